This is an optimization exercise on Yosys and OpenROAD, whose aim is a short achievable clock period and few clock cycles, not a production implementation. Only simulation tests tie the RTL to the original design; equivalence was not proved. Runs are listed by start time; runs that overlapped did not see each other's results, and the first one shown may already differ from the original design. Some runs may be left out. An edit can pass the tests and still lose a function that they never use. Power figures rest on the tool's default switching activity, not on a simulated workload.

==> design/flow/design.v <==
module hart #(
    parameter RESET_ADDR = 32'h00000000
) (
    input  wire        i_clk,
    input  wire        i_rst,
    output wire [31:0] o_imem_raddr,
    input  wire [31:0] i_imem_rdata,
    output wire [31:0] o_dmem_addr,
    output wire        o_dmem_ren,
    output wire        o_dmem_wen,
    output wire [31:0] o_dmem_wdata,
    output wire [ 3:0] o_dmem_mask,
    input  wire [31:0] i_dmem_rdata,
    output wire        o_retire_valid,
    output wire [31:0] o_retire_inst,
    output wire        o_retire_halt,
    output wire [ 4:0] o_retire_rs1_raddr,
    output wire [ 4:0] o_retire_rs2_raddr,
    output wire [31:0] o_retire_rs1_rdata,
    output wire [31:0] o_retire_rs2_rdata,
    output wire [ 4:0] o_retire_rd_waddr,
    output wire [31:0] o_retire_rd_wdata,
    output wire [31:0] o_retire_dmem_addr,
    output wire [ 3:0] o_retire_dmem_mask,
    output wire        o_retire_dmem_ren,
    output wire        o_retire_dmem_wen,
    output wire [31:0] o_retire_dmem_rdata,
    output wire [31:0] o_retire_dmem_wdata,
    output wire [31:0] o_retire_pc
);
    reg  [31:2] pc_f;        
    reg  [31:2] i_pc;        
    reg         i_v;
    reg  [31:2] exp_pc;      
    reg  [31:2] i_succ;      
    reg         i_bp;        
    localparam NBTB = 4;
    reg         btb_v   [0:NBTB-1];
    reg  [31:2] btb_tag [0:NBTB-1];
    reg  [31:2] btb_tgt [0:NBTB-1];
    reg  [1:0]  btb_ptr;
    reg         d_v;
    reg  [31:2] d_pc;
    reg  [31:0] d_ir;
    reg         d_bp;
    reg         halted;      
    reg         rst_q;
    always @(posedge i_clk) rst_q <= i_rst;
    reg         e_v;
    reg  [31:2] e_pc;
    reg  [31:0] e_ir;
    reg  [ 4:0] e_rs1a, e_rs2a, e_rd;
    reg  [31:0] e_rs1v, e_rs2v;
    reg  [31:0] e_imm;
    reg  [31:0] e_pre;       
    reg  [31:2] e_tgt;       
    reg  [31:2] e_pc4;
    reg         e_f1m, e_f1w, e_f1r, e_f2m, e_f2w, e_f2r;    
    reg         e_useimm, e_sub, e_pre_sel;
    reg         e_op_add, e_op_sll, e_op_slt, e_op_sltu, e_op_xor, e_op_srl, e_op_or, e_op_and;
    reg         e_sra;
    reg         e_br, e_jalr, e_ld, e_st, e_sys, e_pcop, e_jmp, e_rs1use, e_rs2use;
    reg         e_pred;      
    reg  [ 2:0] e_f3;
    reg         m_v;
    reg  [31:2] m_pc;
    reg  [31:0] m_ir;
    reg  [ 4:0] m_rs1a, m_rs2a, m_rd;
    reg  [31:0] m_rs1v, m_rs2v;
    reg  [31:0] m_res;
    reg         m_ld, m_st, m_sys;
    reg  [ 2:0] m_f3;
    reg  [ 1:0] m_alo;
    reg  [31:2] dm_addr;
    reg         dm_ren, dm_wen;
    reg  [ 3:0] dm_mask;
    reg  [31:0] dm_wdata;
    reg         w_v;
    reg  [31:2] w_pc;
    reg  [31:0] w_ir;
    reg  [ 4:0] w_rs1a, w_rs2a, w_rd;
    reg  [31:0] w_rs1v, w_rs2v;
    reg  [31:0] w_res;
    reg         w_ld, w_st, w_sys;
    reg  [ 2:0] w_f3;
    reg  [ 1:0] w_alo;
    reg  [31:2] w_daddr;
    reg  [ 3:0] w_dmask;
    reg  [31:0] w_dwdata;
    reg         r_v;
    reg  [31:2] r_pc;
    reg  [31:0] r_ir;
    reg  [ 4:0] r_rs1a, r_rs2a, r_rd;
    reg  [31:0] r_rs1v, r_rs2v;
    reg  [31:0] r_res;
    reg         r_ld, r_st, r_sys;
    reg  [31:2] r_daddr;
    reg  [ 3:0] r_dmask;
    reg  [31:0] r_dwdata;
    reg  [31:0] r_drdata;
    reg  [31:0] rf [1:31];
    wire [4:0] d_opc = d_ir[6:2];
    wire d_is_lui   = d_opc == 5'b01101;
    wire d_is_auipc = d_opc == 5'b00101;
    wire d_is_jal   = d_opc == 5'b11011;
    wire d_is_jalr  = d_opc == 5'b11001;
    wire d_is_br    = d_opc == 5'b11000;
    wire d_is_ld    = d_opc == 5'b00000;
    wire d_is_st    = d_opc == 5'b01000;
    wire d_is_opi   = d_opc == 5'b00100;
    wire d_is_op    = d_opc == 5'b01100;
    wire d_is_sys   = d_opc == 5'b11100;
    wire [2:0] d_f3 = d_ir[14:12];
    wire d_rs1use = !(d_is_lui | d_is_auipc | d_is_jal | d_is_sys);
    wire d_rs2use = d_is_op | d_is_st | d_is_br;
    wire d_rdwr   = d_is_op | d_is_opi | d_is_lui | d_is_auipc | d_is_ld | d_is_jal | d_is_jalr;
    wire [4:0] d_rs1a = d_rs1use ? d_ir[19:15] : 5'd0;
    wire [4:0] d_rs2a = d_rs2use ? d_ir[24:20] : 5'd0;
    wire [4:0] d_rd   = d_rdwr   ? d_ir[11:7]  : 5'd0;
    wire [31:0] imm_i = {{21{d_ir[31]}}, d_ir[30:20]};
    wire [31:0] imm_s = {{21{d_ir[31]}}, d_ir[30:25], d_ir[11:7]};
    wire [31:0] imm_b = {{20{d_ir[31]}}, d_ir[7], d_ir[30:25], d_ir[11:8], 1'b0};
    wire [31:0] imm_u = {d_ir[31:12], 12'd0};
    wire [31:0] imm_j = {{12{d_ir[31]}}, d_ir[19:12], d_ir[20], d_ir[30:21], 1'b0};
    wire [31:0] d_imm = d_is_st ? imm_s :
                        d_is_br ? imm_b :
                        (d_is_lui | d_is_auipc) ? imm_u :
                        d_is_jal ? imm_j : imm_i;
    wire [31:0] d_pcx   = {d_pc, 2'b00};
    wire [31:0] d_pcimm = d_pcx + (d_is_br ? imm_b : d_is_jal ? imm_j : imm_u);
    wire [31:2] d_pc4   = d_pc + 30'd1;
    wire [31:0] d_pre   = d_is_lui ? imm_u : d_is_auipc ? d_pcimm : {d_pc4, 2'b00};
    wire [31:0] rf1 = (d_ir[19:15] == 5'd0) ? 32'd0 : rf[d_ir[19:15]];
    wire [31:0] rf2 = (d_ir[24:20] == 5'd0) ? 32'd0 : rf[d_ir[24:20]];
    wire r_wr = r_v & (r_rd != 5'd0);
    wire [31:0] d_rs1v = !d_rs1use ? 32'd0 : (r_wr & (r_rd == d_ir[19:15])) ? r_res : rf1;
    wire [31:0] d_rs2v = !d_rs2use ? 32'd0 : (r_wr & (r_rd == d_ir[24:20])) ? r_res : rf2;
    wire e_wr = e_v & (e_rd != 5'd0);
    wire m_wr = m_v & (m_rd != 5'd0);
    wire w_wr = w_v & (w_rd != 5'd0);
    wire h1e = e_wr & (e_rd == d_rs1a);
    wire h1m = m_wr & (m_rd == d_rs1a);
    wire h1w = w_wr & (w_rd == d_rs1a);
    wire h2e = e_wr & (e_rd == d_rs2a);
    wire h2m = m_wr & (m_rd == d_rs2a);
    wire h2w = w_wr & (w_rd == d_rs2a);
    wire stall = d_v & (((h1e | h2e) & e_ld) | ((h1m & !h1e | h2m & !h2e) & m_ld));
    wire [31:0] mw_res = w_res;
    wire [31:0] ea = e_f1m ? m_res : e_f1w ? w_res : e_f1r ? r_res : e_rs1v;
    wire [31:0] eb = e_f2m ? m_res : e_f2w ? w_res : e_f2r ? r_res : e_rs2v;
    wire [31:0] op2 = e_useimm ? e_imm : eb;
    wire [31:0] sum = e_sub ? ea - op2 : ea + op2;
    wire        lt_s = $signed(ea) < $signed(op2);
    wire        lt_u = ea < op2;
    wire        blt_s = $signed(ea) < $signed(eb);
    wire        blt_u = ea < eb;
    wire        eq   = ea == eb;
    wire [31:0] sll  = ea << op2[4:0];
    wire [31:0] srx  = $signed({e_sra & ea[31], ea}) >>> op2[4:0];
    wire [31:0] e_alu = e_pre_sel ? e_pre :
                        ({32{e_op_add}}  & sum) |
                        ({32{e_op_sll}}  & sll) |
                        ({32{e_op_slt}}  & {31'd0, lt_s}) |
                        ({32{e_op_sltu}} & {31'd0, lt_u}) |
                        ({32{e_op_xor}}  & (ea ^ op2)) |
                        ({32{e_op_srl}}  & srx) |
                        ({32{e_op_or}}   & (ea | op2)) |
                        ({32{e_op_and}}  & (ea & op2));
    wire br_taken = (e_f3[2:1] == 2'b00) ? (eq ^ e_f3[0]) :
                    (e_f3[2:1] == 2'b10) ? (blt_s ^ e_f3[0]) :
                                           (blt_u ^ e_f3[0]);
    wire red_e  = e_v & ((e_br & (br_taken ^ e_pred)) | e_jalr);
    wire [31:2] tgt_e = e_jalr ? sum[31:2] : (br_taken ? e_tgt : e_pc4);
    wire [1:0] alo = sum[1:0];
    wire [3:0] st_mask = (e_f3[1:0] == 2'b00) ? (4'b0001 << alo) :
                         (e_f3[1:0] == 2'b01) ? (alo[1] ? 4'b1100 : 4'b0011) : 4'b1111;
    wire [31:0] st_data = (e_f3[1:0] == 2'b00) ? {4{eb[7:0]}} :
                          (e_f3[1:0] == 2'b01) ? {2{eb[15:0]}} : eb;
    wire d_move = d_v & !stall;
    wire d_free = !d_v | !stall;
    wire red_d  = d_move & !d_bp & (d_is_jal | (d_is_br & d_ir[31]));
    wire accept_d = d_free & i_v & (i_pc == exp_pc) & !red_d;
    wire accept   = accept_d & !red_e;
    wire [31:2] pcf_p4 = pc_f + 30'd1;
    reg         btb_hit;
    reg  [31:2] btb_t;
    integer j;
    always @(*) begin
        btb_hit = 1'b0;
        btb_t   = pcf_p4;
        for (j = 0; j < NBTB; j = j + 1)
            if (btb_v[j] && btb_tag[j] == pc_f) begin
                btb_hit = 1'b1;
                btb_t   = btb_tgt[j];
            end
    end
    wire [31:2] succ_f = btb_t;
    wire pcf_eq_exp   = pc_f == exp_pc;
    wire pcf_eq_isucc = pc_f == i_succ;
    wire pcf_eq_tgtd  = pc_f == d_pcimm[31:2];
    reg [31:2] pc_f_n, exp_n;
    always @(*) begin
        if (red_e) begin
            exp_n  = tgt_e;
            pc_f_n = tgt_e;
        end else if (red_d) begin
            exp_n  = d_pcimm[31:2];
            pc_f_n = pcf_eq_tgtd ? succ_f : d_pcimm[31:2];
        end else if (accept) begin
            exp_n  = i_succ;
            pc_f_n = pcf_eq_isucc ? succ_f : i_succ;
        end else begin
            exp_n  = exp_pc;
            pc_f_n = pcf_eq_exp ? succ_f : exp_pc;
        end
    end
    wire [31:0] ldw = i_dmem_rdata;
    wire [7:0]  ldb = (w_alo == 2'd0) ? ldw[7:0] : (w_alo == 2'd1) ? ldw[15:8] :
                      (w_alo == 2'd2) ? ldw[23:16] : ldw[31:24];
    wire [15:0] ldh = w_alo[1] ? ldw[31:16] : ldw[15:0];
    wire [31:0] ldv = (w_f3[1:0] == 2'b00) ? {{24{ldb[7] & !w_f3[2]}}, ldb} :
                      (w_f3[1:0] == 2'b01) ? {{16{ldh[15] & !w_f3[2]}}, ldh} : ldw;
    wire [31:0] w_final = w_ld ? ldv : w_res;
    integer k;
    always @(posedge i_clk) begin
        if (i_rst) begin
            pc_f   <= RESET_ADDR[31:2];
            i_v    <= 1'b0;
        end else begin
            i_v    <= 1'b1;
            pc_f   <= pc_f_n;
        end
        i_pc   <= pc_f;
        i_succ <= succ_f;
        i_bp   <= btb_hit;
        if (rst_q) begin
            exp_pc <= RESET_ADDR[31:2];
            d_v    <= 1'b0;
            halted <= 1'b0;
            e_v    <= 1'b0;
            m_v    <= 1'b0;
            dm_ren <= 1'b0;
            dm_wen <= 1'b0;
            w_v    <= 1'b0;
            r_v    <= 1'b0;
        end else begin
            exp_pc <= exp_n;
            if (accept_d) begin
                d_pc <= i_pc;
                d_ir <= i_imem_rdata;
                d_bp <= i_bp;
            end
            if (accept)
                d_v  <= 1'b1;
            else if (d_move | red_e)
                d_v  <= 1'b0;
            if (d_move & !red_e & !halted) begin
                e_v      <= 1'b1;
                halted   <= d_is_sys;
            end else begin
                e_v      <= 1'b0;
            end
            begin
                e_pc     <= d_pc;
                e_ir     <= d_ir;
                e_rs1a   <= d_rs1a;
                e_rs2a   <= d_rs2a;
                e_rd     <= d_rd;
                e_rs1v   <= d_rs1v;
                e_rs2v   <= d_rs2v;
                e_imm    <= d_imm;
                e_pre    <= d_pre;
                e_tgt    <= d_pcimm[31:2];
                e_pc4    <= d_pc4;
                e_f1m    <= h1e;
                e_f1w    <= !h1e & h1m;
                e_f1r    <= !h1e & !h1m & h1w;
                e_f2m    <= h2e;
                e_f2w    <= !h2e & h2m;
                e_f2r    <= !h2e & !h2m & h2w;
                e_useimm <= !(d_is_op | d_is_br);
                e_sub    <= d_is_op & d_ir[30] & (d_f3 == 3'b000);
                e_sra    <= d_ir[30];
                e_pre_sel <= d_is_lui | d_is_auipc | d_is_jal | d_is_jalr;
                e_op_add <= ((d_is_op | d_is_opi) & (d_f3 == 3'b000)) | d_is_ld | d_is_st;
                e_op_sll <= (d_is_op | d_is_opi) & (d_f3 == 3'b001);
                e_op_slt <= (d_is_op | d_is_opi) & (d_f3 == 3'b010);
                e_op_sltu <= (d_is_op | d_is_opi) & (d_f3 == 3'b011);
                e_op_xor <= (d_is_op | d_is_opi) & (d_f3 == 3'b100);
                e_op_srl <= (d_is_op | d_is_opi) & (d_f3 == 3'b101);
                e_op_or  <= (d_is_op | d_is_opi) & (d_f3 == 3'b110);
                e_op_and <= (d_is_op | d_is_opi) & (d_f3 == 3'b111);
                e_br     <= d_is_br;
                e_jalr   <= d_is_jalr;
                e_ld     <= d_is_ld;
                e_st     <= d_is_st;
                e_sys    <= d_is_sys;
                e_pcop   <= d_is_auipc | d_is_jal | d_is_jalr;
                e_jmp    <= d_is_jal | d_is_jalr;
                e_rs1use <= d_rs1use;
                e_rs2use <= d_rs2use;
                e_pred   <= d_bp | (d_is_br & d_ir[31]);
                e_f3     <= d_f3;
            end
            m_v    <= e_v;
            m_pc   <= e_pc;
            m_ir   <= e_ir;
            m_rs1a <= e_rs1a;
            m_rs2a <= e_rs2a;
            m_rd   <= e_rd;
            m_rs1v <= e_pcop ? {e_pc, 2'b00} : ea;
            m_rs2v <= e_jmp ? 32'd4 : eb;
            m_res  <= e_alu;
            m_ld   <= e_ld;
            m_st   <= e_st;
            m_sys  <= e_sys;
            m_f3   <= e_f3;
            m_alo  <= alo;
            dm_addr  <= sum[31:2];
            dm_ren   <= e_v & e_ld;
            dm_wen   <= e_v & e_st;
            dm_mask  <= e_ld ? ((e_f3[1:0] == 2'b00) ? (4'b0001 << alo) :
                                (e_f3[1:0] == 2'b01) ? (alo[1] ? 4'b1100 : 4'b0011) : 4'b1111)
                             : st_mask;
            dm_wdata <= st_data;
            w_v    <= m_v;
            w_pc   <= m_pc;
            w_ir   <= m_ir;
            w_rs1a <= m_rs1a;
            w_rs2a <= m_rs2a;
            w_rd   <= m_rd;
            w_rs1v <= m_rs1v;
            w_rs2v <= m_rs2v;
            w_res  <= m_res;
            w_ld   <= m_ld;
            w_st   <= m_st;
            w_sys  <= m_sys;
            w_f3   <= m_f3;
            w_alo  <= m_alo;
            w_daddr  <= dm_addr;
            w_dmask  <= dm_mask;
            w_dwdata <= dm_wdata;
            r_v    <= w_v;
            r_pc   <= w_pc;
            r_ir   <= w_ir;
            r_rs1a <= w_rs1a;
            r_rs2a <= w_rs2a;
            r_rd   <= w_rd;
            r_rs1v <= w_rs1v;
            r_rs2v <= w_rs2v;
            r_res  <= w_final;
            r_ld   <= w_ld;
            r_st   <= w_st;
            r_sys  <= w_sys;
            r_daddr  <= w_daddr;
            r_dmask  <= w_dmask;
            r_dwdata <= w_dwdata;
            r_drdata <= i_dmem_rdata;
        end
    end
    always @(posedge i_clk) begin
        if (rst_q) begin
            for (k = 0; k < NBTB; k = k + 1)
                btb_v[k] <= 1'b0;
            btb_ptr <= 2'd0;
        end else if (red_d & d_is_br) begin
            btb_v[btb_ptr]   <= 1'b1;
            btb_tag[btb_ptr] <= d_pc;
            btb_tgt[btb_ptr] <= d_pcimm[31:2];
            btb_ptr          <= btb_ptr + 2'd1;
        end
    end
    always @(posedge i_clk) begin
        for (k = 1; k < 32; k = k + 1) begin
            if (rst_q)
                rf[k] <= 32'd0;
            else if (r_wr && r_rd == k)
                rf[k] <= r_res;
        end
    end
    assign o_imem_raddr = {pc_f, 2'b00};
    assign o_dmem_addr  = {dm_addr, 2'b00};
    assign o_dmem_ren   = dm_ren;
    assign o_dmem_wen   = dm_wen;
    assign o_dmem_mask  = dm_mask;
    assign o_dmem_wdata = dm_wdata;
    assign o_retire_valid      = r_v;
    assign o_retire_inst       = r_ir;
    assign o_retire_halt       = r_sys;
    assign o_retire_rs1_raddr  = r_rs1a;
    assign o_retire_rs2_raddr  = r_rs2a;
    assign o_retire_rs1_rdata  = r_rs1v;
    assign o_retire_rs2_rdata  = r_rs2v;
    assign o_retire_rd_waddr   = r_rd;
    assign o_retire_rd_wdata   = r_res;
    assign o_retire_dmem_addr  = {r_daddr, 2'b00};
    assign o_retire_dmem_mask  = r_dmask;
    assign o_retire_dmem_ren   = r_ld;
    assign o_retire_dmem_wen   = r_st;
    assign o_retire_dmem_rdata = r_drdata;
    assign o_retire_dmem_wdata = r_dwdata;
    assign o_retire_pc         = {r_pc, 2'b00};
endmodule
==> design/flow/flow/run.sh <==
#!/bin/bash
set -euo pipefail
REPAIR_MARGIN=$(cat flow/margin.txt)
bash standard.sh SETUP_SLACK_MARGIN=$REPAIR_MARGIN finish > standard.log 2>&1
==> design/flow/flow/margin.txt <==
9.5
==> design/flow/standard.sh <==
#!/bin/bash
# synth_recipe.tcl (not shown) runs the flow's synth.tcl, then flattens the netlist and writes it again
# the make line also repeats each setting of config.mk as NAME=value (left out here)
make -C /OpenROAD-flow-scripts/flow DESIGN_CONFIG=/design/flow/config.mk WORK_HOME=/design/flow/orfs CLKGATE_MAP_FILE= SYNTH_SCRIPT=/design/flow/synth_recipe.tcl "${@:-finish}"
==> design/flow/config.mk <==
export PLATFORM = sky130hd
export DESIGN_NAME = hart
export DESIGN_NICKNAME = hart
export VERILOG_FILES = /design/flow/design.v
export SDC_FILE = /design/flow/constraint.sdc
export NUM_CORES = 4
export LEC_CHECK = 0
export ABC_CLOCK_PERIOD_IN_PS = 3000
export CAP_MARGIN = 20
export CORE_MARGIN = 2
export CORE_UTILIZATION = 30
export GPL_ROUTABILITY_DRIVEN = 1
export GPL_TIMING_DRIVEN = 1
export SLEW_MARGIN = 20
==> design/flow/constraint.sdc <==
create_clock -name core_clock -period 14.0 [get_ports {i_clk}]
set_input_delay 2.8000 -clock core_clock [delete_from_list [all_inputs] [get_ports {i_clk}]]
set_output_delay 2.8000 -clock core_clock [all_outputs]
set_load 0.01 [all_outputs]
==> out/results.ini, run 1 <==
[detailed_routing]
vias=115000
via_per_inst=6.28
totalWireLength_um=666000
first_iter_violations=24700
ant_nets=0
drcViolationCount=0
dr.pass1.iters=13
wire_per_inst_um=36.4

[worst_setup_path]
r2r-end=pc_f[6]$_SDFF_PP0_
worstSetupPathType=reg -> reg
cp-end-kind=flip-flop
critPathLaunchType=flip-flop
r2r.worst_path.cells=20
crit_end=pc_f[6]$_SDFF_PP0_
crit_fanout=12
critPathRequiredTime_ns=14.79
crit_start=d_ir[4]$_DFFE_PP_
r2r_slack_ns=8.68
reg2reg_from=d_ir[4]$_DFFE_PP_
cp.arrival_ns=6.11

[pwr]
power.share.combinational_pct=28.9
power.density_nw_per_um2=151
vdd_drop_max_mv=0.120
clkPwrFrac_pct=33.0
p_seq_share_pct=38.1
cellLeakagePower_nw=53.1
internal_power_w=0.0149
sw_frac_of_total_pct=34.4
switching_power_w=0.00781

[final_layout]
largest_reg_flops=992
nets=13000
instances_no_fill=18300
regMostFlops=rf
syn2layout_area_growth_pct=28.7
drive_gt1_share_pct=19.3
final_area_um2=150000
utilization_pct=38.7
top_regs=rf (992), btb_tag (120), btb_tgt (120)

[grt]
grt_remaining_overflow=0
antenna_found_initial=91
grt_max_degree=208
grt_use_total_pct=32.0
grt_pass1_vias=102000
grt_pass1_wl_um=882000

[yosys]
synthAdderAreaFrac_pct=2.01
postSynthCellCount=11900
synthXorXnorAreaFrac_pct=2.92
yosysTopAreaCell=edfxtp_1
ys_ff_latch=2482
synth_compound_area_share_pct=19.1
synthArstFlopShare_pct=0
synth_edf_count=1357
syn_avg_cell_area_um2=9.79
synthTopCellsByArea=edfxtp_1, dfxtp_1, nand2_1, a21oi_1, a221oi_1
synth-simple-area-share_pct=14.5
synthMuxAreaShare_pct=3.17
synthFlopType=edfxtp_1
ys_types=133
synth-seq-area-share_pct=54.1
synth_warnings=34
syn-cell-area_um2=117000
synth_top_family_by_area=compound AO/OA/AOI/OAI gates
synth_top_area_share_pct=34.9

[timing]
fmax_mhz=188
slew_headroom_pct=12.7
clock_skew_ns=0.168
maxSlewViolCount=0
rsz0062_at_grt=yes
min_period_over_period_pct=38.0
tightest_slew_ns=1.31
finalHoldViolCount=0
final.min_clock_period_ns=5.32
finalSetupViolations=0

[placed_design]
routabilityCongestion=1.01
place_area_um2=128000
port_buffers=438
placed_cells=17000
dp_hpwl_um=389000

[clock_network]
clkSlewWorstSetupHoldPaths_ns=0.06
cts.path.max_buffers=4
clockRootBuffer=clkbuf_16
clk_latency_ns=1.06
htree_num_levels=5
cts-buffers-inserted=277
cts_tree=yes
clock_sinks=2482

[run_status]
status=timing/DRC/antenna clean

[die]
fp-row-count=229
die_w_um=628
ios=447
die_h_um=628
die_area_um2=395000
core-area_um2=389000
initial_core_util_pct=30.1

[job]
drv_cap=0

[worst_hold_path]
hold_class=reg -> reg

[metal layers]
metal  up-vias  global-route usage [%]  part of all wire [%]
li1      45300                       -                     -
met1     54800                    39.3                    36
met2     11100                    42.8                    38
met3      3346                    14.5                    16
met4        44                    25.1                    10
met5         -                    1.21                 0.080
[synth_stat cells, drive strengths merged (43+ instances only)]
cell type     n
inv         262
nand3       109
clkbuf      859
a21oi      1383
o21ai       314
o211ai      114
nand4       212
nor2        485
dfxtp      1125
a21o         43
buf         122
edfxtp     1357
nor2b        53
a31oi        57
a211oi       63
nand2      2745
o221ai       81
xor2        138
mux2         92
nor4         60
nand2b       63
o21a         44
nor3         73
xnor2       241
a22o        389
a222oi       68
mux2i       251
ha          183
a221oi      473
[cell families (layout without fill, tap and decap cells)]
family	Yosys count	in the layout
simple gates	3992	4007
buf+inv	1245	2292
fa+ha+maj	186	186
flops	2482	2482
mux	350	350
other cells	1	63
compound gates	3302	3302
xor+xnor	382	382
[final cells by class]
type,instances,area [µm²]
timing repair buffer,1525,16100
fill,38000,238000
antenna,54,135
inverter,264,1110
tap,5197,6500
sequential,2482,63300
clock buffer,379,7740
multi-input combinational,8236,54200
clock inverter,124,1290
[worst min path at each step]
stage | start | to | slack, ns | cells past startpoint
final | w_ir[15]$_DFFE_PN_ | r_ir[15]$_DFFE_PN_ | 0.39 | 0
after global routing | w_ir[15]$_DFFE_PN_ | r_ir[15]$_DFFE_PN_ | 0.40 | 0
after CTS | w_ir[15]$_DFFE_PN_ | r_ir[15]$_DFFE_PN_ | 0.39 | 0
after detailed placement | i_bp$_SDFF_PP1_ | d_bp$_DFFE_PP_ | 0.39 | 0
after global placement | i_bp$_SDFF_PP1_ | d_bp$_DFFE_PP_ | 0.39 | 0
after floorplan | i_bp$_SDFF_PP1_ | d_bp$_DFFE_PP_ | 0.39 | 0
[power by group through the flow]
stage / clock network [W] / logic [W] / registers (W)
2_1_floorplan: 0 / 0.00245 / 0.00870
3_3_place_gp: 0 / 0.00469 / 0.00875
3_5_place_dp: 0 / 0.00465 / 0.00876
4_1_cts: 0.00747 / 0.00589 / 0.00862
5_1_grt: 0.00776 / 0.00663 / 0.00866
6_report: 0.00748 / 0.00656 / 0.00864
[worst max-delay path: stages, from the launching register on]
cell	delay, ns
edfxtp_1	0.48
or4_4	0.66
inv_8	0.12
nor2_2	0.05
buf_6	0.15
nor2b_1	0.13
ha_1	0.32
a21oi_1	0.18
nor2_1	0.13
or2_2	0.33
o21ai_1	0.30
nor3_1	0.15
a211oi_2	0.35
nand4_1	0.17
or4_4	0.46
or4b_4	0.60
buf_12	0.18
buf_12	0.13
nor3_1	0.18
o21ai_2	0.07
o311ai_1	0.07
[placed cells by master, fill, tap and decap left out, types with 226 or more instances in the layout]
cell type / Yosys / layout
dfxtp_1: 1125 / 1113
clkbuf_16: 0 / 286
a22o_1: 389 / 389
a221oi_1: 473 / 456
nand2_1: 2745 / 2697
edfxtp_1: 1357 / 1357
buf_4: 15 / 760
o21ai_0: 302 / 233
xnor2_1: 239 / 226
nor2_1: 485 / 371
dlygate4sd2_1: 0 / 281
a21oi_1: 1380 / 1305
[timing repair]
action,CTS,global route
cloned,78,3
pin swaps,237,202
setup endpoints to repair,1076,537
resized for setup,1709,262
hold buffers,0,0
buffers inserted,486,144
[per-stage QoR]
stage	power (W)	hold slack, ns	TNS, ns	worst slack, ns
after floorplan	0.0111	0.386	-3496.82	-2.80
after global placement	0.0134	0.393	0	6.76
after detailed placement	0.0134	0.390	0	6.75
after CTS	0.0220	0.393	0	8.69
after global routing	0.0231	0.402	0	8.52
final	0.0227	0.395	0	8.68
Testbench counts, summed over its fixed seeds: cycles 42,841.
==> run 2: changes to the inputs <==
==> design/flow/design.v (replaced) <==
module hart #(
    parameter RESET_ADDR = 32'h00000000
) (
    input  wire        i_clk,
    input  wire        i_rst,
    output wire [31:0] o_imem_raddr,
    input  wire [31:0] i_imem_rdata,
    output wire [31:0] o_dmem_addr,
    output wire        o_dmem_ren,
    output wire        o_dmem_wen,
    output wire [31:0] o_dmem_wdata,
    output wire [ 3:0] o_dmem_mask,
    input  wire [31:0] i_dmem_rdata,
    output wire        o_retire_valid,
    output wire [31:0] o_retire_inst,
    output wire        o_retire_halt,
    output wire [ 4:0] o_retire_rs1_raddr,
    output wire [ 4:0] o_retire_rs2_raddr,
    output wire [31:0] o_retire_rs1_rdata,
    output wire [31:0] o_retire_rs2_rdata,
    output wire [ 4:0] o_retire_rd_waddr,
    output wire [31:0] o_retire_rd_wdata,
    output wire [31:0] o_retire_dmem_addr,
    output wire [ 3:0] o_retire_dmem_mask,
    output wire        o_retire_dmem_ren,
    output wire        o_retire_dmem_wen,
    output wire [31:0] o_retire_dmem_rdata,
    output wire [31:0] o_retire_dmem_wdata,
    output wire [31:0] o_retire_pc
);
    reg         rst_q;
    always @(posedge i_clk) rst_q <= i_rst;
    reg  [31:2] pc_f;        
    reg  [31:2] i_pc;        
    reg         i_v;
    reg  [31:2] i_succ;      
    reg         i_bp;        
    reg  [31:2] exp_mv;      
    reg  [31:2] exp_st;      
    reg         stalled;     
    wire [31:2] exp_pc = stalled ? exp_st : exp_mv;    
    reg         halted;      
    localparam NBTB = 4;
    reg         btb_v   [0:NBTB-1];
    reg  [31:2] btb_tag [0:NBTB-1];
    reg  [31:2] btb_tgt [0:NBTB-1];
    reg  [1:0]  btb_ptr;
    reg         btb_wr;      
    reg  [31:2] btb_wpc, btb_wtgt;
    reg         e_v;
    reg  [31:2] e_pc;
    reg  [31:0] e_ir;
    reg  [ 4:0] e_rs1a, e_rs2a, e_rd;
    reg  [31:0] e_pa, e_pb;     
    reg  [31:0] e_po2;          
    reg  [31:0] e_timm;         
    reg  [31:2] e_pc4;
    reg         e_f1m, e_f2m, e_fo2;    
    reg         e_sub, e_sra, e_link, e_lui, e_rs1use, e_rs2use;
    reg         e_op_add, e_op_sll, e_op_slt, e_op_sltu, e_op_xor, e_op_srl, e_op_or, e_op_and;
    reg         e_br, e_jal, e_jalr, e_ld, e_st, e_sys, e_pcop;
    reg         e_pred;      
    reg         e_t4;        
    reg         e_t8;        
    reg  [ 2:0] e_f3;
    reg         m_v;
    reg  [31:2] m_pc;
    reg  [31:0] m_ir;
    reg  [ 4:0] m_rs1a, m_rs2a, m_rd;
    reg  [31:0] m_rs1v, m_rs2v;
    reg  [31:0] m_res;
    reg         m_ld, m_st, m_sys;
    reg  [ 2:0] m_f3;
    reg  [ 1:0] m_alo;
    reg  [31:2] dm_addr;
    reg         dm_ren, dm_wen;
    reg  [ 3:0] dm_mask;
    reg  [31:0] dm_wdata;
    reg         w_v;
    reg  [31:2] w_pc;
    reg  [31:0] w_ir;
    reg  [ 4:0] w_rs1a, w_rs2a, w_rd;
    reg  [31:0] w_rs1v, w_rs2v;
    reg  [31:0] w_res;
    reg         w_ld, w_st, w_sys;
    reg  [ 2:0] w_f3;
    reg  [ 1:0] w_alo;
    reg  [31:2] w_daddr;
    reg  [ 3:0] w_dmask;
    reg  [31:0] w_dwdata;
    reg         r_v;
    reg  [31:2] r_pc;
    reg  [31:0] r_ir;
    reg  [ 4:0] r_rs1a, r_rs2a, r_rd;
    reg  [31:0] r_rs1v, r_rs2v;
    reg  [31:0] r_res;
    reg         r_ld, r_st, r_sys;
    reg  [31:2] r_daddr;
    reg  [ 3:0] r_dmask;
    reg  [31:0] r_dwdata;
    reg  [31:0] r_drdata;
    reg  [31:0] rf [1:31];
    wire [31:0] rfa [0:31];      
    genvar g;
    assign rfa[0] = 32'd0;
    generate
        for (g = 1; g < 32; g = g + 1) begin : g_rfa
            assign rfa[g] = rf[g];
        end
    endgenerate
    wire [31:0] d_ir = i_imem_rdata;
    wire [31:2] d_pc = exp_pc;
    wire        d_v  = i_v & (i_pc == exp_pc);
    wire [4:0] d_opc = d_ir[6:2];
    wire d_is_lui   = d_opc == 5'b01101;
    wire d_is_auipc = d_opc == 5'b00101;
    wire d_is_jal   = d_opc == 5'b11011;
    wire d_is_jalr  = d_opc == 5'b11001;
    wire d_is_br    = d_opc == 5'b11000;
    wire d_is_ld    = d_opc == 5'b00000;
    wire d_is_st    = d_opc == 5'b01000;
    wire d_is_opi   = d_opc == 5'b00100;
    wire d_is_op    = d_opc == 5'b01100;
    wire d_is_sys   = d_opc == 5'b11100;
    wire [2:0] d_f3 = d_ir[14:12];
    wire d_rs1use = !(d_is_lui | d_is_auipc | d_is_jal | d_is_sys);
    wire d_rs2use = d_is_op | d_is_st | d_is_br;
    wire d_rdwr   = d_is_op | d_is_opi | d_is_lui | d_is_auipc | d_is_ld | d_is_jal | d_is_jalr;
    wire [4:0] d_rs1a = d_rs1use ? d_ir[19:15] : 5'd0;
    wire [4:0] d_rs2a = d_rs2use ? d_ir[24:20] : 5'd0;
    wire [4:0] d_rd   = d_rdwr   ? d_ir[11:7]  : 5'd0;
    wire [31:0] imm_i = {{21{d_ir[31]}}, d_ir[30:20]};
    wire [31:0] imm_s = {{21{d_ir[31]}}, d_ir[30:25], d_ir[11:7]};
    wire [31:0] imm_b = {{20{d_ir[31]}}, d_ir[7], d_ir[30:25], d_ir[11:8], 1'b0};
    wire [31:0] imm_u = {d_ir[31:12], 12'd0};
    wire [31:0] imm_j = {{12{d_ir[31]}}, d_ir[19:12], d_ir[20], d_ir[30:21], 1'b0};
    wire [31:0] d_imm = d_is_st ? imm_s : (d_is_lui | d_is_auipc) ? imm_u : imm_i;
    wire        d_sub = d_is_op & d_ir[30] & (d_f3 == 3'b000);
    wire [31:0] rf1 = rfa[d_ir[19:15]];
    wire [31:0] rf2 = rfa[d_ir[24:20]];
    wire e_wr = e_v & (e_rd != 5'd0);
    wire m_wr = m_v & (m_rd != 5'd0);
    wire w_wr = w_v & (w_rd != 5'd0);
    wire h1e = e_wr & (e_rd == d_rs1a);
    wire h1m = m_wr & (m_rd == d_rs1a);
    wire h1w = w_wr & (w_rd == d_rs1a);
    wire h2e = e_wr & (e_rd == d_rs2a);
    wire h2m = m_wr & (m_rd == d_rs2a);
    wire h2w = w_wr & (w_rd == d_rs2a);
    wire stall = ((h1e | h2e) & e_ld) | ((h1m & !h1e | h2m & !h2e) & m_ld);
    wire [31:0] ldw = i_dmem_rdata;
    wire [7:0]  ldb = (w_alo == 2'd0) ? ldw[7:0] : (w_alo == 2'd1) ? ldw[15:8] :
                      (w_alo == 2'd2) ? ldw[23:16] : ldw[31:24];
    wire [15:0] ldh = w_alo[1] ? ldw[31:16] : ldw[15:0];
    wire [31:0] ldv = (w_f3[1:0] == 2'b00) ? {{24{ldb[7] & !w_f3[2]}}, ldb} :
                      (w_f3[1:0] == 2'b01) ? {{16{ldh[15] & !w_f3[2]}}, ldh} : ldw;
    wire [31:0] w_final = w_ld ? ldv : w_res;
    wire        x1m = m_wr & (m_rd == d_ir[19:15]);
    wire        x1w = w_wr & (w_rd == d_ir[19:15]);
    wire        x2m = m_wr & (m_rd == d_ir[24:20]);
    wire        x2w = w_wr & (w_rd == d_ir[24:20]);
    wire        d_pcsel = d_is_auipc | d_is_jal;
    wire        d_f1    = d_pcsel | x1m | x1w;
    wire [31:0] d_f1v   = d_pcsel ? {d_pc, 2'b00} : x1m ? m_res : w_final;
    wire [31:0] d_pa    = d_f1 ? d_f1v : rf1;
    wire        d_f2    = x2m | x2w;
    wire [31:0] d_f2v   = x2m ? m_res : w_final;
    wire [31:0] d_pb    = d_f2 ? d_f2v : rf2;
    wire        d_rsel  = d_is_op | d_is_br;
    wire        d_po2rf = d_rsel & !d_f2;
    wire [31:0] d_po2o  = d_rsel ? (d_f2v ^ {32{d_sub}}) : d_imm;
    wire [31:0] d_po2   = d_po2rf ? (rf2 ^ {32{d_sub}}) : d_po2o;
    wire [31:0] ea  = e_f1m ? m_res : e_pa;
    wire [31:0] eb  = e_f2m ? m_res : e_pb;
    wire [31:0] op2 = e_fo2 ? (m_res ^ {32{e_sub}}) : e_po2;
    wire [32:0] sum33 = {ea, 1'b1} + {op2, e_sub};
    wire [31:0] sum = sum33[32:1];
    wire        lt_s = $signed(ea) < $signed(op2);
    wire        lt_u = ea < op2;
    wire        blt_s = $signed(ea) < $signed(eb);
    wire        blt_u = ea < eb;
    wire        eq   = ea == eb;
    wire [31:0] sll  = ea << op2[4:0];
    wire [31:0] srx  = $signed({e_sra & ea[31], ea}) >>> op2[4:0];
    wire [31:0] e_alu = ({32{e_link}}    & {e_pc4, 2'b00}) |
                        ({32{e_lui}}     & e_po2) |
                        ({32{e_op_add}}  & sum) |
                        ({32{e_op_sll}}  & sll) |
                        ({32{e_op_slt}}  & {31'd0, lt_s}) |
                        ({32{e_op_sltu}} & {31'd0, lt_u}) |
                        ({32{e_op_xor}}  & (ea ^ op2)) |
                        ({32{e_op_srl}}  & srx) |
                        ({32{e_op_or}}   & (ea | op2)) |
                        ({32{e_op_and}}  & (ea & op2));
    wire [31:0] e_tgtx = {e_pc, 2'b00} + e_timm;
    wire [31:2] e_tgt  = e_tgtx[31:2];
    wire br_taken = (e_f3[2:1] == 2'b00) ? (eq ^ e_f3[0]) :
                    (e_f3[2:1] == 2'b10) ? (blt_s ^ e_f3[0]) :
                                           (blt_u ^ e_f3[0]);
    wire e_brv   = e_v & e_br;
    wire e_jalrv = e_v & e_jalr;
    wire e_jalv  = e_v & e_jal & !e_pred & !e_t4;
    wire e_bjump = e_brv & !e_pred & !e_t4;    
    wire red_e   = e_jalrv | e_jalv | (e_bjump & br_taken) | (e_brv & e_pred & !br_taken);
    wire [31:2] e_pc8 = e_pc4 + 30'd1;
    wire        e_tf  = e_t8 & (pc_f == e_pc8);
    wire [1:0] alo = sum[1:0];
    wire [3:0] st_mask = (e_f3[1:0] == 2'b00) ? (4'b0001 << alo) :
                         (e_f3[1:0] == 2'b01) ? (alo[1] ? 4'b1100 : 4'b0011) : 4'b1111;
    wire [31:0] st_data = (e_f3[1:0] == 2'b00) ? {4{eb[7:0]}} :
                          (e_f3[1:0] == 2'b01) ? {2{eb[15:0]}} : eb;
    wire d_move = d_v & !stall;
    wire [31:2] pcf_p4 = pc_f + 30'd1;
    reg         btb_hit;
    reg  [31:2] btb_t;
    integer j;
    always @(*) begin
        btb_hit = 1'b0;
        btb_t   = pcf_p4;
        for (j = 0; j < NBTB; j = j + 1)
            if (btb_v[j] && btb_tag[j] == pc_f) begin
                btb_hit = 1'b1;
                btb_t   = btb_tgt[j];
            end
    end
    wire [31:2] succ_f = btb_t;
    wire pcf_eq_exp   = pc_f == exp_pc;
    wire pcf_eq_isucc = pc_f == i_succ;
    wire [31:2] exp_ne = d_v ? i_succ : exp_pc;
    wire [31:2] pcf_ne = d_v ? (pcf_eq_isucc ? succ_f : i_succ)
                             : (pcf_eq_exp ? succ_f : exp_pc);
    wire [31:2] tgt_f = e_tf ? succ_f : e_tgt;   
    wire [31:2] pcf_t = e_bjump ? tgt_f : pcf_ne;
    wire [31:2] pcf_n = (e_brv &  e_pred) ? e_pc4 : pcf_ne;
    wire [31:2] exp_t = e_bjump ? e_tgt : exp_ne;
    wire [31:2] exp_nt = (e_brv &  e_pred) ? e_pc4 : exp_ne;
    wire [31:2] pc_f_n = e_jalrv ? sum[31:2] : e_jalv ? tgt_f : br_taken ? pcf_t : pcf_n;
    wire [31:2] exp_n  = e_jalrv ? sum[31:2] : e_jalv ? e_tgt : br_taken ? exp_t : exp_nt;
    integer k;
    always @(posedge i_clk) begin
        if (i_rst) begin
            pc_f   <= RESET_ADDR[31:2];
            i_v    <= 1'b0;
        end else begin
            i_v    <= 1'b1;
            pc_f   <= pc_f_n;
        end
        i_pc   <= pc_f;
        i_succ <= succ_f;
        i_bp   <= btb_hit;
        if (rst_q) begin
            exp_mv  <= RESET_ADDR[31:2];
            exp_st  <= RESET_ADDR[31:2];
            stalled <= 1'b0;
            halted <= 1'b0;
            e_v    <= 1'b0;
            m_v    <= 1'b0;
            dm_ren <= 1'b0;
            dm_wen <= 1'b0;
            w_v    <= 1'b0;
            r_v    <= 1'b0;
        end else begin
            exp_mv  <= exp_n;
            exp_st  <= exp_pc;
            stalled <= d_v & stall & !red_e;
            if (d_move & !red_e & !halted) begin
                e_v    <= 1'b1;
                halted <= d_is_sys;
            end else begin
                e_v    <= 1'b0;
            end
            m_v    <= e_v;
            dm_ren <= e_v & e_ld;
            dm_wen <= e_v & e_st;
            w_v    <= m_v;
            r_v    <= w_v;
        end
    end
    always @(posedge i_clk) begin
        e_pc      <= d_pc;
        e_ir      <= d_ir;
        e_rs1a    <= d_rs1a;
        e_rs2a    <= d_rs2a;
        e_rd      <= d_rd;
        e_pa      <= d_pa;
        e_pb      <= d_pb;
        e_po2     <= d_po2;
        e_timm    <= d_is_br ? imm_b : imm_j;
        e_pc4     <= d_pc + 30'd1;
        e_f1m     <= h1e & !(d_is_auipc | d_is_jal);
        e_f2m     <= h2e;
        e_fo2     <= h2e & (d_is_op | d_is_br);
        e_sub     <= d_sub;
        e_sra     <= d_ir[30];
        e_link    <= d_is_jal | d_is_jalr;
        e_op_add  <= ((d_is_op | d_is_opi) & (d_f3 == 3'b000)) | d_is_ld | d_is_st | d_is_auipc;
        e_lui     <= d_is_lui;
        e_rs1use  <= d_rs1use;
        e_rs2use  <= d_rs2use;
        e_op_sll  <= (d_is_op | d_is_opi) & (d_f3 == 3'b001);
        e_op_slt  <= (d_is_op | d_is_opi) & (d_f3 == 3'b010);
        e_op_sltu <= (d_is_op | d_is_opi) & (d_f3 == 3'b011);
        e_op_xor  <= (d_is_op | d_is_opi) & (d_f3 == 3'b100);
        e_op_srl  <= (d_is_op | d_is_opi) & (d_f3 == 3'b101);
        e_op_or   <= (d_is_op | d_is_opi) & (d_f3 == 3'b110);
        e_op_and  <= (d_is_op | d_is_opi) & (d_f3 == 3'b111);
        e_br      <= d_is_br;
        e_jal     <= d_is_jal;
        e_jalr    <= d_is_jalr;
        e_ld      <= d_is_ld;
        e_st      <= d_is_st;
        e_sys     <= d_is_sys;
        e_pcop    <= d_is_auipc | d_is_jal | d_is_jalr;
        e_pred    <= i_bp;
        e_t4      <= d_is_br ? (imm_b == 32'd4) : (imm_j == 32'd4);
        e_t8      <= d_is_br ? (imm_b == 32'd8) : (imm_j == 32'd8);
        e_f3      <= d_f3;
        m_pc   <= e_pc;
        m_ir   <= e_ir;
        m_rs1a <= e_rs1a;
        m_rs2a <= e_rs2a;
        m_rd   <= e_rd;
        m_rs1v <= e_pcop ? {e_pc, 2'b00} : e_rs1use ? ea : 32'd0;
        m_rs2v <= e_link ? 32'd4 : e_rs2use ? eb : 32'd0;
        m_res  <= e_alu;
        m_ld   <= e_ld;
        m_st   <= e_st;
        m_sys  <= e_sys;
        m_f3   <= e_f3;
        m_alo  <= alo;
        dm_addr  <= sum[31:2];
        dm_mask  <= e_ld ? ((e_f3[1:0] == 2'b00) ? (4'b0001 << alo) :
                            (e_f3[1:0] == 2'b01) ? (alo[1] ? 4'b1100 : 4'b0011) : 4'b1111)
                         : st_mask;
        dm_wdata <= st_data;
        w_pc   <= m_pc;
        w_ir   <= m_ir;
        w_rs1a <= m_rs1a;
        w_rs2a <= m_rs2a;
        w_rd   <= m_rd;
        w_rs1v <= m_rs1v;
        w_rs2v <= m_rs2v;
        w_res  <= m_res;
        w_ld   <= m_ld;
        w_st   <= m_st;
        w_sys  <= m_sys;
        w_f3   <= m_f3;
        w_alo  <= m_alo;
        w_daddr  <= dm_addr;
        w_dmask  <= dm_mask;
        w_dwdata <= dm_wdata;
        r_pc   <= w_pc;
        r_ir   <= w_ir;
        r_rs1a <= w_rs1a;
        r_rs2a <= w_rs2a;
        r_rd   <= w_rd;
        r_rs1v <= w_rs1v;
        r_rs2v <= w_rs2v;
        r_res  <= w_final;
        r_ld   <= w_ld;
        r_st   <= w_st;
        r_sys  <= w_sys;
        r_daddr  <= w_daddr;
        r_dmask  <= w_dmask;
        r_dwdata <= w_dwdata;
        r_drdata <= i_dmem_rdata;
    end
    always @(posedge i_clk) begin
        if (rst_q) begin
            for (k = 0; k < NBTB; k = k + 1)
                btb_v[k] <= 1'b0;
            btb_ptr <= 2'd0;
            btb_wr  <= 1'b0;
        end else begin
            btb_wr <= e_brv & !e_pred & e_timm[31] & br_taken;
            if (btb_wr) begin
                btb_v[btb_ptr]   <= 1'b1;
                btb_tag[btb_ptr] <= btb_wpc;
                btb_tgt[btb_ptr] <= btb_wtgt;
                btb_ptr          <= btb_ptr + 2'd1;
            end
        end
        btb_wpc  <= e_pc;
        btb_wtgt <= e_tgt;
    end
    always @(posedge i_clk) begin
        for (k = 1; k < 32; k = k + 1) begin
            if (rst_q)
                rf[k] <= 32'd0;
            else if (w_wr && w_rd == k)
                rf[k] <= w_final;
        end
    end
    assign o_imem_raddr = {pc_f, 2'b00};
    assign o_dmem_addr  = {dm_addr, 2'b00};
    assign o_dmem_ren   = dm_ren;
    assign o_dmem_wen   = dm_wen;
    assign o_dmem_mask  = dm_mask;
    assign o_dmem_wdata = dm_wdata;
    assign o_retire_valid      = r_v;
    assign o_retire_inst       = r_ir;
    assign o_retire_halt       = r_sys;
    assign o_retire_rs1_raddr  = r_rs1a;
    assign o_retire_rs2_raddr  = r_rs2a;
    assign o_retire_rs1_rdata  = r_rs1v;
    assign o_retire_rs2_rdata  = r_rs2v;
    assign o_retire_rd_waddr   = r_rd;
    assign o_retire_rd_wdata   = r_res;
    assign o_retire_dmem_addr  = {r_daddr, 2'b00};
    assign o_retire_dmem_mask  = r_dmask;
    assign o_retire_dmem_ren   = r_ld;
    assign o_retire_dmem_wen   = r_st;
    assign o_retire_dmem_rdata = r_drdata;
    assign o_retire_dmem_wdata = r_dwdata;
    assign o_retire_pc         = {r_pc, 2'b00};
endmodule
==> design/flow/flow/margin.txt (replaced) <==
10
--- a/design/flow/config.mk
+++ b/design/flow/config.mk
@@ -7,6 +7,8 @@
 export LEC_CHECK = 0
 export ABC_CLOCK_PERIOD_IN_PS = 3000
 export CAP_MARGIN = 20
+export CELL_PAD_IN_SITES_DETAIL_PLACEMENT = 1
+export CELL_PAD_IN_SITES_GLOBAL_PLACEMENT = 2
 export CORE_MARGIN = 2
 export CORE_UTILIZATION = 30
 export GPL_ROUTABILITY_DRIVEN = 1
==> run 2 against run 1 <==
Net effect: hold slack worse by 0.083 ns; highest routed layer unchanged; final area down 4.0%; die area down 13%.
==> out/results.ini, run 2 <==
[grt]
grt_max_degree=172  ; was 208
grt_use_total_pct=40.3  ; was 32.0%
antenna_found_initial=71  ; was 91
grt_pass1_vias=105000  ; was 102000
grt_pass1_wl_um=944000  ; was 882000 µm
grt_remaining_overflow=0  ; unchanged

[pwr]
cellLeakagePower_nw=52.8  ; was 53.1 nW
internal_power_w=0.0135  ; was 0.0149 W
switching_power_w=0.00624  ; was 0.00781 W
power.density_nw_per_um2=137  ; was 151 nW/µm²
vdd_drop_max_mv=0.144  ; was 0.120 mV
clkPwrFrac_pct=40.0  ; was 33.0%
p_seq_share_pct=39.8  ; was 38.1%
power.share.combinational_pct=20.2  ; was 28.9%
sw_frac_of_total_pct=31.6  ; was 34.4%

[worst_setup_path]
crit_buf_inv=4  ; unchanged
path_common_cell=buf_12
critPathRequiredTime_ns=14.86  ; was 14.79 ns
critPathTopFamily=simple AND/OR/NAND/NOR gates  ; unchanged
cp-end-kind=flip-flop  ; unchanged
cp_cell_sequence=buf_12 -> buf_12 -> nor2b_4 -> nand2b_4 -> buf_4 -> nor2_4 -> buf_12 -> a22oi_1 -> nand4_1 -> or4_4 -> nand2_1 -> a21oi_1 -> a221oi_1  ; was or4_4 -> inv_8 -> nor2_2 -> buf_6 -> nor2b_1 -> ha_1 -> a21oi_1 -> nor2_1 -> or2_2 -> o21ai_1 -> nor3_1 -> a211oi_2 -> nand4_1 -> or4_4 -> or4b_4 -> buf_12 -> buf_12 -> nor3_1 -> o21ai_2 -> o311ai_1
critPathLaunchType=input port  ; was flip-flop
worstSetupPathType=in -> reg  ; was reg -> reg
cp.arrival_ns=5.53  ; was 6.11 ns
slowest_delay_ns=0.71  ; was 0.66 ns
crit_fanout=32  ; was 12
slowest_stage=or4_4  ; unchanged

[worst_hold_path]
hold_class=reg -> reg  ; unchanged

[detailed_routing]
dr.pass1.iters=8  ; was 13
totalWireLength_um=722000  ; was 666000 µm
first_iter_violations=14500  ; was 24700
via_per_inst=6.29  ; was 6.28
drcViolationCount=0  ; unchanged
wire_per_inst_um=42.0  ; was 36.4 µm
ant_nets=0  ; unchanged
vias=108000  ; was 115000

[final_layout]
syn2layout_area_growth_pct=42.1  ; was 28.7%
nets=12600  ; was 13000
final_area_um2=144000  ; was 150000 µm²
utilization_pct=42.9  ; was 38.7%
layout_common_cells=dfxtp_1, nand2_1, a21oi_1, nor2_1, buf_4  ; was nand2_1, edfxtp_1, a21oi_1, dfxtp_1, buf_4
layout_commonest_cell=dfxtp_1  ; was nand2_1
drive_gt1_share_pct=31.3  ; was 19.3%
top_regs=rf (992), btb_tag (120), btb_tgt (120)  ; unchanged
regMostFlops=rf  ; unchanged
largest_reg_flops=992  ; unchanged

[timing]
setup_ws_ns=9.32  ; was 8.68 ns
rsz0062_at_grt=yes  ; unchanged
whs_ns=0.312  ; was 0.395 ns
final.min_clock_period_ns=4.68  ; was 5.32 ns
fin_setup_tns_ns=0  ; unchanged
min_period_over_period_pct=33.4  ; was 38.0%
clock_skew_ns=0.0770  ; was 0.168 ns
finalSetupViolations=0  ; unchanged
tightest_slew_ns=1.30  ; was 1.31 ns
fmax_mhz=214  ; was 188 MHz
maxSlewViolCount=0  ; unchanged
finalHoldViolCount=0  ; unchanged
slew_headroom_pct=13.1  ; was 12.7%

[yosys]
synthFlopType=dfxtp_1  ; was edfxtp_1
synth_warnings=2  ; was 34
synthTopCellsByArea=dfxtp_1, edfxtp_1, nand2_1, a21oi_1, a22oi_1  ; was edfxtp_1, dfxtp_1, nand2_1, a21oi_1, a221oi_1
post_synth_most_frequent_cells=dfxtp_1, nand2_1, a21oi_1, nor2_1, clkbuf_1  ; was nand2_1, a21oi_1, edfxtp_1, dfxtp_1, clkbuf_1
synth-seq-area-share_pct=50.3  ; was 54.1%
syn-cell-area_um2=102000  ; was 117000 µm²
synth_edf_count=244  ; was 1357
yosysTopAreaCell=dfxtp_1  ; was edfxtp_1
ys_ff_latch=2433  ; was 2482
yosysMostFrequentCell=dfxtp_1  ; was nand2_1
synth_top_area_share_pct=43.1  ; was 34.9%
ys_types=109  ; was 133
syn_avg_cell_area_um2=9.05  ; was 9.79 µm²
synthArstFlopShare_pct=0  ; unchanged
postSynthCellCount=11200  ; was 11900

[clock_network]
cts.path.max_buffers=4  ; unchanged
clk_latency_ns=1.04  ; was 1.06 ns
clock_sinks=2433  ; was 2482
clkSlewWorstSetupHoldPaths_ns=0.06  ; about the same
cts_tree=yes  ; unchanged
clockRootBuffer=clkbuf_16  ; unchanged
htree_num_levels=5  ; unchanged
hold_buffers=0  ; unchanged
cts-buffers-inserted=293  ; was 277

[placed_design]
place_ws_ns=6.44  ; was 6.75 ns
place_area_um2=115000  ; was 128000 µm²
dp_hpwl_um=428000  ; was 389000 µm
port_buffers=438  ; unchanged
routabilityCongestion=0.942  ; was 1.01

[die]
fp-row-count=213  ; was 229
die_h_um=586  ; was 628 µm
initial_core_util_pct=30.2  ; was 30.1%
ios=447  ; unchanged
core-area_um2=337000  ; was 389000 µm²
die_area_um2=344000  ; was 395000 µm²
die_w_um=586  ; was 628 µm

[job]
drv_cap=0  ; unchanged

[run_status]
status=timing/DRC/antenna clean  ; unchanged

[run 2: cell types whose count changed after synthesis, moves of 232 or more]
cell      previous run  this run
a211oi_1            62       323
a21oi_1           1380      1148
a221oi_1           473       226
a22oi_1             27       525
dfxtp_1           1125      2189
edfxtp_1          1357       244
nand2_1           2745      1923
nor2_1             485       836
[run 2: repair_timing]
| item | CTS | global route |
|---|---|---|
| setup buffers | 710 | 178 |
| endpoints found under the setup margin | 1645 | 942 |
| pin swaps | 499 | 373 |
| cloned | 86 | 18 |
| endpoints found under the hold margin | 0 | 0 |
| resized for setup | 3657 | 637 |
[run 2: final timing paths]
path,startpoint,endpoint,slack [ns],cells after the start
min reg2reg,m_rs2v[28]$_SDFF_PP0_,w_rs2v[28]$_DFF_P_,0.31,0
min,m_rs2v[28]$_SDFF_PP0_,w_rs2v[28]$_DFF_P_,0.31,0
max,i_imem_rdata[21],e_po2[25]$_DFF_P_,9.32,13
max reg2reg,e_f1m$_DFF_P_,exp_mv[22]$_SDFF_PP0_,9.50,22
[run 2: power groups by stage]
stage	Sequential (W)	Combinational (W)	Clock [W]
3_3_place_gp	0.00797	0.00305	0
6_report	0.00786	0.00399	0.00788
4_1_cts	0.00784	0.00363	0.00796
2_1_floorplan	0.00777	0.00186	0
5_1_grt	0.00787	0.00410	0.00823
3_5_place_dp	0.00798	0.00307	0
[run 2: through the flow]
stage	power, W	std cells
global placement	0.0110	15600
CTS	0.0194	17000
finish	0.0197	17200
floorplan	0.00963	11200
global route	0.0202	17200
detailed placement	0.0110	15700
[run 2: worst reg2reg max path: cells and delay by family, from the launching register on]
family | cells | cell delay [ns]
multiplexers | 1 | 0.21
AO/OA/AOI/OAI | 7 | 1.14
flip-flops | 1 | 0.45
adder cells (fa/ha/maj) | 1 | 0.38
AND/OR/NAND/NOR | 4 | 0.65
buffers and inverters | 9 | 1.61
[run 2: cells by family (layout without fill, tap and decap cells)]
family	after synthesis	after routing	share of synthesized area, %
adder cells (fa/ha/maj)	145	145	1.78
AO/OA/AOI/OAI	3194	3208	21.1
AND/OR/NAND/NOR	3585	3594	15.1
buffers and inverters	1104	2485	4.26
flip-flops	2433	2433	50.3
other	1	49	0.00369
XOR/XNOR	429	429	3.70
multiplexers	342	342	3.68
[run 2: layout make-up]
type	count	area, µm²
Inverter	180	758
Tap cell	4515	5650
Multi-Input combinational cell	7726	55000
Clock inverter	126	1440
Antenna cell	41	103
Clock buffer	390	8210
Fill cell	36900	192000
Sequential cell	2433	51700
Timing Repair Buffer	1789	21600
[run 2: metal layers]
layer	track usage [%]	vias to the layer above	part of all wire, %
li1	-	42900	-
met1	46.9	54600	37
met2	60.7	7788	43
met3	12.4	2975	10
met4	33.3	26	9.9
met5	0.168	-	0.048
Testbench counts for the RTL of run 2, summed over its fixed seeds: cycles 41,241.
==> run 3: changes to the inputs <==
--- a/design/flow/design.v
+++ b/design/flow/design.v
@@ -47,7 +47,9 @@
     reg  [1:0]  btb_ptr;
     reg         btb_wr;      
     reg  [31:2] btb_wpc, btb_wtgt;
-    reg         e_v;
+    reg         e_v;         
+    reg         e_kill;      
+    wire        ev = e_v & !e_kill;
     reg  [31:2] e_pc;
     reg  [31:0] e_ir;
     reg  [ 4:0] e_rs1a, e_rs2a, e_rd;
@@ -56,7 +58,7 @@
     reg  [31:0] e_timm;         
     reg  [31:2] e_pc4;
     reg         e_f1m, e_f2m, e_fo2;    
-    reg         e_sub, e_sra, e_link, e_lui, e_rs1use, e_rs2use;
+    reg         e_sub, e_inv, e_sra, e_link, e_lui, e_rs1use, e_rs2use;
     reg         e_op_add, e_op_sll, e_op_slt, e_op_sltu, e_op_xor, e_op_srl, e_op_or, e_op_and;
     reg         e_br, e_jal, e_jalr, e_ld, e_st, e_sys, e_pcop;
     reg         e_pred;      
@@ -138,7 +140,7 @@
     wire        d_sub = d_is_op & d_ir[30] & (d_f3 == 3'b000);
     wire [31:0] rf1 = rfa[d_ir[19:15]];
     wire [31:0] rf2 = rfa[d_ir[24:20]];
-    wire e_wr = e_v & (e_rd != 5'd0);
+    wire e_wr = ev & (e_rd != 5'd0);
     wire m_wr = m_v & (m_rd != 5'd0);
     wire w_wr = w_v & (w_rd != 5'd0);
     wire h1e = e_wr & (e_rd == d_rs1a);
@@ -169,10 +171,10 @@
     wire        d_rsel  = d_is_op | d_is_br;
     wire        d_po2rf = d_rsel & !d_f2;
     wire [31:0] d_po2o  = d_rsel ? (d_f2v ^ {32{d_sub}}) : d_imm;
-    wire [31:0] d_po2   = d_po2rf ? (rf2 ^ {32{d_sub}}) : d_po2o;
+    wire [31:0] d_po2   = d_po2rf ? rf2 : d_po2o;    
     wire [31:0] ea  = e_f1m ? m_res : e_pa;
     wire [31:0] eb  = e_f2m ? m_res : e_pb;
-    wire [31:0] op2 = e_fo2 ? (m_res ^ {32{e_sub}}) : e_po2;
+    wire [31:0] op2 = e_fo2 ? (m_res ^ {32{e_sub}}) : (e_po2 ^ {32{e_inv}});
     wire [32:0] sum33 = {ea, 1'b1} + {op2, e_sub};
     wire [31:0] sum = sum33[32:1];
     wire        lt_s = $signed(ea) < $signed(op2);
@@ -197,9 +199,9 @@
     wire br_taken = (e_f3[2:1] == 2'b00) ? (eq ^ e_f3[0]) :
                     (e_f3[2:1] == 2'b10) ? (blt_s ^ e_f3[0]) :
                                            (blt_u ^ e_f3[0]);
-    wire e_brv   = e_v & e_br;
-    wire e_jalrv = e_v & e_jalr;
-    wire e_jalv  = e_v & e_jal & !e_pred & !e_t4;
+    wire e_brv   = ev & e_br;
+    wire e_jalrv = ev & e_jalr;
+    wire e_jalv  = ev & e_jal & !e_pred & !e_t4;
     wire e_bjump = e_brv & !e_pred & !e_t4;    
     wire red_e   = e_jalrv | e_jalv | (e_bjump & br_taken) | (e_brv & e_pred & !br_taken);
     wire [31:2] e_pc8 = e_pc4 + 30'd1;
@@ -234,8 +236,12 @@
     wire [31:2] pcf_n = (e_brv &  e_pred) ? e_pc4 : pcf_ne;
     wire [31:2] exp_t = e_bjump ? e_tgt : exp_ne;
     wire [31:2] exp_nt = (e_brv &  e_pred) ? e_pc4 : exp_ne;
-    wire [31:2] pc_f_n = e_jalrv ? sum[31:2] : e_jalv ? tgt_f : br_taken ? pcf_t : pcf_n;
-    wire [31:2] exp_n  = e_jalrv ? sum[31:2] : e_jalv ? e_tgt : br_taken ? exp_t : exp_nt;
+    wire [31:2] pcf_tj = e_jalv ? tgt_f : pcf_t;
+    wire [31:2] pcf_nj = e_jalv ? tgt_f : pcf_n;
+    wire [31:2] exp_tj = e_jalv ? e_tgt : exp_t;
+    wire [31:2] exp_nj = e_jalv ? e_tgt : exp_nt;
+    wire [31:2] pc_f_n = e_jalrv ? sum[31:2] : br_taken ? pcf_tj : pcf_nj;
+    wire [31:2] exp_n  = e_jalrv ? sum[31:2] : br_taken ? exp_tj : exp_nj;
     integer k;
     always @(posedge i_clk) begin
         if (i_rst) begin
@@ -254,6 +260,7 @@
             stalled <= 1'b0;
             halted <= 1'b0;
             e_v    <= 1'b0;
+            e_kill <= 1'b0;
             m_v    <= 1'b0;
             dm_ren <= 1'b0;
             dm_wen <= 1'b0;
@@ -263,15 +270,12 @@
             exp_mv  <= exp_n;
             exp_st  <= exp_pc;
             stalled <= d_v & stall & !red_e;
-            if (d_move & !red_e & !halted) begin
-                e_v    <= 1'b1;
-                halted <= d_is_sys;
-            end else begin
-                e_v    <= 1'b0;
-            end
-            m_v    <= e_v;
-            dm_ren <= e_v & e_ld;
-            dm_wen <= e_v & e_st;
+            e_v    <= d_move & !halted & !(ev & e_sys);
+            e_kill <= red_e;
+            halted <= halted | (ev & e_sys);
+            m_v    <= ev;
+            dm_ren <= ev & e_ld;
+            dm_wen <= ev & e_st;
             w_v    <= m_v;
             r_v    <= w_v;
         end
@@ -291,6 +295,7 @@
         e_f2m     <= h2e;
         e_fo2     <= h2e & (d_is_op | d_is_br);
         e_sub     <= d_sub;
+        e_inv     <= d_sub & d_po2rf;
         e_sra     <= d_ir[30];
         e_link    <= d_is_jal | d_is_jalr;
         e_op_add  <= ((d_is_op | d_is_opi) & (d_f3 == 3'b000)) | d_is_ld | d_is_st | d_is_auipc;
==> run 3 against run 2 <==
Net effect: sequential share of layout area about the same; global-route usage grew 0.92 points; via count is 0.12% higher.
==> out/results.ini, run 3 <==
[run_status]
status=timing/DRC/antenna clean  ; unchanged

[worst_setup_path]
cp.depth=12  ; was 13
path_common_cell=buf_12  ; unchanged
slowest_stage=or4_4  ; unchanged
r2r-end=pc_f[21]$_SDFF_PP0_  ; was exp_mv[22]$_SDFF_PP0_
crit_buf_inv=4  ; unchanged
crit_fanout=5  ; was 32
critPathTopFamily=simple AND/OR/NAND/NOR gates  ; unchanged
critPathRequiredTime_ns=14.78  ; was 14.86 ns
cp.arrival_ns=5.24  ; was 5.53 ns
cp-end-kind=flip-flop  ; unchanged
critPathLaunchType=input port  ; unchanged
cp_cell_sequence=buf_12 -> buf_16 -> or3b_4 -> buf_12 -> nor2_4 -> buf_12 -> a22o_1 -> a221oi_2 -> nand3_1 -> or4_4 -> a21oi_2 -> o21ai_1  ; was buf_12 -> buf_12 -> nor2b_4 -> nand2b_4 -> buf_4 -> nor2_4 -> buf_12 -> a22oi_1 -> nand4_1 -> or4_4 -> nand2_1 -> a21oi_1 -> a221oi_1
slowest_delay_ns=0.59  ; was 0.71 ns
reg2reg_from=e_f1m$_DFF_P_  ; unchanged
r2r_slack_ns=9.77  ; was 9.50 ns
worstSetupPathType=in -> reg  ; unchanged
r2r.worst_path.cells=22  ; unchanged

[timing]
final.min_clock_period_ns=4.46  ; was 4.68 ns
slew_headroom_pct=12.9  ; was 13.1%
maxSlewViolCount=0  ; unchanged
fin_setup_tns_ns=0  ; unchanged
finalSetupViolations=0  ; unchanged
whs_ns=0.307  ; was 0.312 ns
clock_skew_ns=0.0830  ; was 0.0770 ns
finalHoldViolCount=0  ; unchanged
rsz0062_at_grt=yes  ; unchanged
min_period_over_period_pct=31.9  ; was 33.4%
tightest_slew_ns=1.31  ; was 1.30 ns
fmax_mhz=224  ; was 214 MHz

[detailed_routing]
via_per_inst=6.28  ; was 6.29
wire_per_inst_um=43.3  ; was 42.0 µm
vias=108000  ; about the same
totalWireLength_um=747000  ; was 722000 µm
first_iter_violations=14800  ; was 14500
ant_nets=0  ; unchanged
drcViolationCount=0  ; unchanged
dr.pass1.iters=10  ; was 8

[grt]
grt_pass1_wl_um=973000  ; was 944000 µm
antenna_found_initial=67  ; was 71
grt_remaining_overflow=0  ; unchanged
grt_pass1_vias=105000  ; about the same
grt_max_degree=189  ; was 172
grt_use_total_pct=41.2  ; was 40.3%

[yosys]
synth-seq-area-share_pct=50.0  ; was 50.3%
ys_types=97  ; was 109
synthFlopType=dfxtp_1  ; unchanged
ys_ff_latch=2435  ; was 2433
syn-cell-area_um2=102000  ; about the same
synth_edf_count=244  ; unchanged
yosysMostFrequentCell=dfxtp_1  ; unchanged
yosysTopAreaCell=dfxtp_1  ; unchanged
postSynthCellCount=11300  ; was 11200
synthTopCellsByArea=dfxtp_1, nand2_1, edfxtp_1, a21oi_1, a22oi_1  ; was dfxtp_1, edfxtp_1, nand2_1, a21oi_1, a22oi_1
post_synth_most_frequent_cells=dfxtp_1, nand2_1, a21oi_1, clkbuf_1, nor2_1  ; was dfxtp_1, nand2_1, a21oi_1, nor2_1, clkbuf_1
synthArstFlopShare_pct=0  ; unchanged
synth_warnings=2  ; unchanged
syn_avg_cell_area_um2=9.07  ; was 9.05 µm²
synth_top_area_share_pct=42.8  ; was 43.1%

[die]
die_h_um=588  ; was 586 µm
ios=447  ; unchanged
fp-row-count=214  ; was 213
die_area_um2=346000  ; was 344000 µm²
initial_core_util_pct=30.1  ; was 30.2%
core-area_um2=340000  ; was 337000 µm²
die_w_um=588  ; was 586 µm

[final_layout]
layout_commonest_cell=nand2_1  ; was dfxtp_1
syn2layout_area_growth_pct=41.1  ; was 42.1%
utilization_pct=42.5  ; was 42.9%
nets=12700  ; was 12600
layout_common_cells=nand2_1, dfxtp_1, a21oi_1, buf_4, nor2_1  ; was dfxtp_1, nand2_1, a21oi_1, nor2_1, buf_4
final_area_um2=144000  ; about the same
drive_gt1_share_pct=29.8  ; was 31.3%
largest_reg_flops=992  ; unchanged
top_regs=rf (992), btb_tag (120), btb_tgt (120)  ; unchanged
regMostFlops=rf  ; unchanged

[placed_design]
port_buffers=438  ; unchanged
place_area_um2=115000  ; about the same
dp_hpwl_um=447000  ; was 428000 µm
routabilityCongestion=0.970  ; was 0.942

[clock_network]
htree_num_levels=5  ; unchanged
clk_latency_ns=1.00  ; was 1.04 ns
cts_tree=yes  ; unchanged
cts-buffers-inserted=294  ; was 293
hold_buffers=0  ; unchanged
clkSlewWorstSetupHoldPaths_ns=0.07  ; was 0.06 ns
clockRootBuffer=clkbuf_16  ; unchanged
cts.path.max_buffers=4  ; unchanged
clock_sinks=2435  ; was 2433

[pwr]
vdd_drop_max_mv=0.0962  ; was 0.144 mV
cellLeakagePower_nw=53.7  ; was 52.8 nW
power.density_nw_per_um2=135  ; was 137 nW/µm²

[worst_hold_path]
min_delay_path_depth=0  ; unchanged
hold_path_end=w_rs2v[31]$_DFF_P_  ; was w_rs2v[28]$_DFF_P_
hold_start=m_rs2v[31]$_SDFF_PP0_  ; was m_rs2v[28]$_SDFF_PP0_
hold_class=reg -> reg  ; unchanged

[job]
drv_cap=0  ; unchanged

run 3: cell count changes in the layout (fill, tap and decap cells not counted), sizes merged, moves of 58 or more:
| cell | before | now |
|---|---|---|
| nor2 | 838 | 647 |
| a21oi | 1154 | 1025 |
| a22oi | 525 | 456 |
| o22ai | 86 | 28 |
| o21ai | 226 | 318 |
| nand2 | 1927 | 2057 |
run 3: cells by family (layout without fill, tap and decap cells):
| group | Yosys count | after routing | share of synthesized area (%) |
|---|---|---|---|
| adders and majority gates | 162 | 162 | 1.99 |
| buffers and inverters | 1167 | 2530 | 4.41 |
| DFF | 2435 | 2435 | 50.0 |
| muxes | 319 | 319 | 3.50 |
| other | 1 | 51 | 0.00366 |
| xor gates and xnor gates | 480 | 480 | 4.11 |
| and+or+nand+nor | 3534 | 3543 | 14.8 |
| AOI/OAI and AO/OA | 3187 | 3193 | 21.2 |
run 3: metrics by stage:
stage                     setup slack (ns)  cells  total power, W
after floorplan                       9.19  11300         0.00932
after global placement                7.07  15700          0.0108
after detailed placement              7.06  15700          0.0108
after CTS                             9.55  17000          0.0192
after global routing                  9.55  17200          0.0199
final                                 9.54  17200          0.0194
run 3: worst max path at each step:
stage,from,end,slack [ns]
floorplan,i_imem_rdata[4],stalled$_SDFF_PP0_,9.19
global placement,i_imem_rdata[4],e_v$_SDFF_PP0_,7.07
detailed placement,i_imem_rdata[4],e_v$_SDFF_PP0_,7.06
CTS,r_rd[2]$_DFF_P_,o_retire_rd_waddr[2],9.55
global route,i_imem_rdata[23],e_po2[11]$_DFF_P_,9.55
finish,i_imem_rdata[23],e_po2[11]$_DFF_P_,9.54
run 3: power breakdown:
group	leakage (nW)	switching (W)	internal, W	total, W
Sequential	20.2	0.000568	0.00748	0.00804
Clock	4.88	0.00337	0.00467	0.00804
Combinational	28.6	0.00211	0.00124	0.00335
Total	53.7	0.00604	0.0134	0.0194
run 3: layer usage:
layer,track usage [%],vias to the layer above,share of wire [%]
met3,13.7,3095,10
li1,-,43000,-
met4,36.1,22,11
met1,46.7,54500,36
met2,62.1,7771,42
met5,0,-,0.027
run 3: area by class of cell:
class                           count  area [µm²]
Multi-Input combinational cell   7705       54300
Timing Repair Buffer             1780       21800
Antenna cell                       43         108
Timing Repair inverter              1        11.3
Fill cell                       36800      195000
Inverter                          217         910
Clock buffer                      414        8500
Clock inverter                    118        1440
Sequential cell                  2435       51700
Tap cell                         4536        5680
run 3: what timing repair did:
item,CTS,global route
buffers inserted,662,157
pin swaps,395,284
cloned,109,14
resized for setup,3534,497
endpoints found under the setup margin,1645,844
Testbench counts for the RTL of run 3, summed over its fixed seeds: cycles 41,241.

-- static timing again, ports no longer ideal --
The flow's constraints put no driver on any port. The routed layouts listed below were extracted and timed again, unchanged, in two steps.
Step 1 assumes that a clkbuf_16 drives the clock port and a buf_2 every other input.
Step 2 adds t to the input delays and takes it off the output delays; t is the mean of the earliest and latest rising clock arrival at the registers after step 1. Input paths then give back, and output paths get back, about the clock's delay inside the block.
Slacks: no drivers / after step 1 / after step 2; pairs: no drivers / after step 1.
run	shift t [ns]	setup slack, ns	slew at the worst register clock pin (ns)	pins driven straight from the clock port
run 1	1.055	8.681 / 8.681 / 8.595	0.07 / 0.07	1
run 2	1.108	9.324 / 9.383 / 8.275	0.07 / 0.07	1
run 3	1.073	9.536 / 9.471 / 8.531	0.07 / 0.07	1
After both steps every run listed still meets setup and hold. For run 2, which loses most, drivers alone change the setup slack by +0.059 ns; drivers and shift together by -1.049 ns.
